From an optimization exercise on the open Yosys and OpenROAD flow, aimed at small area; shortcuts taken in it are not production practice.
At most, simulation tests tie the RTL to the original design; equivalence was not proved.
Order is by start time. A run may have started before the one above it ended, and the first run may already hold edits.
Not every run is shown, and edits may drop behaviour that the tests do not exercise.
No functional check of the RTL was part of run 2.
No activity file was given, so power comes from the tool's default toggle rates.

### flow/run.sh
#!/bin/bash
# synth_recipe.tcl (not shown) runs the flow's synth.tcl, then flattens the netlist and writes it again
# the make line also repeats each setting of config.mk as NAME=value (left out here)
make -C /OpenROAD-flow-scripts/flow DESIGN_CONFIG=/design/flow/config.mk WORK_HOME=/design/flow/orfs CLKGATE_MAP_FILE= SYNTH_SCRIPT=/design/flow/synth_recipe.tcl finish
### flow/design.v
module Reg_file #(
    parameter ADDRESS_WIDTH = 5,
              DATA_WIDTH = 32
)(
    input   logic [ADDRESS_WIDTH-1:0]        AD1,
    input   logic [ADDRESS_WIDTH-1:0]        AD2,
    input   logic [ADDRESS_WIDTH-1:0]        AD3,
    input   logic                            WE3,
    input   logic [DATA_WIDTH-1:0]           WD3,
    input   logic                            clk,
    output  logic [DATA_WIDTH-1:0]           RD1,
    output  logic [DATA_WIDTH-1:0]           RD2,
    output  logic [DATA_WIDTH-1:0]           a0
);
    logic [DATA_WIDTH-1:0] reg_array [2**ADDRESS_WIDTH-1:1];
    always_ff @ (posedge clk)
        if (WE3 == 1'b1 && AD3 != 5'b00000)
            reg_array[AD3] <= WD3;
    assign a0 = reg_array[5'b01010];
    assign    RD1 = (AD1 == 5'b00000) ? '0 : reg_array[AD1];
    assign    RD2 = (AD2 == 5'b00000) ? '0 : reg_array[AD2];
endmodule
module alu_(
    input   logic [31:0]      ALUop1, ALUop2,
    input   logic [2:0]            ALUctrl,
    output  logic [31:0]       ALUout,
    output  logic               EQ
);
always_comb
    case (ALUctrl)
    3'b000:     ALUout = ALUop1 + ALUop2;
    3'b001:     ALUout = ALUop1 - ALUop2;
    3'b010:     ALUout = ALUop1 & ALUop2;
    3'b011:     ALUout = ALUop1 | ALUop2;
    default:    ALUout = 0;
    endcase
    assign      EQ = ALUop1 == ALUop2 ? 1:0;
endmodule
module mux(
    input   logic [31:0]      regOp2, ImmOp,
    input   logic             ALUsrc,
    output  logic [31:0]       ALUop2
);
    assign ALUop2 = ALUsrc ? ImmOp : regOp2;
endmodule
module ALU #(
    parameter A_WIDTH = 5,
              D_WIDTH = 32
)(
    input logic               clk,
    input logic               ALUsrc,
    input logic [2:0]         ALUctrl,
    input logic [D_WIDTH-1:0] ImmOp,
    input logic               WE3,
    input logic [A_WIDTH-1:0] AD1,
    input logic [A_WIDTH-1:0] AD2,
    input logic [A_WIDTH-1:0] AD3,
    output logic              EQ,
    output logic [D_WIDTH-1:0] a0
);
    logic [D_WIDTH-1:0] regOp2;
    logic [D_WIDTH-1:0] ALUop1;
    logic [D_WIDTH-1:0] ALUop2;
    logic [D_WIDTH-1:0] ALUout;
alu_ addralu (
    .ALUop1 (ALUop1),
    .ALUop2 (ALUop2),
    .EQ  (EQ),
    .ALUctrl (ALUctrl),
    .ALUout (ALUout)
);
Reg_file regfile(
    .clk (clk),
    .AD1 (AD1),
    .AD2 (AD2),
    .AD3 (AD3),
    .WE3 (WE3),
    .RD1 (ALUop1),
    .RD2 (regOp2),
    .WD3 (ALUout),
    .a0 (a0)
);
mux mux(
    .ALUsrc (ALUsrc),
    .regOp2 (regOp2),
    .ALUop2 (ALUop2),
    .ImmOp (ImmOp)
);
endmodule
module PC_Reg (
    input logic [31:0]            next_PC,
    input logic                   rst,
    input logic                   clk,
    output logic [31:0]           PC
);
logic [31:0] sreg;
always_ff @ (posedge clk, posedge rst)
    if (rst)
        sreg <= 32'b0;
    else
        sreg <= next_PC;
assign PC = sreg;
endmodule
module Countermux (
  input logic [31:0]      PC,
  input logic [31:0]      ImmOp,
  input logic             PCsrc,
  output  logic [31:0]    next_PC
);
logic  [31:0]       branch_PC;
logic  [31:0]       inc_PC;
assign branch_PC = PC + ImmOp;
assign inc_PC = PC + 32'b100;
assign next_PC = PCsrc ? branch_PC : inc_PC;
endmodule
module toppc (
  input logic  [31:0]      ImmOp,
  input logic              rst,
  input logic              PCsrc,
  input logic              clk,
  output logic  [31:0]     PC
);
  logic  [31:0]        next_PC;
Countermux Countermux (
  .PC (PC),
  .ImmOp (ImmOp),
  .next_PC (next_PC),
  .PCsrc (PCsrc)
);
PC_Reg  PC_Reg(
  .rst (rst),
  .next_PC (next_PC),
  .clk (clk),
  .PC (PC)
);
endmodule
module SignEx (
    input logic        ImmSrc,
    input logic [31:0] instr,
    output logic [31:0] ImmOp
);
always_comb
    if (ImmSrc == 1'b0)  
        ImmOp = {{20{instr[31]}}, instr[31:20]};
    else                 
        ImmOp = {{20{instr[31]}}, instr[7], instr[30:25], instr[11:8], 1'b0};
endmodule
module ControlUnit #(
    parameter   DATA_WIDTH = 32
)(
    input  logic [DATA_WIDTH-1:0]  instr,
    input  logic                   EQ,
    output logic                   RegWrite,
    output logic [2:0]             ALUctrl,
    output logic                   ALUsrc,
    output logic                   ImmSrc,
    output logic                   PCsrc
);
logic [6:0] opcode;
logic [6:0] funct7;
logic [2:0] funct3;
assign opcode = instr[6:0];
assign funct7 = instr[31:25];
assign funct3 = instr[14:12];
always_comb begin
    ALUctrl  = 3'b000;
    ALUsrc   = 1'b0;
    RegWrite = 1'b0;
    ImmSrc   = 1'b0;
    PCsrc    = 1'b0;
    if (opcode==7'b0110011 && funct3==3'b000 && funct7==7'b0000000) begin  
        ALUctrl  = 3'b000;
        ALUsrc   = 1'b0;
        RegWrite = 1'b1;
    end
    else if (opcode==7'b0010011 && funct3==3'b000) begin  
        ALUctrl  = 3'b000;
        ALUsrc   = 1'b1;
        RegWrite = 1'b1;
        ImmSrc   = 1'b0;
    end
    else if (opcode==7'b1100011 && funct3==3'b001) begin  
        ImmSrc   = 1'b1;
        RegWrite = 1'b0;
        if (EQ==0)
            PCsrc = 1'b1;
        else
            PCsrc = 1'b0;
    end
end
endmodule
module cpu #(
    parameter A_WIDTH = 32,
              D_WIDTH = 32
)(
    input  logic               clk,
    input  logic               rst,
    input  logic [D_WIDTH-1:0] instr,
    output logic [A_WIDTH-1:0] pc,
    output logic [D_WIDTH-1:0] a0
);
logic [A_WIDTH-1:0] PC_q;
logic PCsrc;
logic [2:0] ALUctrl;
logic ALUsrc;
logic EQ;
logic regwrite;
logic Immsrc;
logic [31:0] Immop;
logic [4:0] rs1;
logic [4:0] rs2;
logic [4:0] rd;
assign rs1 = instr[19:15];
assign rs2 = instr[24:20];
assign rd = instr[11:7];
assign pc = PC_q;
SignEx immext(
    .ImmOp (Immop),
    .ImmSrc (Immsrc),
    .instr(instr)
);
toppc pc_unit (
    .clk (clk),
    .rst (rst),
    .PC (PC_q),
    .PCsrc (PCsrc),
    .ImmOp (Immop)
);
ControlUnit controlunit (
    .PCsrc (PCsrc),
    .RegWrite (regwrite),
    .ALUctrl (ALUctrl),
    .ALUsrc (ALUsrc),
    .ImmSrc (Immsrc),
    .EQ (EQ),
    .instr (instr)
);
ALU alublock(
    .AD1 (rs1),
    .AD2 (rs2),
    .AD3 (rd),
    .WE3 (regwrite & ~rst),
    .clk (clk),
    .EQ (EQ),
    .ALUctrl (ALUctrl),
    .ALUsrc (ALUsrc),
    .ImmOp (Immop),
    .a0 (a0)
);
endmodule
### flow/config.mk
export PLATFORM = sky130hd
export DESIGN_NAME = cpu
export DESIGN_NICKNAME = cpu
export VERILOG_FILES = /design/flow/design.v
export SDC_FILE = /design/flow/constraint.sdc
export NUM_CORES = 4
export LEC_CHECK = 0
export CAP_MARGIN = 20
export CORE_MARGIN = 2
export CORE_UTILIZATION = 40
export SLEW_MARGIN = 20
### flow/constraint.sdc
create_clock -name core_clock -period 8.0 [get_ports {clk}]
set_input_delay 1.6000 -clock core_clock [delete_from_list [all_inputs] [get_ports {clk}]]
set_output_delay 1.6000 -clock core_clock [all_outputs]
set_load 0.01 [all_outputs]
==> results by group, run 1 <==
Timing
  – Final hold violations: 0
  – Period utilisation layout: 86.2%
  – Fin Setup TNS: 0 ns
  – WHS: 0.466 ns
  – RSZ-0062 raised after global routing: false
  – Worst Tran Pin Value: 1.05 ns
  – Slew Limit Fails: 0
  – Slew headroom: 29.9%
  – Final Setup Violations: 0
  – Worst Skew: 0.0696 ns
  – Min cycle time layout: 6.90 ns
  – Fmax: 0.145 GHz

Yosys
  – Post-synth top area cell: edfxtp_1
  – Seq/Total Area, Yosys: 59.8%
  – Synth unique cells: 67
  – Post-synth EDFFs: 992
  – Synthesized area: 51100 um^2
  – Largest cells by area after synthesis: edfxtp_1, mux4_2, mux2i_1
  – Synth Flop Type: edfxtp_1
  – Post-Syn Area per Cell: 17.2 um^2
  – Synth Instances: 2966
  – Yosys top cell area share: 58.3%
  – Synth async-reset ratio: 3.13%
  – Yosys warns: 5
  – Number of synthesized register bits: 1024

Die
  – Core Area: 127000 um^2
  – Horiz. Die Dim: 361 um
  – Top Ports: 98
  – Die ar.: 131000 um^2
  – Site Rows: 131
  – Initial Util: 40.2%
  – Die height: 361 um

Power and ir drop
  – Power Dens Cells: 245 nW/um^2
  – Maximum vdd drop: 0.247 mV
  – Static Leak: 0.0195 uW

Critical path
  – R2R setup slack: 2.44 ns
  – Delay-heaviest family, CP: simple AND/OR/NAND/NOR gates
  – Worst Path Required: 8.46 ns
  – R2R Path End: alublock.regfile.reg_array[1][24]
  – FF-to-FF Start: alublock.regfile.reg_array[10][0]
  – Worst Setup SP: instr[3]
  – Worst Setup Start Kind: input pin
  – Worst path bufs/invs: 3
  – Crit path DAT: 7.36 ns
  – CP Cell Sequence: clkdlybuf4s50_1 -> or4_1 -> or3_1 -> mux2_2 -> nand2_1 -> o21ai_0 -> ha_1 -> nor2b_1 -> o31a_1 -> o211ai_1 -> a31oi_1 -> buf_4 -> o21a_1 -> a41o_1 -> or4b_2 -> nand2_1 -> o311ai_4 -> buf_6
  – CP most frequent cell: nand2_1
  – CP peak stage delay: 0.69 ns
  – Slowest stage cell, crit path: or3_1
  – Critical path class: in2reg
  – CP max FO: 24
  – Worst Reg-to-Reg Cells: 18
  – Critical Path Sink Type: register

Final layout
  – Area of the multi-input gates: 20200 um^2
  – Commonest non-fill, non-tap cells in the layout: edfxtp_1, mux4_2, nor2_1
  – Post-layout net count: 3251
  – Final core utilization: 46.5%
  – Most common cell after layout, fill and taps aside: edfxtp_1
  – Filler cells: 10700
  – Share of cells above drive strength 1: 29.8%
  – Sequential cell area: 30600 um^2
  – Area grow syn2layout: 15.8%

Drt
  – Detailed Route Iter0 Violations: 3811
  – Antenna-violating nets left: 0
  – # DRC: 0
  – Via count: 31500
  – Drt pass-1 iters: 5
  – Mean routed wirelength per cell: 33.1 um
  – Post-Route WL: 162000 um
  – Vias/cell: 6.43

Clocking
  – CTS tree: yes
  – Clock Path Buffers: 3
  – CTS H-Tree Depth: 3
  – Clock slew at reported path FFs: 0.06 ns
  – Root Buffer: clkbuf_16
  – CTS Hold Bufs: 0
  – Post-CTS sizing: 0
  – Clk sink count: 1024
  – Worst skew pair latency: 0.75 ns
  – Post-CTS setup buffer count: 0
  – Cts bufs inserted: 111

Worst hold path
  – Hold_sp: pc_unit.PC_Reg.sreg[31]
  – HP Class: reg2reg
  – Hold-critical path depth: 1
  – WHS Endpoint: pc_unit.PC_Reg.sreg[31]

Placement
  – Gpl congestion: 0.912
  – DPL Wire Length: 101000 um
  – Port-buffer cells: 97

Status
  – Status: timing/DRC/antenna clean

GRT
  – Largest net degree at the start of global routing: 70
  – First-pass GRT wire length: 233000 um
  – GRT Total Usage: 24.8%
  – Grt ovf: 0
  – Initial antenna violation count: 7
  – Number of global-route vias before repair: 32200

Run
  – MaxCap Viol Count: 0
## sequential cells by signal (all words and copies together), names as in the netlist
signal and count:
pc_unit.PC_Reg.sreg 32, alublock.regfile.reg_array 992
## where the power goes
part	switching, uW	total, uW	internal, uW	leakage (uW)
combinational	1670	2570	898	0.00845
clock	2210	5180	2970	0.00174
sequential	58.9	6750	6690	0.00927
## metrics by stage
stage                     worst slack (ns)  power (uW)  cells  area (um^2)
after detailed placement             0.201        9360   4699        55400
after global placement               0.307        9250   4698        55400
after CTS                            0.975       14500   4897        59000
after floorplan                      0.251        8370   2966        51100
final                                 1.10       14500   4900        59200
after global routing                 0.804       15000   4900        59200
## cell type report
type / count / area share [%]
Sequential cell: 1024 / 51.7
Antenna cell: 2 / 0.00846
Multi-Input combinational cell: 1711 / 34.1
Inverter: 29 / 0.184
Timing Repair Buffer: 274 / 4.41
Clock inverter: 64 / 1.31
Tap cell: 1662 / 3.51
Clock buffer: 134 / 4.84
## logic make-up after synthesis
logic type,after synthesis,synth area share (%)
buffers and inverters,231,1.88
AND/OR/NAND/NOR,414,3.63
AO/OA/AOI/OAI,437,5.45
flip-flops,1024,59.8
XOR/XNOR,79,1.37
adder cells (fa/ha/maj),66,1.64
multiplexers,715,26.2
## worst reg2reg max path, cell delays in order (launching register included)
cell	delay, ns
edfxtp_1	0.43
mux4_2	0.49
mux4_2	0.49
a22oi_1	0.15
o21ai_0	0.11
ha_1	0.31
inv_1	0.11
fa_1	0.30
nor2b_1	0.11
o31a_1	0.31
o211ai_1	0.30
a31oi_1	0.13
buf_4	0.17
o21a_1	0.22
a41o_1	0.29
or4b_2	0.67
nand2_1	0.24
o311ai_4	0.18
buf_6	0.26
## how the worst max path moves through the flow
stage / slack (ns) / depth (start not counted) / to
6_report: 1.10 / 18 / alublock.regfile.reg_array[1][24]
2_1_floorplan: 0.25 / 18 / alublock.regfile.reg_array[10][29]
4_1_cts: 0.98 / 18 / alublock.regfile.reg_array[16][27]
3_5_place_dp: 0.20 / 18 / alublock.regfile.reg_array[10][27]
5_1_grt: 0.80 / 20 / alublock.regfile.reg_array[28][20]
3_3_place_gp: 0.31 / 18 / alublock.regfile.reg_array[2][27]
## layer usage
layer / GRT usage (%) / vias up / share of wire, %
met4: 9.49 / 8 / 4.1
met3: 5.40 / 395 / 9.4
met5: 0 / - / 0.032
met1: 32.6 / 16600 / 38
li1: - / 12800 / -
met2: 40.2 / 1705 / 48
## cells in the mapped netlist (7+ instances only)
| library cell | n |
|---|---|
| o211ai_1 | 31 |
| mux4_2 | 494 |
| buf_1 | 41 |
| a221oi_1 | 24 |
| nand2_1 | 84 |
| a31oi_1 | 7 |
| inv_1 | 29 |
| o21bai_1 | 9 |
| nand3b_1 | 7 |
| o21ai_0 | 76 |
| mux2_2 | 38 |
| xor2_1 | 30 |
| buf_6 | 7 |
| ha_1 | 64 |
| dfrtp_1 | 32 |
| nand2b_1 | 12 |
| clkbuf_1 | 122 |
| nand4_1 | 18 |
| mux2i_1 | 183 |
| a22oi_1 | 37 |
| nor4_1 | 11 |
| nand3_1 | 19 |
| a21oi_2 | 12 |
| a21o_1 | 27 |
| a21oi_1 | 147 |
| nor2b_1 | 7 |
| and3_1 | 10 |
| o21a_1 | 12 |
| a211oi_1 | 8 |
| buf_2 | 32 |
| edfxtp_1 | 992 |
| nor3_1 | 14 |
| xnor2_1 | 48 |
| nor2_1 | 207 |
==> run 2: changes to the inputs <==
==> flow/design.v (replaced) <==
module Reg_row (
    input  logic        clk,
    input  logic        we,
    input  logic        nwe,
    input  logic [31:0] WD,
    output logic [31:0] q
);
    always_ff @(posedge clk)
        q <= (WD & {32{we}}) | (q & {32{nwe}});
endmodule
module Rd_bit (
    input  logic [31:1] d,
    input  logic [31:1] sel,
    output logic        y
);
    assign y = |(d & sel);
endmodule
module Reg_file (
    input  logic        clk,
    input  logic [4:0]  AD1,
    input  logic [4:0]  AD2,
    input  logic [4:0]  AD3,
    input  logic        WE3,
    input  logic [31:0] WD3,
    output logic [31:0] RD1,
    output logic [31:0] RD2,
    output logic [31:0] a0
);
    logic [31:0] q   [1:31];
    logic [31:1] s1, s2, we, nwe;
    always_comb
        for (int i = 1; i < 32; i++) begin
            s1[i]  = AD1 == i;
            s2[i]  = AD2 == i;
            we[i]  = WE3 && AD3 == i;
            nwe[i] = !(WE3 && AD3 == i);
        end
    genvar k, b;
    generate
        for (k = 1; k < 32; k = k + 1) begin : row
            Reg_row r (
                .clk (clk),
                .we  (we[k]),
                .nwe (nwe[k]),
                .WD  (WD3),
                .q   (q[k])
            );
        end
        for (b = 0; b < 32; b = b + 1) begin : bit_
            logic [31:1] d;
            for (k = 1; k < 32; k = k + 1) begin : col
                assign d[k] = q[k][b];
            end
            Rd_bit p1 (.d (d), .sel (s1), .y (RD1[b]));
            Rd_bit p2 (.d (d), .sel (s2), .y (RD2[b]));
        end
    endgenerate
    assign a0 = q[10];
endmodule
module alu_ (
    input  logic [31:0] ALUop1,
    input  logic [31:0] ALUop2,
    input  logic [31:0] RegOp2,
    output logic [31:0] ALUout,
    output logic        NE
);
    assign ALUout = ALUop1 + ALUop2;
    assign NE     = ALUop1 != RegOp2;
endmodule
module mux (
    input  logic [31:0] regOp2,
    input  logic [31:0] ImmOp,
    input  logic        ALUsrc,
    output logic [31:0] ALUop2
);
    assign ALUop2 = ALUsrc ? ImmOp : regOp2;
endmodule
module ALU (
    input  logic        clk,
    input  logic        ALUsrc,
    input  logic [31:0] ImmOp,
    input  logic        WE3,
    input  logic [4:0]  AD1,
    input  logic [4:0]  AD2,
    input  logic [4:0]  AD3,
    output logic        NE,
    output logic [31:0] a0
);
    logic [31:0] ALUop1, regOp2, ALUop2, ALUout;
    alu_ addralu (
        .ALUop1 (ALUop1),
        .ALUop2 (ALUop2),
        .RegOp2 (regOp2),
        .ALUout (ALUout),
        .NE     (NE)
    );
    Reg_file regfile (
        .clk (clk),
        .AD1 (AD1),
        .AD2 (AD2),
        .AD3 (AD3),
        .WE3 (WE3),
        .WD3 (ALUout),
        .RD1 (ALUop1),
        .RD2 (regOp2),
        .a0  (a0)
    );
    mux mux (
        .ALUsrc (ALUsrc),
        .regOp2 (regOp2),
        .ALUop2 (ALUop2),
        .ImmOp  (ImmOp)
    );
endmodule
module PC_Reg (
    input  logic [31:0] next_PC,
    input  logic        rst,
    input  logic        clk,
    output logic [31:0] PC
);
    always_ff @(posedge clk, posedge rst)
        if (rst)
            PC <= 32'b0;
        else
            PC <= next_PC;
endmodule
module Countermux (
    input  logic [31:0] PC,
    input  logic [12:1] OffB,
    input  logic        PCsrc,
    output logic [31:0] next_PC
);
    logic [31:0] step;
    assign step    = PCsrc ? {{19{OffB[12]}}, OffB, 1'b0} : 32'd4;
    assign next_PC = PC + step;
endmodule
module toppc (
    input  logic [12:1] OffB,
    input  logic        rst,
    input  logic        PCsrc,
    input  logic        clk,
    output logic [31:0] PC
);
    logic [31:0] next_PC;
    Countermux Countermux (
        .PC      (PC),
        .OffB    (OffB),
        .next_PC (next_PC),
        .PCsrc   (PCsrc)
    );
    PC_Reg PC_Reg (
        .rst     (rst),
        .next_PC (next_PC),
        .clk     (clk),
        .PC      (PC)
    );
endmodule
module SignEx (
    input  logic [31:0] instr,
    output logic [31:0] ImmI,
    output logic [12:1] OffB
);
    assign ImmI = {{20{instr[31]}}, instr[31:20]};
    assign OffB = {instr[31], instr[7], instr[30:25], instr[11:8]};
endmodule
module ControlUnit (
    input  logic [31:0] instr,
    input  logic        NE,
    output logic        RegWrite,
    output logic        ALUsrc,
    output logic        PCsrc
);
    assign RegWrite = ~instr[6];            
    assign ALUsrc   = ~instr[5];            
    assign PCsrc    = instr[6] & NE;        
endmodule
module cpu #(
    parameter A_WIDTH = 32,
              D_WIDTH = 32
)(
    input  logic               clk,
    input  logic               rst,
    input  logic [D_WIDTH-1:0] instr,
    output logic [A_WIDTH-1:0] pc,
    output logic [D_WIDTH-1:0] a0
);
    logic [31:0] PC_q;
    logic        PCsrc, ALUsrc, NE, regwrite;
    logic [31:0] ImmI;
    logic [12:1] OffB;
    assign pc = PC_q;
    SignEx immext (
        .instr (instr),
        .ImmI  (ImmI),
        .OffB  (OffB)
    );
    toppc pc_unit (
        .clk   (clk),
        .rst   (rst),
        .PC    (PC_q),
        .PCsrc (PCsrc),
        .OffB  (OffB)
    );
    ControlUnit controlunit (
        .instr    (instr),
        .NE       (NE),
        .RegWrite (regwrite),
        .ALUsrc   (ALUsrc),
        .PCsrc    (PCsrc)
    );
    ALU alublock (
        .clk    (clk),
        .ALUsrc (ALUsrc),
        .ImmOp  (ImmI),
        .WE3    (regwrite & ~rst),
        .AD1    (instr[19:15]),
        .AD2    (instr[24:20]),
        .AD3    (instr[11:7]),
        .NE     (NE),
        .a0     (a0)
    );
endmodule
--- a/flow/config.mk
+++ b/flow/config.mk
@@ -9,3 +9,4 @@
 export CORE_MARGIN = 2
 export CORE_UTILIZATION = 40
 export SLEW_MARGIN = 20
+export SYNTH_HIERARCHICAL = 1
==> run 2 against run 1 <==
Net effect: maximum frequency is 11% lower; still clean; critical endpoint is now pc_unit.PC_Reg.PC[29]; clock skew is 0.023 ns lower; clock power is 3% higher; global-route usage is 8.8 points higher; worst hold slack worse by 0.087 ns; power is 7.2% higher; register-to-register slack worse by 0.14 ns; highest routed layer unchanged.
==> results by group, run 2 <==
Status
  – Status: timing/DRC/antenna clean

Timing
  – RSZ-0062 raised after global routing: false
  – Final Setup Violations: 0
  – Worst Skew: 0.0466 ns
  – Period utilisation layout: 96.7%
  – Fmax: 0.129 GHz
  – Min setup slack post-route: 0.261 ns
  – Final hold violations: 0
  – Min cycle time layout: 7.74 ns
  – Slew Limit Fails: 0
  – WHS: 0.379 ns
  – Slew headroom: 16.7%
  – Worst Tran Pin Value: 1.25 ns

Die
  – Die height: 347 um
  – Site Rows: 125
  – Core Area: 116000 um^2
  – Horiz. Die Dim: 347 um
  – Die ar.: 120000 um^2
  – Initial Util: 40.4%
  – Top Ports: 98

Drt
  – # DRC: 0
  – Drt pass-1 iters: 8
  – Mean routed wirelength per cell: 33.9 um
  – Antenna-violating nets left: 0
  – Via count: 44100
  – Vias/cell: 7.10
  – Post-Route WL: 211000 um
  – Detailed Route Iter0 Violations: 6550

Yosys
  – Synth Flop Type: dfxtp_1
  – Yosys warns: 10
  – Adder-Cell Fraction of Synth Area: 1.20%
  – Most frequent cell after synthesis: a22o_1
  – Post-synth top area cell: dfxtp_1
  – Synth async-reset ratio: 3.13%
  – Post-Syn Area per Cell: 10.9 um^2
  – Commonest cells in the netlist: a22o_1, dfxtp_1, a22oi_1
  – Synth Instances: 4296
  – Synth Area in Compound Gates: 38.0%
  – Synth unique cells: 94
  – Seq/Total Area, Yosys: 44.0%
  – Largest family of logic cells by synthesized area: compound AO/OA/AOI/OAI gates
  – Synthesized area: 47000 um^2
  – Synth Area in XOR/XNOR: 1.71%
  – Yosys top cell area share: 42.2%
  – Post-synth EDFFs: 0
  – Post-synthesis mux area share: 1.18%
  – Largest cells by area after synthesis: dfxtp_1, a22o_1, a22oi_1
  – Number of synthesized register bits: 1024
  – Simple-gate share of the synthesized area: 8.12%

Clocking
  – CTS tree: yes
  – CTS H-Tree Depth: 3
  – Clock Path Buffers: 3
  – Worst skew pair latency: 0.73 ns
  – CTS Hold Bufs: 0
  – Clk sink count: 1024
  – Post-CTS sizing: 0
  – Clock slew at reported path FFs: 0.06 ns
  – Post-CTS setup buffer count: 0
  – Root Buffer: clkbuf_16
  – Cts bufs inserted: 107

Final layout
  – Design Area, Final: 55300 um^2
  – Commonest non-fill, non-tap cells in the layout: a22o_1, dfxtp_1, a22oi_1
  – Post-layout net count: 4674
  – Top reg by flops: alublock.regfile.row.r.q
  – Most common cell after layout, fill and taps aside: a22o_1
  – Largest regs: alublock.regfile.row.r.q x992, pc_unit.PC_Reg.PC x32
  – Share of cells above drive strength 1: 18.4%
  – Filler cells: 10800
  – Max FFs per register: 992
  – Area grow syn2layout: 17.6%

Run
  – MaxCap Viol Count: 0

GRT
  – GRT Total Usage: 33.6%
  – Largest net degree at the start of global routing: 33
  – Grt ovf: 0
  – Initial antenna violation count: 17
  – First-pass GRT wire length: 299000 um
  – Number of global-route vias before repair: 41300

Worst hold path
  – HP Class: reg2reg

Power and ir drop
  – Static Leak: 0.0215 uW
  – Maximum vdd drop: 0.184 mV
  – Power Dens Cells: 281 nW/um^2

Placement
  – Gpl congestion: 1.08
  – DPL Wire Length: 135000 um
  – Place WS: -0.192 ns
  – Port-buffer cells: 89
  – Placed cell areas: 51500 um^2

Critical path
  – Worst Setup Start Kind: input pin
  – Critical Path Sink Type: register
  – Crit path DAT: 8.37 ns
  – Worst Path Required: 8.63 ns
  – Critical path class: in2reg
  – CP max FO: 24
[run 2: cell type report]
cell class / instances / area (um^2) / area share, %
repair buffers: 466 / 4520 / 8.18
well taps: 1524 / 1910 / 3.45
clock inverters: 40 / 524 / 0.948
multi-input cells: 2981 / 24400 / 44.2
inverters: 16 / 60.1 / 0.109
clock buffers: 155 / 3170 / 5.74
diodes: 7 / 17.5 / 0.0317
flip-flops and latches: 1024 / 20700 / 37.4
[run 2: Yosys stat by module (local to each module, per instance), a selection]
module | times used | cell area [um^2] | flops+latches
PC_Reg | 1 | 805 | 32
Rd_bit | 64 | 154 | 0
Reg_row | 31 | 991 | 32
Reg_file | 1 | 906 | 0
Countermux | 1 | 1730 | 0
SignEx | 1 | 330 | 0
ControlUnit | 1 | 13.8 | 0
alu_ | 1 | 2090 | 0
cpu | 1 | 13.8 | 0
[run 2: worst paths after layout]
path	start	endpoint	slack [ns]	cells after the start
worst max-delay path	instr[17]	pc_unit.PC_Reg.PC[29]	0.26	23
worst min-delay path	pc_unit.PC_Reg.PC[0]	pc_unit.PC_Reg.PC[0]	0.38	0
worst max register to register	alublock.regfile.row[14].r.q[6]	pc_unit.PC_Reg.PC[29]	2.30	19
worst min register to register	pc_unit.PC_Reg.PC[0]	pc_unit.PC_Reg.PC[0]	0.38	0
max in group asynchronous	rst	pc_unit.PC_Reg.PC[17]	6.28	3
min in group asynchronous	rst	pc_unit.PC_Reg.PC[1]	1.36	3
[run 2: routing by layer]
layer	global-route usage [%]	share of wire, %	vias to the layer above
met1	44.0	39	21700
li1	-	-	18500
met4	21.1	7.2	10
met3	10.8	13	714
met2	47.4	41	3132
met5	0	0.032	-
[run 2: stage by stage]
stage / instances / utilization, % / power, uW / TNS [ns]
after detailed placement: 6010 / 44.3 / 10200 / -0.908
after floorplan: 4296 / - / 8440 / 0
after global routing: 6206 / 47.5 / 16000 / 0
after global placement: 6009 / 44.3 / 10100 / -0.0785
after CTS: 6205 / 47.5 / 15400 / 0
final: 6213 / 47.5 / 15500 / 0
[run 2: kinds of logic after synthesis]
| logic type | after synthesis |
|---|---|
| AND/OR/NAND/NOR | 689 |
| AO/OA/AOI/OAI | 2116 |
| XOR/XNOR | 92 |
| adder cells (fa/ha/maj) | 44 |
| buffers and inverters | 291 |
| multiplexers | 40 |
| flip-flops | 1024 |
[run 2: power breakdown]
part / leakage, uW / switching (uW) / total [uW] / internal [uW]
sequential: 0.00850 / 757 / 6680 / 5920
combinational: 0.0112 / 2110 / 3560 / 1450
clock: 0.00182 / 2210 / 5310 / 3100
[run 2: worst max-delay path, stage by stage]
cell and delay (ns):
clkdlybuf4s50_1 0.67, or3b_1 0.58, nor2_4 0.86, buf_4 0.32, a22oi_1 0.10, nand4_1 0.33
or4_1 0.23, xnor2_1 0.17, nand4_1 0.14, nor4_1 0.44, buf_4 0.20, nand2_1 0.18
and2_1 0.31, nand2b_1 0.14, inv_1 0.06, fa_1 0.43, nor2b_1 0.18, o2111ai_1 0.21
a211o_1 0.38, a221oi_2 0.30, o21ai_1 0.11, mux2i_1 0.18, xor2_1 0.17
==> run 3: changes to the inputs <==
--- a/flow/design.v
+++ b/flow/design.v
@@ -7,13 +7,6 @@
 );
     always_ff @(posedge clk)
         q <= (WD & {32{we}}) | (q & {32{nwe}});
-endmodule
-module Rd_bit (
-    input  logic [31:1] d,
-    input  logic [31:1] sel,
-    output logic        y
-);
-    assign y = |(d & sel);
 endmodule
 module Reg_file (
     input  logic        clk,
@@ -22,19 +15,25 @@
     input  logic [4:0]  AD3,
     input  logic        WE3,
     input  logic [31:0] WD3,
+    input  logic        ImmSel,
+    input  logic [31:0] Imm,
     output logic [31:0] RD1,
     output logic [31:0] RD2,
     output logic [31:0] a0
 );
     logic [31:0] q   [1:31];
-    logic [31:1] s1, s2, we, nwe;
-    always_comb
+    logic [31:0] s1, s2;
+    logic [31:1] we, nwe;
+    always_comb begin
+        s1[0] = 1'b0;
+        s2[0] = ImmSel;
         for (int i = 1; i < 32; i++) begin
             s1[i]  = AD1 == i;
-            s2[i]  = AD2 == i;
+            s2[i]  = !ImmSel && AD2 == i;
             we[i]  = WE3 && AD3 == i;
             nwe[i] = !(WE3 && AD3 == i);
         end
+    end
     genvar k, b;
     generate
         for (k = 1; k < 32; k = k + 1) begin : row
@@ -47,12 +46,15 @@
             );
         end
         for (b = 0; b < 32; b = b + 1) begin : bit_
-            logic [31:1] d;
+            logic [31:0] d1, d2;
+            assign d1[0] = 1'b0;
+            assign d2[0] = Imm[b];
             for (k = 1; k < 32; k = k + 1) begin : col
-                assign d[k] = q[k][b];
+                assign d1[k] = q[k][b];
+                assign d2[k] = q[k][b];
             end
-            Rd_bit p1 (.d (d), .sel (s1), .y (RD1[b]));
-            Rd_bit p2 (.d (d), .sel (s2), .y (RD2[b]));
+            Rd_bit31 p1 (.d (d1[31:1]), .sel (s1[31:1]), .y (RD1[b]));
+            Rd_bit p2 (.d (d2), .sel (s2), .y (RD2[b]));
         end
     endgenerate
     assign a0 = q[10];
@@ -60,20 +62,55 @@
 module alu_ (
     input  logic [31:0] ALUop1,
     input  logic [31:0] ALUop2,
-    input  logic [31:0] RegOp2,
     output logic [31:0] ALUout,
     output logic        NE
 );
     assign ALUout = ALUop1 + ALUop2;
-    assign NE     = ALUop1 != RegOp2;
-endmodule
-module mux (
-    input  logic [31:0] regOp2,
-    input  logic [31:0] ImmOp,
-    input  logic        ALUsrc,
-    output logic [31:0] ALUop2
-);
-    assign ALUop2 = ALUsrc ? ImmOp : regOp2;
+    assign NE     = ALUop1 != ALUop2;
+endmodule
+module Ao222n (
+    input  logic [2:0] d,
+    input  logic [2:0] s,
+    output logic       y
+);
+    assign y = ~|(d & s);
+endmodule
+module Ao22n (
+    input  logic [1:0] d,
+    input  logic [1:0] s,
+    output logic       y
+);
+    assign y = ~|(d & s);
+endmodule
+module Rd_bit (
+    input  logic [31:0] d,
+    input  logic [31:0] sel,
+    output logic        y
+);
+    logic [10:0] n;
+    genvar g;
+    generate
+        for (g = 0; g < 10; g = g + 1) begin : grp
+            Ao222n a (.d (d[3*g +: 3]), .s (sel[3*g +: 3]), .y (n[g]));
+        end
+    endgenerate
+    Ao22n last (.d (d[31:30]), .s (sel[31:30]), .y (n[10]));
+    assign y = ~&n;
+endmodule
+module Rd_bit31 (
+    input  logic [31:1] d,
+    input  logic [31:1] sel,
+    output logic        y
+);
+    logic [10:0] n;
+    genvar g;
+    generate
+        for (g = 0; g < 10; g = g + 1) begin : grp
+            Ao222n a (.d (d[3*g+1 +: 3]), .s (sel[3*g+1 +: 3]), .y (n[g]));
+        end
+    endgenerate
+    assign n[10] = ~(d[31] & sel[31]);
+    assign y = ~&n;
 endmodule
 module ALU (
     input  logic        clk,
@@ -86,53 +123,103 @@
     output logic        NE,
     output logic [31:0] a0
 );
-    logic [31:0] ALUop1, regOp2, ALUop2, ALUout;
+    logic [31:0] ALUop1, ALUop2, ALUout;
     alu_ addralu (
         .ALUop1 (ALUop1),
         .ALUop2 (ALUop2),
-        .RegOp2 (regOp2),
         .ALUout (ALUout),
         .NE     (NE)
     );
     Reg_file regfile (
-        .clk (clk),
-        .AD1 (AD1),
-        .AD2 (AD2),
-        .AD3 (AD3),
-        .WE3 (WE3),
-        .WD3 (ALUout),
-        .RD1 (ALUop1),
-        .RD2 (regOp2),
-        .a0  (a0)
-    );
-    mux mux (
-        .ALUsrc (ALUsrc),
-        .regOp2 (regOp2),
-        .ALUop2 (ALUop2),
-        .ImmOp  (ImmOp)
+        .clk    (clk),
+        .AD1    (AD1),
+        .AD2    (AD2),
+        .AD3    (AD3),
+        .WE3    (WE3),
+        .WD3    (ALUout),
+        .ImmSel (ALUsrc),
+        .Imm    (ImmOp),
+        .RD1    (ALUop1),
+        .RD2    (ALUop2),
+        .a0     (a0)
     );
 endmodule
 module PC_Reg (
-    input  logic [31:0] next_PC,
+    input  logic [31:1] next_PC,
     input  logic        rst,
     input  logic        clk,
-    output logic [31:0] PC
+    output logic [31:1] PC
 );
     always_ff @(posedge clk, posedge rst)
         if (rst)
-            PC <= 32'b0;
+            PC <= 31'b0;
         else
             PC <= next_PC;
 endmodule
+module Ha (
+    input  logic a,
+    input  logic b,
+    output logic s,
+    output logic co
+);
+    assign {co, s} = a + b;
+endmodule
+module Fa (
+    input  logic a,
+    input  logic b,
+    input  logic ci,
+    output logic s,
+    output logic co
+);
+    assign {co, s} = a + b + ci;
+endmodule
 module Countermux (
-    input  logic [31:0] PC,
+    input  logic [31:1] PC,
     input  logic [12:1] OffB,
     input  logic        PCsrc,
-    output logic [31:0] next_PC
-);
-    logic [31:0] step;
-    assign step    = PCsrc ? {{19{OffB[12]}}, OffB, 1'b0} : 32'd4;
-    assign next_PC = PC + step;
+    output logic [31:1] next_PC
+);
+    logic [12:2] inc;           
+    logic [13:2] ic;            
+    logic [12:1] br;            
+    logic [13:1] bc;            
+    logic [31:13] dec;          
+    logic [32:13] db;           
+    genvar i;
+    assign ic[2] = 1'b1;
+    generate
+        for (i = 2; i < 13; i = i + 1) begin : incr
+            Ha h (.a (PC[i]), .b (ic[i]), .s (inc[i]), .co (ic[i+1]));
+        end
+    endgenerate
+    assign br[1] = PC[1] ^ OffB[1];
+    assign bc[2] = PC[1] & OffB[1];
+    generate
+        for (i = 2; i < 13; i = i + 1) begin : badd
+            Fa f (.a (PC[i]), .b (OffB[i]), .ci (bc[i]), .s (br[i]), .co (bc[i+1]));
+        end
+    endgenerate
+    assign db[13] = 1'b1;
+    generate
+        for (i = 13; i < 32; i = i + 1) begin : decr
+            assign dec[i]  = PC[i] ^ db[i];
+            assign db[i+1] = ~PC[i] & db[i];
+        end
+    endgenerate
+    logic up, dn;
+    assign up = PCsrc ? (bc[13] & ~OffB[12]) : ic[13];
+    assign dn = PCsrc & ~bc[13] & OffB[12];
+    logic [31:13] hinc;
+    logic [32:13] hc;
+    assign hc[13] = 1'b1;
+    generate
+        for (i = 13; i < 32; i = i + 1) begin : hincr
+            Ha h (.a (PC[i]), .b (hc[i]), .s (hinc[i]), .co (hc[i+1]));
+        end
+    endgenerate
+    assign next_PC[1]     = PCsrc ? br[1] : PC[1];
+    assign next_PC[12:2]  = PCsrc ? br[12:2] : inc[12:2];
+    assign next_PC[31:13] = up ? hinc : (dn ? dec : PC[31:13]);
 endmodule
 module toppc (
     input  logic [12:1] OffB,
@@ -141,9 +228,9 @@
     input  logic        clk,
     output logic [31:0] PC
 );
-    logic [31:0] next_PC;
+    logic [31:1] next_PC, PC_q;
     Countermux Countermux (
-        .PC      (PC),
+        .PC      (PC_q),
         .OffB    (OffB),
         .next_PC (next_PC),
         .PCsrc   (PCsrc)
@@ -152,8 +239,9 @@
         .rst     (rst),
         .next_PC (next_PC),
         .clk     (clk),
-        .PC      (PC)
-    );
+        .PC      (PC_q)
+    );
+    assign PC = {PC_q, 1'b0};
 endmodule
 module SignEx (
     input  logic [31:0] instr,
--- a/flow/config.mk
+++ b/flow/config.mk
@@ -7,6 +7,9 @@
 export LEC_CHECK = 0
 export CAP_MARGIN = 20
 export CORE_MARGIN = 2
-export CORE_UTILIZATION = 40
+export CORE_UTILIZATION = 55
+export CTS_BUF_LIST = sky130_fd_sc_hd__clkbuf_8 sky130_fd_sc_hd__clkbuf_16
+export CTS_CLUSTER_DIAMETER = 100
+export CTS_CLUSTER_SIZE = 30
 export SLEW_MARGIN = 20
 export SYNTH_HIERARCHICAL = 1
==> run 3 against run 2 <==
Net effect: count of clock-buffer cells in the layout shrank 111; final cell count shrank 18%; setup slack gained 0.49 ns; critical path depth shrank 6; cell area shrank 11%; via count grew 3.7%; critical path type unchanged; largest cell class unchanged; largest power group unchanged.
==> results by group, run 3 <==
Timing
  – RSZ-0062 raised after global routing: false
  – Worst Tran Pin Value: 1.31 ns
  – Min cycle time layout: 7.25 ns
  – Fin Setup TNS: 0 ns
  – Slew headroom: 12.7%
  – Worst Skew: 0.0418 ns
  – Slew Limit Fails: 0
  – Period utilisation layout: 90.7%
  – Final Setup Violations: 0
  – Fmax: 0.138 GHz
  – Final hold violations: 0

Power and ir drop
  – Sw frac: 32.6%
  – Total Power: 11700 uW
  – Logic pwr share: 20.6%
  – Switching power: 3800 uW
  – Power Dens Cells: 238 nW/um^2
  – Static Leak: 0.0187 uW
  – Clock power share: 24.0%
  – Pint: 7860 uW
  – Reg power frac: 55.4%
  – Maximum vdd drop: 0.181 mV

Clocking
  – Worst skew pair latency: 0.68 ns
  – Root Buffer: clkbuf_16
  – CTS tree: yes
  – Post-CTS setup buffer count: 0
  – CTS H-Tree Depth: 2
  – CTS Hold Bufs: 0
  – Cts bufs inserted: 42
  – Clock slew at reported path FFs: 0.12 ns
  – Clk sink count: 1023
  – Clock Path Buffers: 3
  – Post-CTS sizing: 0

Die
  – Die height: 291 um
  – Horiz. Die Dim: 291 um
  – Site Rows: 105
  – Initial Util: 55.3%
  – Top Ports: 98
  – Die ar.: 84400 um^2
  – Core Area: 81700 um^2

GRT
  – Initial antenna violation count: 5
  – GRT Total Usage: 52.4%
  – Number of global-route vias before repair: 43500
  – First-pass GRT wire length: 320000 um
  – Grt ovf: 0
  – Largest net degree at the start of global routing: 33

Critical path
  – Crit path DAT: 7.86 ns
  – CP most frequent cell: buf_4
  – Worst Path Required: 8.60 ns
  – Critical Path Sink Type: register
  – Critical path class: in2reg
  – Slowest stage cell, crit path: nor3_2
  – Delay-heaviest family, CP: simple AND/OR/NAND/NOR gates
  – CP Cell Sequence: clkdlybuf4s50_1 -> nand4bb_1 -> nor3_2 -> buf_4 -> a222oi_1 -> nand4_1 -> or3_1 -> ha_1 -> buf_4 -> a21oi_1 -> nor3_1 -> nor2_1 -> a21oi_1 -> a21boi_0 -> xnor2_2 -> buf_4 -> a22o_1
  – Worst path bufs/invs: 4
  – CP peak stage delay: 0.99 ns
  – Worst Setup Start Kind: input pin
  – CP max FO: 31

Drt
  – Antenna-violating nets left: 0
  – Vias/cell: 9.02
  – Post-Route WL: 232000 um
  – Via count: 45800
  – # DRC: 0
  – Detailed Route Iter0 Violations: 11400
  – Mean routed wirelength per cell: 45.7 um
  – Drt pass-1 iters: 15

Yosys
  – Synth async-reset ratio: 3.03%
  – Synth Flop Type: dfxtp_1
  – Synthesized area: 45200 um^2
  – Seq/Total Area, Yosys: 45.7%
  – Commonest cells in the netlist: dfxtp_1, a22o_1, a222oi_1
  – Post-Syn Area per Cell: 11.6 um^2
  – Largest cells by area after synthesis: dfxtp_1, a22o_1, a222oi_1
  – Number of synthesized register bits: 1023
  – Most frequent cell after synthesis: dfxtp_1
  – Synth Instances: 3879
  – Yosys warns: 10
  – Yosys top cell area share: 44.0%
  – Synth unique cells: 85
  – Post-synth top area cell: dfxtp_1
  – Post-synth EDFFs: 0

Final layout
  – Top reg by flops: alublock.regfile.row.r.q
  – Most common cell after layout, fill and taps aside: dfxtp_1
  – Filler cells: 6761
  – Area grow syn2layout: 8.70%
  – Area of the multi-input gates: 22600 um^2
  – Design Area, Final: 49100 um^2
  – Share of cells above drive strength 1: 14.3%
  – Largest regs: alublock.regfile.row.r.q x992, pc_unit.PC_Reg.PC x31
  – Commonest non-fill, non-tap cells in the layout: dfxtp_1, a22o_1, a222oi_1
  – Max FFs per register: 992
  – Sequential cell area: 20600 um^2
  – Post-layout net count: 4108

Run
  – MaxCap Viol Count: 0

Status
  – Status: timing/DRC/antenna clean

Placement
  – DPL Wire Length: 143000 um
  – Gpl congestion: 1.08
  – Port-buffer cells: 88
  – Placed cell areas: 47800 um^2

Worst hold path
  – HP Class: reg2reg
-- run 3: power groups by stage --
stage / logic, uW / registers (uW) / clock network (uW)
after floorplan: 1390 / 6370 / 0
after CTS: 2320 / 6420 / 2750
after detailed placement: 2310 / 6530 / 0
after global routing: 2540 / 6530 / 2910
final: 2400 / 6460 / 2800
after global placement: 2230 / 6490 / 0
-- run 3: kinds of logic (layout without fill, tap and decap cells) --
| group | after synthesis | in the layout | synth area share [%] |
|---|---|---|---|
| buffers and inverters | 308 | 422 | 6.22 |
| flip-flops | 1023 | 1023 | 45.7 |
| adder cells (fa/ha/maj) | 91 | 91 | 2.72 |
| AO/OA/AOI/OAI | 1846 | 1846 | 37.6 |
| other | 2 | 12 | 0.0166 |
| multiplexers | 15 | 15 | 0.371 |
| XOR/XNOR | 31 | 31 | 0.618 |
| AND/OR/NAND/NOR | 563 | 563 | 6.73 |
-- run 3: metrics by stage --
step / setup slack, ns / instances / utilization, % / hold slack (ns)
final: 0.748 / 5073 / 60.1 / 0.515
after global routing: 0.543 / 5064 / 60.0 / 0.521
after CTS: 0.799 / 5061 / 60.0 / 0.511
after detailed placement: 0.193 / 5006 / 58.5 / 0.480
after floorplan: 0.394 / 3880 / - / 0.462
after global placement: 0.292 / 5004 / 58.4 / 0.476
-- run 3: layer usage --
layer	global-route usage, %	share of wire, %	vias to the layer above
li1	-	-	17200
met1	62.5	33	22100
met2	71.3	39	5049
met3	26.4	18	1483
met4	40.0	9.8	6
met5	1.82	0.032	-
-- run 3: layout make-up --
cell class                      count  area share (%)
Multi-Input combinational cell   2549            46.1
Sequential cell                  1023            42.0
Timing Repair Buffer              335            6.32
Tap cell                         1070            2.73
Clock buffer                       44            2.22
Clock inverter                     11           0.283
Inverter                           32           0.245
Antenna cell                        9          0.0459
-- run 3: worst paths after layout --
path	from	to	slack, ns	cells past startpoint
min in group asynchronous	rst	pc_unit.PC_Reg.PC[6]	1.28	2
worst min-delay path	alublock.regfile.row[8].r.q[18]	alublock.regfile.row[8].r.q[18]	0.51	1
worst min register to register	alublock.regfile.row[8].r.q[18]	alublock.regfile.row[8].r.q[18]	0.51	1
max in group asynchronous	rst	pc_unit.PC_Reg.PC[29]	6.07	3
worst max register to register	pc_unit.PC_Reg.PC[1]	pc_unit.PC_Reg.PC[26]	1.71	15
worst max-delay path	instr[22]	alublock.regfile.row[11].r.q[17]	0.75	17
-- run 3: Yosys stat by module, one instance, submodules excluded, excerpt --
module / times used / cells / flops+latches
Rd_bit31: 32 / 4 / 0
Ao22n: 32 / 1 / 0
Countermux: 1 / 172 / 0
Reg_file: 1 / 191 / 0
PC_Reg: 1 / 32 / 31
cpu: 1 / 1 / 0
alu_: 1 / 295 / 0
toppc: 1 / 2 / 0
Fa: 11 / 1 / 0
ControlUnit: 1 / 3 / 0
Reg_row: 31 / 70 / 32
SignEx: 1 / 44 / 0
Ha: 30 / 1 / 0
Ao222n: 640 / 1 / 0
==> run 4: changes to the inputs <==
--- a/flow/design.v
+++ b/flow/design.v
@@ -59,14 +59,138 @@
     endgenerate
     assign a0 = q[10];
 endmodule
+module Pg (
+    input  logic a,
+    input  logic b,
+    output logic g,
+    output logic p
+);
+    assign {g, p} = a + b;
+endmodule
+module Gc (
+    input  logic gh,
+    input  logic ph,
+    input  logic gl,
+    output logic g
+);
+    assign g = gh | (ph & gl);
+endmodule
+module Bc (
+    input  logic gh,
+    input  logic ph,
+    input  logic gl,
+    input  logic pl,
+    output logic g,
+    output logic p
+);
+    assign g = gh | (ph & gl);
+    assign p = ph & pl;
+endmodule
 module alu_ (
     input  logic [31:0] ALUop1,
     input  logic [31:0] ALUop2,
     output logic [31:0] ALUout,
     output logic        NE
 );
-    assign ALUout = ALUop1 + ALUop2;
-    assign NE     = ALUop1 != ALUop2;
+    logic [31:0] g, p, c;
+    logic wn0_g, wn10_g, wn10_p, wn11_g, wn11_p, wn12_g, wn12_p, wn13_g, wn13_p, wn14_g, wn14_p, wn15_g, wn15_p, wn16_g, wn17_g, wn17_p, wn18_g, wn18_p, wn19_g, wn19_p, wn1_g, wn1_p, wn20_g, wn20_p, wn21_g, wn21_p, wn22_g, wn22_p, wn23_g, wn23_p, wn24_g, wn25_g, wn25_p, wn26_g, wn26_p, wn27_g, wn27_p, wn28_g, wn29_g, wn29_p, wn2_g, wn2_p, wn30_g, wn31_g, wn32_g, wn33_g, wn34_g, wn35_g, wn36_g, wn37_g, wn38_g, wn39_g, wn3_g, wn3_p, wn40_g, wn41_g, wn42_g, wn43_g, wn44_g, wn45_g, wn46_g, wn47_g, wn48_g, wn49_g, wn4_g, wn4_p, wn50_g, wn51_g, wn52_g, wn53_g, wn54_g, wn55_g, wn56_g, wn5_g, wn5_p, wn6_g, wn6_p, wn7_g, wn7_p, wn8_g, wn8_p, wn9_g, wn9_p;
+    genvar i;
+    generate
+        for (i = 0; i < 32; i = i + 1) begin : bitpg
+            Pg pg (.a (ALUop1[i]), .b (ALUop2[i]), .g (g[i]), .p (p[i]));
+        end
+    endgenerate
+    Gc n0 (.gh (g[1]), .ph (p[1]), .gl (g[0]), .g (wn0_g));
+    Bc n1 (.gh (g[3]), .ph (p[3]), .gl (g[2]), .pl (p[2]), .g (wn1_g), .p (wn1_p));
+    Bc n2 (.gh (g[5]), .ph (p[5]), .gl (g[4]), .pl (p[4]), .g (wn2_g), .p (wn2_p));
+    Bc n3 (.gh (g[7]), .ph (p[7]), .gl (g[6]), .pl (p[6]), .g (wn3_g), .p (wn3_p));
+    Bc n4 (.gh (g[9]), .ph (p[9]), .gl (g[8]), .pl (p[8]), .g (wn4_g), .p (wn4_p));
+    Bc n5 (.gh (g[11]), .ph (p[11]), .gl (g[10]), .pl (p[10]), .g (wn5_g), .p (wn5_p));
+    Bc n6 (.gh (g[13]), .ph (p[13]), .gl (g[12]), .pl (p[12]), .g (wn6_g), .p (wn6_p));
+    Bc n7 (.gh (g[15]), .ph (p[15]), .gl (g[14]), .pl (p[14]), .g (wn7_g), .p (wn7_p));
+    Bc n8 (.gh (g[17]), .ph (p[17]), .gl (g[16]), .pl (p[16]), .g (wn8_g), .p (wn8_p));
+    Bc n9 (.gh (g[19]), .ph (p[19]), .gl (g[18]), .pl (p[18]), .g (wn9_g), .p (wn9_p));
+    Bc n10 (.gh (g[21]), .ph (p[21]), .gl (g[20]), .pl (p[20]), .g (wn10_g), .p (wn10_p));
+    Bc n11 (.gh (g[23]), .ph (p[23]), .gl (g[22]), .pl (p[22]), .g (wn11_g), .p (wn11_p));
+    Bc n12 (.gh (g[25]), .ph (p[25]), .gl (g[24]), .pl (p[24]), .g (wn12_g), .p (wn12_p));
+    Bc n13 (.gh (g[27]), .ph (p[27]), .gl (g[26]), .pl (p[26]), .g (wn13_g), .p (wn13_p));
+    Bc n14 (.gh (g[29]), .ph (p[29]), .gl (g[28]), .pl (p[28]), .g (wn14_g), .p (wn14_p));
+    Bc n15 (.gh (g[31]), .ph (p[31]), .gl (g[30]), .pl (p[30]), .g (wn15_g), .p (wn15_p));
+    Gc n16 (.gh (wn1_g), .ph (wn1_p), .gl (wn0_g), .g (wn16_g));
+    Bc n17 (.gh (wn3_g), .ph (wn3_p), .gl (wn2_g), .pl (wn2_p), .g (wn17_g), .p (wn17_p));
+    Bc n18 (.gh (wn5_g), .ph (wn5_p), .gl (wn4_g), .pl (wn4_p), .g (wn18_g), .p (wn18_p));
+    Bc n19 (.gh (wn7_g), .ph (wn7_p), .gl (wn6_g), .pl (wn6_p), .g (wn19_g), .p (wn19_p));
+    Bc n20 (.gh (wn9_g), .ph (wn9_p), .gl (wn8_g), .pl (wn8_p), .g (wn20_g), .p (wn20_p));
+    Bc n21 (.gh (wn11_g), .ph (wn11_p), .gl (wn10_g), .pl (wn10_p), .g (wn21_g), .p (wn21_p));
+    Bc n22 (.gh (wn13_g), .ph (wn13_p), .gl (wn12_g), .pl (wn12_p), .g (wn22_g), .p (wn22_p));
+    Bc n23 (.gh (wn15_g), .ph (wn15_p), .gl (wn14_g), .pl (wn14_p), .g (wn23_g), .p (wn23_p));
+    Gc n24 (.gh (wn17_g), .ph (wn17_p), .gl (wn16_g), .g (wn24_g));
+    Bc n25 (.gh (wn19_g), .ph (wn19_p), .gl (wn18_g), .pl (wn18_p), .g (wn25_g), .p (wn25_p));
+    Bc n26 (.gh (wn21_g), .ph (wn21_p), .gl (wn20_g), .pl (wn20_p), .g (wn26_g), .p (wn26_p));
+    Bc n27 (.gh (wn23_g), .ph (wn23_p), .gl (wn22_g), .pl (wn22_p), .g (wn27_g), .p (wn27_p));
+    Gc n28 (.gh (wn25_g), .ph (wn25_p), .gl (wn24_g), .g (wn28_g));
+    Bc n29 (.gh (wn27_g), .ph (wn27_p), .gl (wn26_g), .pl (wn26_p), .g (wn29_g), .p (wn29_p));
+    Gc n30 (.gh (wn29_g), .ph (wn29_p), .gl (wn28_g), .g (wn30_g));
+    Gc n31 (.gh (wn26_g), .ph (wn26_p), .gl (wn28_g), .g (wn31_g));
+    Gc n32 (.gh (wn18_g), .ph (wn18_p), .gl (wn24_g), .g (wn32_g));
+    Gc n33 (.gh (wn20_g), .ph (wn20_p), .gl (wn28_g), .g (wn33_g));
+    Gc n34 (.gh (wn22_g), .ph (wn22_p), .gl (wn31_g), .g (wn34_g));
+    Gc n35 (.gh (wn2_g), .ph (wn2_p), .gl (wn16_g), .g (wn35_g));
+    Gc n36 (.gh (wn4_g), .ph (wn4_p), .gl (wn24_g), .g (wn36_g));
+    Gc n37 (.gh (wn6_g), .ph (wn6_p), .gl (wn32_g), .g (wn37_g));
+    Gc n38 (.gh (wn8_g), .ph (wn8_p), .gl (wn28_g), .g (wn38_g));
+    Gc n39 (.gh (wn10_g), .ph (wn10_p), .gl (wn33_g), .g (wn39_g));
+    Gc n40 (.gh (wn12_g), .ph (wn12_p), .gl (wn31_g), .g (wn40_g));
+    Gc n41 (.gh (wn14_g), .ph (wn14_p), .gl (wn34_g), .g (wn41_g));
+    Gc n42 (.gh (g[2]), .ph (p[2]), .gl (wn0_g), .g (wn42_g));
+    Gc n43 (.gh (g[4]), .ph (p[4]), .gl (wn16_g), .g (wn43_g));
+    Gc n44 (.gh (g[6]), .ph (p[6]), .gl (wn35_g), .g (wn44_g));
+    Gc n45 (.gh (g[8]), .ph (p[8]), .gl (wn24_g), .g (wn45_g));
+    Gc n46 (.gh (g[10]), .ph (p[10]), .gl (wn36_g), .g (wn46_g));
+    Gc n47 (.gh (g[12]), .ph (p[12]), .gl (wn32_g), .g (wn47_g));
+    Gc n48 (.gh (g[14]), .ph (p[14]), .gl (wn37_g), .g (wn48_g));
+    Gc n49 (.gh (g[16]), .ph (p[16]), .gl (wn28_g), .g (wn49_g));
+    Gc n50 (.gh (g[18]), .ph (p[18]), .gl (wn38_g), .g (wn50_g));
+    Gc n51 (.gh (g[20]), .ph (p[20]), .gl (wn33_g), .g (wn51_g));
+    Gc n52 (.gh (g[22]), .ph (p[22]), .gl (wn39_g), .g (wn52_g));
+    Gc n53 (.gh (g[24]), .ph (p[24]), .gl (wn31_g), .g (wn53_g));
+    Gc n54 (.gh (g[26]), .ph (p[26]), .gl (wn40_g), .g (wn54_g));
+    Gc n55 (.gh (g[28]), .ph (p[28]), .gl (wn34_g), .g (wn55_g));
+    Gc n56 (.gh (g[30]), .ph (p[30]), .gl (wn41_g), .g (wn56_g));
+    assign c[0] = 1'b0;
+    assign c[1] = g[0];
+    assign c[2] = wn0_g;
+    assign c[3] = wn42_g;
+    assign c[4] = wn16_g;
+    assign c[5] = wn43_g;
+    assign c[6] = wn35_g;
+    assign c[7] = wn44_g;
+    assign c[8] = wn24_g;
+    assign c[9] = wn45_g;
+    assign c[10] = wn36_g;
+    assign c[11] = wn46_g;
+    assign c[12] = wn32_g;
+    assign c[13] = wn47_g;
+    assign c[14] = wn37_g;
+    assign c[15] = wn48_g;
+    assign c[16] = wn28_g;
+    assign c[17] = wn49_g;
+    assign c[18] = wn38_g;
+    assign c[19] = wn50_g;
+    assign c[20] = wn33_g;
+    assign c[21] = wn51_g;
+    assign c[22] = wn39_g;
+    assign c[23] = wn52_g;
+    assign c[24] = wn31_g;
+    assign c[25] = wn53_g;
+    assign c[26] = wn40_g;
+    assign c[27] = wn54_g;
+    assign c[28] = wn34_g;
+    assign c[29] = wn55_g;
+    assign c[30] = wn41_g;
+    assign c[31] = wn56_g;
+    assign ALUout = p ^ c;
+    assign NE     = |p;
 endmodule
 module Ao222n (
     input  logic [2:0] d,
@@ -183,8 +307,6 @@
     logic [13:2] ic;            
     logic [12:1] br;            
     logic [13:1] bc;            
-    logic [31:13] dec;          
-    logic [32:13] db;           
     genvar i;
     assign ic[2] = 1'b1;
     generate
@@ -199,27 +321,21 @@
             Fa f (.a (PC[i]), .b (OffB[i]), .ci (bc[i]), .s (br[i]), .co (bc[i+1]));
         end
     endgenerate
-    assign db[13] = 1'b1;
+    logic [32:13] a, z;
+    logic         up, dn;
+    assign a[13] = 1'b1;
+    assign z[13] = 1'b1;
     generate
-        for (i = 13; i < 32; i = i + 1) begin : decr
-            assign dec[i]  = PC[i] ^ db[i];
-            assign db[i+1] = ~PC[i] & db[i];
+        for (i = 13; i < 32; i = i + 1) begin : flip
+            assign a[i+1] = a[i] & PC[i];
+            assign z[i+1] = z[i] & ~PC[i];
+            assign next_PC[i] = PC[i] ^ ((up & a[i]) | (dn & z[i]));
         end
     endgenerate
-    logic up, dn;
     assign up = PCsrc ? (bc[13] & ~OffB[12]) : ic[13];
     assign dn = PCsrc & ~bc[13] & OffB[12];
-    logic [31:13] hinc;
-    logic [32:13] hc;
-    assign hc[13] = 1'b1;
-    generate
-        for (i = 13; i < 32; i = i + 1) begin : hincr
-            Ha h (.a (PC[i]), .b (hc[i]), .s (hinc[i]), .co (hc[i+1]));
-        end
-    endgenerate
     assign next_PC[1]     = PCsrc ? br[1] : PC[1];
     assign next_PC[12:2]  = PCsrc ? br[12:2] : inc[12:2];
-    assign next_PC[31:13] = up ? hinc : (dn ? dec : PC[31:13]);
 endmodule
 module toppc (
     input  logic [12:1] OffB,
==> flow/flow/run.sh (new file) <==
#!/bin/bash
set -euo pipefail
export RECOVER_POWER=100
export BUFFER_PORTS_ARGS="-buffer_cell sky130_fd_sc_hd__buf_1"
bash standard.sh > flow.log 2>&1
==> flow/standard.sh (new file) <==
#!/bin/bash
# synth_recipe.tcl (not shown) runs the flow's synth.tcl, then flattens the netlist and writes it again
# the make line also repeats each setting of config.mk as NAME=value (left out here)
make -C /OpenROAD-flow-scripts/flow DESIGN_CONFIG=/design/flow/config.mk WORK_HOME=/design/flow/orfs CLKGATE_MAP_FILE= SYNTH_SCRIPT=/design/flow/synth_recipe.tcl "${@:-finish}"
==> flow/config.mk (replaced) <==
export PLATFORM = sky130hd
export DESIGN_NAME = cpu
export DESIGN_NICKNAME = cpu
export VERILOG_FILES = /design/flow/design.v
export SDC_FILE = /design/flow/constraint.sdc
export NUM_CORES = 4
export LEC_CHECK = 0
export CAP_MARGIN = 20
export CORE_MARGIN = 2
export CORE_UTILIZATION = 45
export CTS_BUF_LIST = sky130_fd_sc_hd__clkbuf_16
export CTS_CLUSTER_DIAMETER = 80
export CTS_CLUSTER_SIZE = 25
export SLEW_MARGIN = 20
export SYNTH_HIERARCHICAL = 1
removed: flow/run.sh
==> run 4 against run 3 <==
Net effect: now fails the layout checks on max-capacitance violations, max-slew violations; power is 3.3% higher; first-iteration DRC count increased by 2.0%; clock power is about 20% higher; sequential cell count did not move; combinational power fell by 12%; synthesized area shrank 3.0%; routed wire length down 5.3%; critical path type unchanged; critical endpoint is now alublock.regfile.row[4].r.q[29]; largest cell class unchanged.
==> results by group, run 4 <==
Status
  – Status: complete, but fails checks
  – SO Viols: max-capacitance violations, max-slew violations

Drt
  – Via count: 42400
  – Drt pass-1 iters: 13
  – Antenna-violating nets left: 0
  – # DRC: 0
  – Vias/cell: 8.38
  – Detailed Route Iter0 Violations: 11600
  – Post-Route WL: 220000 um
  – Mean routed wirelength per cell: 43.4 um

Clocking
  – Clock Path Buffers: 3
  – Clock slew at reported path FFs: 0.10 ns
  – Post-CTS setup buffer count: 0
  – Cts bufs inserted: 52
  – CTS Hold Bufs: 0
  – Worst skew pair latency: 0.72 ns
  – CTS H-Tree Depth: 2
  – CTS tree: yes
  – Post-CTS sizing: 0
  – Clk sink count: 1023
  – Root Buffer: clkbuf_16

Final layout
  – Largest regs: alublock.regfile.row.r.q x992, pc_unit.PC_Reg.PC x31
  – Share of cells above drive strength 1: 14.0%
  – Top reg by flops: alublock.regfile.row.r.q
  – Area grow syn2layout: 8.75%
  – Max FFs per register: 992
  – Most common cell after layout, fill and taps aside: dfxtp_1
  – Post-layout net count: 3848
  – Design Area, Final: 47600 um^2
  – Commonest non-fill, non-tap cells in the layout: dfxtp_1, a22o_1, a222oi_1

Timing
  – Worst Tran Pin Value: 2.70 ns
  – Final Setup Violations: 0
  – Min cycle time layout: 7.71 ns
  – Period utilisation layout: 96.4%
  – Fin Setup TNS: 0 ns
  – Slew headroom: -80.7%
  – Fmax: 0.130 GHz
  – Slew Limit Fails: 224
  – RSZ-0062 raised after global routing: false
  – Final hold violations: 0
  – Worst Skew: 0.0313 ns

Yosys
  – Seq/Total Area, Yosys: 47.1%
  – Synthesized area: 43800 um^2
  – Commonest cells in the netlist: dfxtp_1, a22o_1, a222oi_1
  – Synth Area in XOR/XNOR: 1.02%
  – Adder-Cell Fraction of Synth Area: 1.76%
  – Yosys warns: 10
  – Synth unique cells: 62
  – Synth Instances: 3654
  – Yosys top cell area share: 45.3%
  – Most frequent cell after synthesis: dfxtp_1
  – Number of synthesized register bits: 1023
  – Synth async-reset ratio: 3.03%
  – Largest cells by area after synthesis: dfxtp_1, a22o_1, a222oi_1
  – Post-synth top area cell: dfxtp_1
  – Synth Area in Compound Gates: 37.6%
  – Simple-gate share of the synthesized area: 6.21%
  – Post-Syn Area per Cell: 12.0 um^2
  – Post-synthesis mux area share: 0.354%
  – Largest family of logic cells by synthesized area: compound AO/OA/AOI/OAI gates
  – Synth Flop Type: dfxtp_1
  – Post-synth EDFFs: 0

Placement
  – Gpl congestion: 1.02
  – Port-buffer cells: 88
  – Placed cell areas: 46100 um^2
  – DPL Wire Length: 129000 um

Die
  – Horiz. Die Dim: 316 um
  – Initial Util: 45.4%
  – Die ar.: 99800 um^2
  – Top Ports: 98
  – Die height: 316 um
  – Core Area: 96600 um^2
  – Site Rows: 114

Critical path
  – Worst Path Required: 8.66 ns
  – Crit path DAT: 8.37 ns
  – Critical path class: in2reg
  – Critical Path Sink Type: register
  – Worst Setup Start Kind: input pin
  – CP max FO: 31

GRT
  – Grt ovf: 0
  – Largest net degree at the start of global routing: 33
  – Number of global-route vias before repair: 39300
  – First-pass GRT wire length: 302000 um
  – Initial antenna violation count: 5
  – GRT Total Usage: 42.3%

Worst hold path
  – HP Class: reg2reg

Run
  – MaxCap Viol Count: 7

Power and ir drop
  – Maximum vdd drop: 0.160 mV
  – Power Dens Cells: 253 nW/um^2
  – Static Leak: 0.0183 uW
## run 4: changes by cell type after synthesis, sizes merged, moves of 16 or more
cell,previous run,this run
o21ai,18,2
nor2b,23,4
and2,6,26
xor2,7,35
a21oi,47,3
a21o,8,52
nand2,111,72
ha,79,44
a211oi,18,0
inv,32,3
nor2,124,93
buf,262,245
## run 4: through the flow
stage	hold slack (ns)	setup slack [ns]	total power [uW]	cells	utilization [%]
floorplan	0.462	0.214	7800	3654	-
global placement	0.476	0.347	8720	4980	47.8
detailed placement	0.481	0.347	8760	4980	47.8
CTS	0.507	1.02	12000	5059	49.6
global route	0.522	0.406	12400	5061	49.3
finish	0.507	0.285	12000	5064	49.3
## run 4: routing by layer
metal	part of all wire (%)	GRT usage (%)	vias to the layer above	wire length, um
li1	-	-	16400	-
met1	36	54.8	20600	78900
met2	40	58.7	4307	87400
met3	16	16.4	1077	36000
met4	7.9	26.7	2	17500
met5	0.0055	0.237	-	12
## run 4: where the power goes
| group | switching (uW) | leakage (uW) | internal (uW) | total, uW |
|---|---|---|---|---|
| registers | 743 | 0.00849 | 5830 | 6580 |
| logic | 1260 | 0.00897 | 850 | 2110 |
| clock network | 1890 | 0.000841 | 1460 | 3360 |
## run 4: kinds of logic (layout without fill, tap and decap cells)
kind of cell	count (synthesis)	count (layout)
adders and majority gates	55	55
muxes	14	14
other	2	6
DFF	1023	1023
and+or+nand+nor	481	481
xor gates and xnor gates	51	51
buffers and inverters	261	391
AOI/OAI and AO/OA	1767	1767
## run 4: worst max-delay path, stage by stage
cell and delay, ns:
clkbuf_1 0.68, or4b_1 0.71, nor3_4 0.37, clkbuf_1 1.04, a222oi_1 0.31, nand4_1 0.26
or3_1 0.14, ha_1 0.23, a21o_1 0.22, a21o_1 0.23, a21o_1 0.36, a21o_1 0.37
a21o_1 0.16, clkbuf_1 0.41, a21o_1 0.25, clkbuf_1 0.19, a21o_1 0.15, xor2_1 0.24
buf_12 0.23, a22o_2 0.17
## run 4: per-module statistics from Yosys (local to each module, per instance), a selection
module       copies in the design  cells
Ao222n                        640      1
Ao22n                          32      1
Bc                             22      2
ControlUnit                     1      3
Countermux                      1    112
Ha                             11      1
Pg                             32      1
Rd_bit                         32      4
Rd_bit31                       32      4
Reg_file                        1    191
Reg_row                        31     70
SignEx                          1     44
alu_                            1     43
cpu                             1      1
toppc                           1      2
## run 4: layout make-up
type	instances	area, um^2
fill	8713	48900
multi-input combinational	2370	21500
sequential	1023	20600
timing repair buffer	309	2200
tap	1276	1600
clock buffer	53	1330
clock inverter	26	382
inverter	3	11.3
antenna	4	10.0
## run 4: path summary, 6_finish.rpt
kind | startpoint | end | slack, ns | depth (start not counted)
setup / recovery | instr[20] | alublock.regfile.row[4].r.q[29] | 0.29 | 20
hold / removal | alublock.regfile.row[7].r.q[19] | alublock.regfile.row[7].r.q[19] | 0.51 | 1
setup reg to reg | pc_unit.PC_Reg.PC[1] | pc_unit.PC_Reg.PC[31] | 1.57 | 17
hold reg to reg | alublock.regfile.row[7].r.q[19] | alublock.regfile.row[7].r.q[19] | 0.51 | 1
max in group asynchronous | rst | pc_unit.PC_Reg.PC[20] | 5.46 | 3
min in group asynchronous | rst | pc_unit.PC_Reg.PC[4] | 1.53 | 3
==> run 5: changes to the inputs <==
==> flow/run.sh (new file) <==
#!/bin/bash
# synth_recipe.tcl (not shown) runs the flow's synth.tcl, then flattens the netlist and writes it again
# the make line also repeats each setting of config.mk as NAME=value (left out here)
make -C /OpenROAD-flow-scripts/flow DESIGN_CONFIG=/design/flow/config.mk WORK_HOME=/design/flow/orfs CLKGATE_MAP_FILE= SYNTH_SCRIPT=/design/flow/synth_recipe.tcl finish
--- a/flow/config.mk
+++ b/flow/config.mk
@@ -7,9 +7,10 @@
 export LEC_CHECK = 0
 export CAP_MARGIN = 20
 export CORE_MARGIN = 2
-export CORE_UTILIZATION = 45
+export CORE_UTILIZATION = 25
 export CTS_BUF_LIST = sky130_fd_sc_hd__clkbuf_16
 export CTS_CLUSTER_DIAMETER = 80
 export CTS_CLUSTER_SIZE = 25
+export PLACE_DENSITY = 0.35
 export SLEW_MARGIN = 20
 export SYNTH_HIERARCHICAL = 1
removed: flow/flow/run.sh
removed: flow/standard.sh
==> run 5 against run 4 <==
Net effect: now clean on timing, DRC and antenna; critical endpoint is now pc_unit.PC_Reg.PC[28]; core utilization decreased by 19 points; first-iteration DRC count decreased by 22%; synthesized area unchanged; count of clock-buffer cells in the layout increased by 33; maximum frequency increased by 1.6%; critical path depth decreased by 2; highest routed layer unchanged; largest cell class unchanged; worst hold slack got worse by 0.035 ns.
==> results by group, run 5 <==
Final layout
  – Filler cells: 17700
  – Most common cell after layout, fill and taps aside: dfxtp_1
  – Top reg by flops: alublock.regfile.row.r.q
  – Design Area, Final: 52000 um^2
  – Share of cells above drive strength 1: 18.1%
  – Largest regs: alublock.regfile.row.r.q x992, pc_unit.PC_Reg.PC x31
  – Layout Cells excl Fill: 6249
  – Max FFs per register: 992
  – Commonest non-fill, non-tap cells in the layout: dfxtp_1, a22o_1, a222oi_1
  – Post-layout net count: 3935
  – Area grow syn2layout: 18.6%

Die
  – Initial Util: 25.2%
  – Horiz. Die Dim: 423 um
  – Core Area: 174000 um^2
  – Die height: 423 um
  – Top Ports: 98
  – Die ar.: 179000 um^2
  – Site Rows: 153

Critical path
  – Worst Reg-to-Reg Cells: 18
  – Worst Setup Start Kind: input pin
  – FF-to-FF Start: pc_unit.PC_Reg.PC[1]
  – Crit path DAT: 8.22 ns
  – Slowest stage cell, crit path: nor2_4
  – R2R Path End: pc_unit.PC_Reg.PC[22]
  – Critical Path Sink Type: register
  – CP peak stage delay: 1.10 ns
  – CP most frequent cell: buf_4
  – CP max FO: 17
  – Critical path class: in2reg
  – CP Cell Sequence: clkdlybuf4s50_1 -> nand4bb_1 -> nor2_4 -> buf_4 -> a222oi_1 -> nand3_1 -> or3_1 -> ha_1 -> nor4_1 -> buf_4 -> nand4_1 -> buf_4 -> or2_1 -> and2_1 -> nand2b_1 -> a2111o_1 -> o32ai_1 -> xor2_1
  – R2R setup slack: 1.63 ns
  – Worst Path Required: 8.63 ns

Placement
  – Gpl congestion: 0.883
  – Place WS: -0.141 ns
  – Port-buffer cells: 88
  – Dpl cells: 6084
  – DPL Wire Length: 169000 um
  – Placed cell areas: 48900 um^2

Timing
  – Min setup slack post-route: 0.410 ns
  – Min cycle time layout: 7.59 ns
  – Worst Tran Pin Value: 1.27 ns
  – Slew headroom: 15.3%
  – Final Setup Violations: 0
  – RSZ-0062 raised after global routing: false
  – Fmax: 0.132 GHz
  – Period utilisation layout: 94.9%
  – Worst Skew: 0.0474 ns
  – WHS: 0.472 ns
  – Final hold violations: 0
  – Slew Limit Fails: 0

Clocking
  – Post-CTS setup buffer count: 0
  – Worst skew pair latency: 0.75 ns
  – Post-CTS sizing: 0
  – CTS tree: yes
  – Cts bufs inserted: 85
  – Clock Path Buffers: 3
  – CTS Hold Bufs: 0
  – Clk sink count: 1023
  – Clock slew at reported path FFs: 0.07 ns
  – CTS H-Tree Depth: 3
  – Root Buffer: clkbuf_16

Yosys
  – Yosys top cell area share: 45.3%
  – Synthesized area: 43800 um^2
  – Commonest cells in the netlist: dfxtp_1, a22o_1, a222oi_1
  – Adder-Cell Fraction of Synth Area: 1.76%
  – Synth Area in XOR/XNOR: 1.02%
  – Simple-gate share of the synthesized area: 6.21%
  – Post-synth EDFFs: 0
  – Synth Instances: 3654
  – Post-synth top area cell: dfxtp_1
  – Synth unique cells: 62
  – Largest family of logic cells by synthesized area: compound AO/OA/AOI/OAI gates
  – Post-Syn Area per Cell: 12.0 um^2
  – Number of synthesized register bits: 1023
  – Post-synthesis mux area share: 0.354%
  – Synth Area in Compound Gates: 37.6%
  – Yosys warns: 10
  – Synth Flop Type: dfxtp_1
  – Largest cells by area after synthesis: dfxtp_1, a22o_1, a222oi_1
  – Synth async-reset ratio: 3.03%
  – Seq/Total Area, Yosys: 47.1%
  – Most frequent cell after synthesis: dfxtp_1

Worst hold path
  – Hold_sp: pc_unit.PC_Reg.PC[31]
  – HP Class: reg2reg
  – WHS Endpoint: pc_unit.PC_Reg.PC[31]
  – Hold-critical path depth: 1

Drt
  – Detailed Route Iter0 Violations: 9126
  – Post-Route WL: 279000 um
  – Antenna-violating nets left: 0
  – Via count: 42100
  – Drt pass-1 iters: 13
  – # DRC: 0
  – Vias/cell: 6.74
  – Mean routed wirelength per cell: 44.7 um

GRT
  – Grt ovf: 0
  – Initial antenna violation count: 9
  – First-pass GRT wire length: 370000 um
  – GRT Total Usage: 30.0%
  – Number of global-route vias before repair: 39900
  – Largest net degree at the start of global routing: 33

Run
  – MaxCap Viol Count: 0

Power and ir drop
  – Maximum vdd drop: 0.162 mV
  – Power Dens Cells: 265 nW/um^2
  – Static Leak: 0.0199 uW

Status
  – Status: timing/DRC/antenna clean
-- run 5: cell types whose count changed in the layout (fill, tap and decap cells not counted), sizes merged --
cell,change
clkdlybuf4s50,+87
clkinv,+28
inv,+21
buf,+7
clkbuf,-7
bufinv,-5
clkinvlp,+3
diode,+2
-- run 5: cell families (layout without fill, tap and decap cells) --
group / count (synthesis) / count (layout)
flip-flops: 1023 / 1023
multiplexers: 14 / 14
adder cells (fa/ha/maj): 55 / 55
buffers and inverters: 261 / 525
other: 2 / 8
AND/OR/NAND/NOR: 481 / 481
AO/OA/AOI/OAI: 1767 / 1767
XOR/XNOR: 51 / 51
-- run 5: per-layer routing --
layer / wire length (um) / global-route usage [%] / part of all wire (%)
met1: 113000 / 38.6 / 40
met2: 125000 / 47.1 / 45
met5: 27 / 0 / 0.0097
met4: 17100 / 16.0 / 6.1
met3: 24900 / 6.07 / 8.9
-- run 5: area by class of cell --
class / instances / area (um^2) / area share, %
sequential: 1023 / 20600 / 39.7
antenna: 6 / 15.0 / 0.0289
clock inverter: 73 / 852 / 1.64
clock buffer: 86 / 2150 / 4.14
inverter: 3 / 11.3 / 0.0217
tap: 2325 / 2910 / 5.60
multi-input combinational: 2370 / 21700 / 41.7
timing repair buffer: 363 / 3690 / 7.11
-- run 5: worst max path at each step --
stage / start / end / cells past startpoint
floorplan: instr[5] / alublock.regfile.row[10].r.q[31] / 17
global placement: instr[8] / pc_unit.PC_Reg.PC[26] / 20
detailed placement: instr[8] / pc_unit.PC_Reg.PC[26] / 20
CTS: instr[8] / pc_unit.PC_Reg.PC[26] / 20
global route: instr[8] / pc_unit.PC_Reg.PC[26] / 20
finish: instr[23] / pc_unit.PC_Reg.PC[28] / 18
-- run 5: worst max-delay path, delay by kind of cell --
family,cells,cell delay [ns]
simple gates,9,3.41
buf+inv,4,1.72
compound gates,3,0.98
xor+xnor,1,0.18
fa+ha+maj,1,0.29
-- run 5: modules after synthesis, one instance, submodules excluded, excerpt --
module       flip-flops and latches  area, um^2  copies in the design  cells
Rd_bit                            0        23.8                    32      4
alu_                              0         354                     1     43
toppc                             0        11.3                     1      2
SignEx                            0         330                     1     44
Fa                                0        20.0                    11      1
Rd_bit31                          0        27.5                    32      4
Gc                                0        7.51                    30      1
Pg                                0        12.5                    32      1
Reg_row                          32         991                    31     70
cpu                               0        13.8                     1      1
ControlUnit                       0        13.8                     1      3
Bc                                0        13.8                    22      2
-- run 5: where the power goes --
group / total (uW) / internal [uW] / switching, uW
Combinational: 2460 / 1100 / 1360
Sequential: 6630 / 5830 / 795
Clock: 4700 / 2190 / 2510
-- run 5: metrics by stage --
stage	utilization [%]	setup TNS [ns]	power [uW]
CTS	29.9	0	13800
detailed placement	28.1	-1.23	9140
global route	29.9	0	14300
finish	29.9	0	13800
floorplan	-	0	7800
global placement	28.1	-1.44	9150
==> run 6: changes to the inputs <==
--- a/flow/config.mk
+++ b/flow/config.mk
@@ -7,10 +7,10 @@
 export LEC_CHECK = 0
 export CAP_MARGIN = 20
 export CORE_MARGIN = 2
-export CORE_UTILIZATION = 25
+export CORE_UTILIZATION = 30
 export CTS_BUF_LIST = sky130_fd_sc_hd__clkbuf_16
 export CTS_CLUSTER_DIAMETER = 80
 export CTS_CLUSTER_SIZE = 25
-export PLACE_DENSITY = 0.35
+export PLACE_DENSITY = 0.45
 export SLEW_MARGIN = 20
 export SYNTH_HIERARCHICAL = 1
==> run 6 against run 5 <==
Net effect: sequential share of layout area increased by 1.3 points; power decreased by 6.6%; cell area decreased by 3.2%; sequential cell count unchanged; maximum frequency increased by 0.83%; setup slack improved by 0.062 ns; first-iteration DRC count increased by 7.1%; non-clock buffer count unchanged; synthesized area unchanged; count of clock-buffer cells in the layout decreased by 25; still clean; combinational power decreased by 3%.
==> results by group, run 6 <==
Status
  – Status: timing/DRC/antenna clean

Placement
  – Port-buffer cells: 88
  – DPL Wire Length: 149000 um
  – Gpl congestion: 0.954

Worst hold path
  – Hold-critical path depth: 1
  – WHS Endpoint: pc_unit.PC_Reg.PC[31]
  – HP Class: reg2reg
  – Hold_sp: pc_unit.PC_Reg.PC[31]

Timing
  – Min cycle time layout: 7.53 ns
  – WHS: 0.471 ns
  – Fmax: 0.133 GHz
  – RSZ-0062 raised after global routing: false
  – Worst Tran Pin Value: 1.28 ns
  – Slew headroom: 14.5%
  – Fin Setup TNS: 0 ns
  – Slew Limit Fails: 0
  – Worst Skew: 0.0494 ns
  – Period utilisation layout: 94.1%
  – Final Setup Violations: 0
  – Final hold violations: 0

Critical path
  – Critical Path Sink Type: register
  – Worst path depth: 21
  – Worst Setup Start Kind: input pin
  – Worst Path Required: 8.62 ns
  – R2R setup slack: 1.57 ns
  – R2R Path End: pc_unit.PC_Reg.PC[26]
  – Crit path DAT: 8.15 ns
  – Slowest stage cell, crit path: a222oi_1
  – CP max FO: 9
  – CP peak stage delay: 0.88 ns
  – CP most frequent cell: buf_4
  – CP Cell Sequence: clkdlybuf4s50_1 -> buf_4 -> nand2_1 -> nor2_4 -> buf_4 -> a222oi_1 -> nand4_1 -> or3_1 -> ha_1 -> nor4_1 -> buf_4 -> nand4_1 -> buf_4 -> or2_1 -> and2_1 -> nand2b_1 -> buf_4 -> a2111oi_4 -> buf_4 -> a32oi_1 -> xnor2_1
  – FF-to-FF Start: pc_unit.PC_Reg.PC[1]
  – Worst path bufs/invs: 7
  – Worst Reg-to-Reg Cells: 18
  – Delay-heaviest family, CP: simple AND/OR/NAND/NOR gates
  – Critical path class: in2reg

Final layout
  – Most common cell after layout, fill and taps aside: dfxtp_1
  – Commonest non-fill, non-tap cells in the layout: dfxtp_1, a22o_1, a222oi_1
  – Post-layout net count: 3911
  – Sequential cell area: 20600 um^2
  – Top reg by flops: alublock.regfile.row.r.q
  – Largest regs: alublock.regfile.row.r.q x992, pc_unit.PC_Reg.PC x31
  – Filler cells: 14500
  – Area grow syn2layout: 14.8%
  – Area of the multi-input gates: 21600 um^2
  – Share of cells above drive strength 1: 17.2%
  – Max FFs per register: 992

Clocking
  – CTS H-Tree Depth: 2
  – CTS tree: yes
  – Clock Path Buffers: 3
  – Cts bufs inserted: 61
  – Clk sink count: 1023
  – Post-CTS setup buffer count: 0
  – Post-CTS sizing: 0
  – Worst skew pair latency: 0.77 ns
  – Root Buffer: clkbuf_16
  – CTS Hold Bufs: 0
  – Clock slew at reported path FFs: 0.08 ns

Drt
  – Drt pass-1 iters: 14
  – # DRC: 0
  – Detailed Route Iter0 Violations: 9770
  – Vias/cell: 7.32
  – Post-Route WL: 248000 um
  – Antenna-violating nets left: 0
  – Mean routed wirelength per cell: 42.9 um
  – Via count: 42400

Die
  – Initial Util: 30.1%
  – Die height: 386 um
  – Core Area: 145000 um^2
  – Site Rows: 140
  – Horiz. Die Dim: 386 um
  – Die ar.: 149000 um^2
  – Top Ports: 98

GRT
  – First-pass GRT wire length: 335000 um
  – Initial antenna violation count: 9
  – Grt ovf: 0
  – Number of global-route vias before repair: 39700
  – GRT Total Usage: 32.1%
  – Largest net degree at the start of global routing: 33

Run
  – MaxCap Viol Count: 0

Power and ir drop
  – Static Leak: 0.0193 uW
  – Maximum vdd drop: 0.159 mV
  – Power Dens Cells: 256 nW/um^2

Yosys
  – Number of synthesized register bits: 1023
  – Yosys warns: 10
  – Commonest cells in the netlist: dfxtp_1, a22o_1, a222oi_1
  – Synthesized area: 43800 um^2
  – Post-synth EDFFs: 0
  – Synth Flop Type: dfxtp_1
  – Seq/Total Area, Yosys: 47.1%
  – Yosys top cell area share: 45.3%
  – Synth unique cells: 62
  – Synth async-reset ratio: 3.03%
  – Most frequent cell after synthesis: dfxtp_1
  – Post-Syn Area per Cell: 12.0 um^2
  – Largest cells by area after synthesis: dfxtp_1, a22o_1, a222oi_1
  – Synth Instances: 3654
  – Post-synth top area cell: dfxtp_1
-- run 6: cell counts after synthesis --
No cell type changed its count.
-- run 6: layer usage --
layer | part of all wire [%] | vias to the layer above | global-route usage [%] | wire length (um)
met5 | 0 | - | 0 | 0
met4 | 5.6 | 0 | 15.8 | 14000
met3 | 13 | 744 | 9.15 | 31400
met2 | 41 | 3592 | 46.4 | 103000
met1 | 40 | 21500 | 43.5 | 100000
li1 | - | 16500 | - | -
-- run 6: metrics by stage --
| step | area, um^2 | cells | util, % | power, uW | worst slack [ns] |
|---|---|---|---|---|---|
| final | 50300 | 5795 | 34.6 | 12900 | 0.472 |
| after global routing | 50300 | 5791 | 34.6 | 13300 | 0.247 |
| after CTS | 50200 | 5788 | 34.5 | 12800 | 0.495 |
| after detailed placement | 48000 | 5674 | 33.0 | 9010 | -0.276 |
| after global placement | 48000 | 5673 | 33.0 | 9000 | -0.179 |
| after floorplan | 43800 | 3654 | - | 7800 | 0.214 |
-- run 6: Yosys stat by module (local to each module, per instance), a selection --
module      cells  copies in the design  area (um^2)
PC_Reg         32                     1          779
toppc           2                     1         11.3
Reg_row        70                    31          991
SignEx         44                     1          330
Ao22n           1                    32         12.5
Pg              1                    32         12.5
Ao222n          1                   640         10.0
alu_           43                     1          354
Gc              1                    30         7.51
Countermux    112                     1          843
cpu             1                     1         13.8
Rd_bit          4                    32         23.8
Ha              1                    11         12.5
Bc              2                    22         13.8
-- run 6: report_power, final --
group,internal (uW),switching (uW),leakage [uW]
logic,1050,1330,0.00972
clock network,1700,2190,0.00109
registers,5830,766,0.00849
total,8580,4290,0.0193
-- run 6: area by class of cell --
class	instances	share of cell area [%]
multi-input cells	2370	43.0
flip-flops and latches	1023	41.0
repair buffers	363	6.79
well taps	1917	4.77
clock buffers	61	3.04
clock inverters	53	1.33
diodes	5	0.0249
inverters	3	0.0224
-- run 6: kinds of logic (layout without fill, tap and decap cells) --
group | Yosys count | after routing | synth area share (%)
AOI/OAI and AO/OA | 1767 | 1767 | 37.6
DFF | 1023 | 1023 | 47.1
and+or+nand+nor | 481 | 481 | 6.21
buffers and inverters | 261 | 480 | 5.89
adders and majority gates | 55 | 55 | 1.76
xor gates and xnor gates | 51 | 51 | 1.02
muxes | 14 | 14 | 0.354
other | 2 | 7 | 0.0171
-- run 6: worst max-delay path by stage --
| stage | slack (ns) | to | start |
|---|---|---|---|
| after global routing | 0.25 | pc_unit.PC_Reg.PC[29] | instr[8] |
| final | 0.47 | pc_unit.PC_Reg.PC[29] | instr[20] |
| after detailed placement | -0.28 | pc_unit.PC_Reg.PC[26] | instr[8] |
| after floorplan | 0.21 | alublock.regfile.row[10].r.q[31] | instr[5] |
| after CTS | 0.49 | pc_unit.PC_Reg.PC[22] | instr[8] |
| after global placement | -0.18 | pc_unit.PC_Reg.PC[26] | instr[8] |

[static timing again, ports no longer ideal]
The results above use ideal ports. As a check the final layouts listed here were re-extracted and re-timed, cells and wires unchanged. Step 1 assumes that a clkbuf_16 drives the clock port and a buf_2 every other input. Step 2, shift: input delay + t, output delay - t, t = (earliest + latest rising clock arrival at the registers) / 2. This alone moves slack from input paths to output paths. a / b / c = ideal ports / drivers / drivers and shift; a / b = the first two.
run | shift t [ns] | slack for setup (ns) | worst hold slack (ns) | worst data-port slew with drivers (ns) | cell pins on the clock port's net
run 1 | 0.793 | 1.104 / 1.150 / 0.357 | 0.466 / 0.466 / 0.466 | 0.15 | 1
run 2 | 0.778 | 0.261 / 0.299 / -0.479 | 0.379 / 0.379 / 0.379 | 0.10 | 1
run 3 | 0.729 | 0.748 / 0.758 / 0.029 | 0.515 / 0.515 / 0.515 | 0.07 | 1
run 4 | 0.772 | 0.285 / 0.293 / -0.479 | 0.507 / 0.507 / 0.507 | 0.09 | 1
run 5 | 0.814 | 0.410 / 0.451 / -0.362 | 0.472 / 0.472 / 0.472 | 0.09 | 1
run 6 | 0.830 | 0.472 / 0.521 / -0.308 | 0.471 / 0.471 / 0.471 | 0.19 | 1
The setup slack of run 6, which loses most, moves by +0.049 ns with the drivers and by -0.780 ns with both steps.
